Background: an optimization exercise with open tools, aiming at small area. Do not read the settings as production practice. Function was checked by simulation only, so behaviour that the tests miss may differ from the original. Order is by start time. A run may have started before the one above it ended, and the first run may already hold edits. The series may have gaps, and a smaller design here may also do less where the tests do not look. Power figures rest on the tool's default switching activity, not on a simulated workload. The flow treats the clock pin as an ideal source, which a real chip does not have.

==> flow/design.v <==
module router(clk, reset, polarity, 
N_S_di_v0, N_S_di_v1, N_S_si_v0, N_S_si_v1, N_S_ri_v0, N_S_ri_v1, S_N_do_v0, S_N_do_v1, S_N_so_v0, S_N_so_v1, S_N_ro_v0, S_N_ro_v1,  
S_N_di_v0, S_N_di_v1, S_N_si_v0, S_N_si_v1, S_N_ri_v0, S_N_ri_v1, N_S_do_v0, N_S_do_v1, N_S_so_v0, N_S_so_v1, N_S_ro_v0, N_S_ro_v1,  
E_W_di_v0, E_W_di_v1, E_W_si_v0, E_W_si_v1, E_W_ri_v0, E_W_ri_v1, W_E_do_v0, W_E_do_v1, W_E_so_v0, W_E_so_v1, W_E_ro_v0, W_E_ro_v1,  
W_E_di_v0, W_E_di_v1, W_E_si_v0, W_E_si_v1, W_E_ri_v0, W_E_ri_v1, E_W_do_v0, E_W_do_v1, E_W_so_v0, E_W_so_v1, E_W_ro_v0, E_W_ro_v1,  
pedi_v0, pedi_v1, pesi_v0, pesi_v1, peri_v0, peri_v1, pedo_v0, pedo_v1, peso_v0, peso_v1, pero_v0, pero_v1                           
);
input clk, reset;
output polarity;
reg polarity;
input[63:0] N_S_di_v0, N_S_di_v1;
input N_S_si_v0, N_S_si_v1;
output N_S_ri_v0, N_S_ri_v1;
output[63:0] S_N_do_v0, S_N_do_v1;
output S_N_so_v0, S_N_so_v1;
input S_N_ro_v0, S_N_ro_v1;
input[63:0] S_N_di_v0, S_N_di_v1;
input S_N_si_v0, S_N_si_v1;
output S_N_ri_v0, S_N_ri_v1;
output[63:0] N_S_do_v0, N_S_do_v1;
output N_S_so_v0, N_S_so_v1;
input N_S_ro_v0, N_S_ro_v1;
input[63:0] E_W_di_v0, E_W_di_v1;
input E_W_si_v0, E_W_si_v1;
output E_W_ri_v0, E_W_ri_v1;
output[63:0] W_E_do_v0, W_E_do_v1;
output W_E_so_v0, W_E_so_v1;
input W_E_ro_v0, W_E_ro_v1;
input[63:0] W_E_di_v0, W_E_di_v1;
input W_E_si_v0, W_E_si_v1;
output W_E_ri_v0, W_E_ri_v1;
output[63:0] E_W_do_v0, E_W_do_v1;           
output E_W_so_v0, E_W_so_v1;                 
input E_W_ro_v0, E_W_ro_v1;
input[63:0] pedi_v0, pedi_v1;
input pesi_v0, pesi_v1;
output peri_v0, peri_v1;
output[63:0] pedo_v0, pedo_v1;
output peso_v0, peso_v1;
input pero_v0, pero_v1;
reg[63:0] N_S_dir_v0, N_S_dir_v1; 
reg N_S_ri_v0, N_S_ri_v1;
reg[63:0] S_N_dir_v0, S_N_dir_v1; 
reg S_N_ri_v0, S_N_ri_v1;
reg[63:0] E_W_dir_v0, E_W_dir_v1; 
reg E_W_ri_v0, E_W_ri_v1;
reg[63:0] W_E_dir_v0, W_E_dir_v1; 
reg W_E_ri_v0, W_E_ri_v1;
reg[63:0] pedir_v0, pedir_v1; 
reg peri_v0, peri_v1;
reg E_W_so_v0, E_W_so_v1;
reg[63:0] E_W_do_v0, E_W_do_v1;
reg W_E_so_v0, W_E_so_v1;
reg[63:0] W_E_do_v0, W_E_do_v1;
reg S_N_so_v0, S_N_so_v1;
reg[63:0] S_N_do_v0, S_N_do_v1;
reg N_S_so_v0, N_S_so_v1;
reg[63:0] N_S_do_v0, N_S_do_v1;
reg peso_v0, peso_v1;
reg[63:0] pedo_v0, pedo_v1;
always@(posedge clk)
begin
if(reset) 
       begin
	   polarity <= 0;
	   N_S_ri_v1 <= 1; N_S_ri_v0 <= 1; N_S_dir_v0 <= 64'hFFFFFFFF_FFFFFFFF; N_S_dir_v1 <= 64'hFFFFFFFF_FFFFFFFF;	    
	   S_N_ri_v1 <= 1; S_N_ri_v0 <= 1; S_N_dir_v0 <= 64'hFFFFFFFF_FFFFFFFF; S_N_dir_v1 <= 64'hFFFFFFFF_FFFFFFFF;	    
	   E_W_ri_v1 <= 1; E_W_ri_v0 <= 1; E_W_dir_v0 <= 64'hFFFFFFFF_FFFFFFFF; E_W_dir_v1 <= 64'hFFFFFFFF_FFFFFFFF;	    
	   W_E_ri_v1 <= 1; W_E_ri_v0 <= 1; W_E_dir_v0 <= 64'hFFFFFFFF_FFFFFFFF; W_E_dir_v1 <= 64'hFFFFFFFF_FFFFFFFF;	    
	   peri_v1 <= 1; peri_v0 <= 1; pedir_v0 <= 64'hFFFFFFFF_FFFFFFFF; pedir_v1 <= 64'hFFFFFFFF_FFFFFFFF;	    
	   E_W_so_v0 <= 0; E_W_so_v1 <= 0;    E_W_do_v0 <=64'hFFFFFFFF_FFFFFFFF; E_W_do_v1 <=64'hFFFFFFFF_FFFFFFFF;  
	   W_E_so_v0 <= 0; W_E_so_v1 <= 0;    W_E_do_v0 <=64'hFFFFFFFF_FFFFFFFF; W_E_do_v1 <=64'hFFFFFFFF_FFFFFFFF;  
	   S_N_so_v0 <= 0; S_N_so_v1 <= 0;    S_N_do_v0 <=64'hFFFFFFFF_FFFFFFFF; S_N_do_v1 <=64'hFFFFFFFF_FFFFFFFF;  
	   N_S_so_v0 <= 0; N_S_so_v1 <= 0;    N_S_do_v0 <=64'hFFFFFFFF_FFFFFFFF; N_S_do_v1 <=64'hFFFFFFFF_FFFFFFFF;  
	   peso_v0 <= 0;   peso_v1 <= 0;      pedo_v0 <=64'hFFFFFFFF_FFFFFFFF;   pedo_v1 <=64'hFFFFFFFF_FFFFFFFF;    
	   end
else  
       begin
	   polarity <= ~polarity;
	   if( (polarity==0) & (N_S_di_v0[63]==0)&(N_S_si_v0==1)&(N_S_ri_v0==1)   )  
	      begin
		  N_S_dir_v0[63:56] <= N_S_di_v0[63:56]; N_S_dir_v0[55:52] <= {N_S_di_v0[55:52]}; N_S_dir_v0[51:48] <= {1'b0,  N_S_di_v0[51:49]}; 
		  N_S_dir_v0[47:0] <= N_S_di_v0[47:0];                      N_S_ri_v0 <= 0;  
		  end
	   if( (polarity==1) & (N_S_di_v1[63]==1)&(N_S_si_v1==1)&(N_S_ri_v1==1)   )  
	      begin
		  N_S_dir_v1[63:56] <= N_S_di_v1[63:56]; N_S_dir_v1[55:52] <= {N_S_di_v1[55:52]}; N_S_dir_v1[51:48] <= {1'b0,  N_S_di_v1[51:49]}; 
		  N_S_dir_v1[47:0] <= N_S_di_v1[47:0];                      N_S_ri_v1 <= 0;  
		  end
	   if( (polarity==0) & (S_N_di_v0[63]==0)&(S_N_si_v0==1)&(S_N_ri_v0==1)  )  
	      begin
		  S_N_dir_v0[63:56] <= S_N_di_v0[63:56]; S_N_dir_v0[55:52] <= {S_N_di_v0[55:52]}; S_N_dir_v0[51:48] <= {1'b0,  S_N_di_v0[51:49]}; 
		  S_N_dir_v0[47:0] <= S_N_di_v0[47:0];                      S_N_ri_v0 <= 0;  
		  end
	   if( (polarity==1) & (S_N_di_v1[63]==1)&(S_N_si_v1==1)&(S_N_ri_v1==1)  )  
	      begin
		  S_N_dir_v1[63:56] <= S_N_di_v1[63:56]; S_N_dir_v1[55:52] <= {S_N_di_v1[55:52]}; S_N_dir_v1[51:48] <= {1'b0,  S_N_di_v1[51:49]}; 
		  S_N_dir_v1[47:0] <= S_N_di_v1[47:0];                      S_N_ri_v1 <= 0;  
		  end
	   if( (polarity==0) & (E_W_di_v0[63]==0)&(E_W_si_v0==1)&(E_W_ri_v0==1)   )  
	      begin                                            
		  E_W_dir_v0[63:56] <= E_W_di_v0[63:56]; E_W_dir_v0[55:52] <= {1'b0, E_W_di_v0[55:53]}; E_W_dir_v0[51:48] <= {E_W_di_v0[51:48]}; 
		  E_W_dir_v0[47:0] <= E_W_di_v0[47:0];                      E_W_ri_v0 <= 0;  
		  end
	   if( (polarity==1) & (E_W_di_v1[63]==1)&(E_W_si_v1==1)&(E_W_ri_v1==1)   )  
	      begin
		  E_W_dir_v1[63:56] <= E_W_di_v1[63:56]; E_W_dir_v1[55:52] <= {1'b0, E_W_di_v1[55:53]}; E_W_dir_v1[51:48] <= {E_W_di_v1[51:48]}; 
		  E_W_dir_v1[47:0] <= E_W_di_v1[47:0];                      E_W_ri_v1 <= 0;  
		  end
	   if( (polarity==0) & (W_E_di_v0[63]==0)&(W_E_si_v0==1)&(W_E_ri_v0==1)   )  
	      begin
		  W_E_dir_v0[63:56] <= W_E_di_v0[63:56]; W_E_dir_v0[55:52] <= {1'b0, W_E_di_v0[55:53]}; W_E_dir_v0[51:48] <= {W_E_di_v0[51:48]}; 
		  W_E_dir_v0[47:0] <= W_E_di_v0[47:0];                      W_E_ri_v0 <= 0;  
		  end
	   if( (polarity==1) & (W_E_di_v1[63]==1)&(W_E_si_v1==1)&(W_E_ri_v1==1) )  
          begin
		  W_E_dir_v1[63:56] <= W_E_di_v1[63:56]; W_E_dir_v1[55:52] <= {1'b0,  W_E_di_v1[55:53]}; W_E_dir_v1[51:48] <= {W_E_di_v1[51:48]}; 
		  W_E_dir_v1[47:0] <= W_E_di_v1[47:0];                      W_E_ri_v1 <= 0;  
		  end	   
	   if( (polarity==0) & (pedi_v0[63]==0)&(pesi_v0==1)&(peri_v0==1)   )  
	      begin
		  pedir_v0 <=  pedi_v0; peri_v0 <= 0;
		  end
	   if( (polarity==1) & (pedi_v1[63]==1)&(pesi_v1==1)&(peri_v1==1)   )  
	      begin
		  pedir_v1 <=  pedi_v1; peri_v1 <= 0;
		  end
	  if(  (polarity==1) & (E_W_so_v0==0)   )   
	       begin
    	   if(  (E_W_ri_v0==0) & (E_W_dir_v0[63]==0) & (E_W_dir_v0[62]==0) & (E_W_dir_v0[55:52]!=4'b0000)   ) 
                begin 
				E_W_do_v0 <= E_W_dir_v0;  E_W_ri_v0 <= 1;
                E_W_so_v0 <= 1;
                end				
    	   else if(   (peri_v0==0) & (pedir_v0[63]==0) & (pedir_v0[62]==0) & (pedir_v0[55:52]!=4'b0000)   ) 
                begin 
				E_W_do_v0 <= pedir_v0;  peri_v0 <= 1;
                E_W_so_v0 <= 1;
                end				                 		   
           end
      else if(  (polarity==0) & (E_W_so_v1==0)   )   
		   begin
    	   if(  (E_W_ri_v1==0) & (E_W_dir_v1[63]==1) & (E_W_dir_v1[62]==0) & (E_W_dir_v1[55:52]!=4'b0000)   ) 
                begin 
				E_W_do_v1 <= E_W_dir_v1;  E_W_ri_v1 <= 1;
                E_W_so_v1 <= 1;
                end				
    	   else if(   (peri_v1==0) & (pedir_v1[63]==1) & (pedir_v1[62]==0) & (pedir_v1[55:52]!=4'b0000)   ) 
                begin 
				E_W_do_v1 <= pedir_v1;  peri_v1 <= 1;
                E_W_so_v1 <= 1;
                end				                 		   
           end
	  if(  (polarity==1) & (W_E_so_v0==0)   )   
	       begin
    	   if(  (W_E_ri_v0==0) & (W_E_dir_v0[63]==0) & (W_E_dir_v0[62]==1) & (W_E_dir_v0[55:52]!=4'b0000)   ) 
                begin 
				W_E_do_v0 <= W_E_dir_v0;  W_E_ri_v0 <= 1;
                W_E_so_v0 <= 1;
                end				
    	   else if(   (peri_v0==0) & (pedir_v0[63]==0) & (pedir_v0[62]==1) & (pedir_v0[55:52]!=4'b0000)   ) 
                begin 
				W_E_do_v0 <= pedir_v0;  peri_v0 <= 1;
                W_E_so_v0 <= 1;
                end				                 		   
           end
      else if(  (polarity==0) & (W_E_so_v1==0)   )   
		   begin
    	   if(  (W_E_ri_v1==0) & (W_E_dir_v1[63]==1) & (W_E_dir_v1[62]==1) & (W_E_dir_v1[55:52]!=4'b0000)   ) 
                begin 
				W_E_do_v1 <= W_E_dir_v1;  W_E_ri_v1 <= 1;
                W_E_so_v1 <= 1;
                end				
    	   else if(   (peri_v1==0) & (pedir_v1[63]==1) & (pedir_v1[62]==1) & (pedir_v1[55:52]!=4'b0000)   ) 
                begin 
				W_E_do_v1 <= pedir_v1;  peri_v1 <= 1;
                W_E_so_v1 <= 1;
                end				                 		   
           end
	  if(  (polarity==1) & (S_N_so_v0==0)   )   
	       begin                                     
		   if( (S_N_ri_v0==0) & (S_N_dir_v0[63]==0) & (S_N_dir_v0[61]==0) & (S_N_dir_v0[55:52]==4'b0000) & (S_N_dir_v0[51:48]!=4'b0000) ) 
                begin 
				S_N_do_v0 <= S_N_dir_v0;  S_N_ri_v0 <= 1; S_N_so_v0 <= 1;
				end
		   else if( (W_E_ri_v0==0) & (W_E_dir_v0[63]==0) & (W_E_dir_v0[61]==0) & (W_E_dir_v0[55:52]==4'b0000) & (W_E_dir_v0[51:48]!=4'b0000) ) 
		        begin
				S_N_do_v0 <= W_E_dir_v0;  W_E_ri_v0 <= 1; S_N_so_v0 <= 1;
				end
		   else if( (E_W_ri_v0==0) & (E_W_dir_v0[63]==0) & (E_W_dir_v0[61]==0) & (E_W_dir_v0[55:52]==4'b0000) & (E_W_dir_v0[51:48]!=4'b0000) ) 
		        begin
				S_N_do_v0 <= E_W_dir_v0;  E_W_ri_v0 <= 1; S_N_so_v0 <= 1;
				end
		   else if( (peri_v0==0) & (pedir_v0[63]==0) & (pedir_v0[55:52]==4'b0000)& (pedir_v0[61]==0) & (pedir_v0[51:48]!=4'b0000) ) 
		        begin
				S_N_do_v0 <= pedir_v0;  peri_v0 <= 1; S_N_so_v0 <= 1;
				end				
		   end
	  else if(  (polarity==0) & (S_N_so_v1==0)   )   
		   begin                                    
		   if( (S_N_ri_v1==0) & (S_N_dir_v1[63]==1) & (S_N_dir_v1[61]==0) & (S_N_dir_v1[55:52]==4'b0000) & (S_N_dir_v1[51:48]!=4'b0000) ) 
                begin 
				S_N_do_v1 <= S_N_dir_v1;  S_N_ri_v1 <= 1; S_N_so_v1 <= 1;
				end
		   else if( (W_E_ri_v1==0) & (W_E_dir_v1[63]==1) & (W_E_dir_v1[61]==0) & (W_E_dir_v1[55:52]==4'b0000) & (W_E_dir_v1[51:48]!=4'b0000) ) 
		        begin
				S_N_do_v1 <= W_E_dir_v1;  W_E_ri_v1 <= 1; S_N_so_v1 <= 1;
				end
		   else if( (E_W_ri_v1==0) & (E_W_dir_v1[63]==1) & (E_W_dir_v1[61]==0) & (E_W_dir_v1[55:52]==4'b0000) & (E_W_dir_v1[51:48]!=4'b0000) ) 
		        begin
				S_N_do_v1 <= E_W_dir_v1;  E_W_ri_v1 <= 1; S_N_so_v1 <= 1;
				end
		   else if( (peri_v1==0) & (pedir_v1[63]==1) & (pedir_v1[55:52]==4'b0000) & (pedir_v1[61]==0) & (pedir_v1[51:48]!=4'b0000) ) 
		        begin
				S_N_do_v1 <= pedir_v1;  peri_v1 <= 1; S_N_so_v1 <= 1;
				end						
		   end	
	  if(  (polarity==1) & (N_S_so_v0==0)   )   
	       begin                                     
		   if( (N_S_ri_v0==0) & (N_S_dir_v0[63]==0) & (N_S_dir_v0[61]==1) & (N_S_dir_v0[55:52]==4'b0000) & (N_S_dir_v0[51:48]!=4'b0000) ) 
                begin 
				N_S_do_v0 <= N_S_dir_v0;  N_S_ri_v0 <= 1; N_S_so_v0 <= 1;
				end
		   else if( (W_E_ri_v0==0) & (W_E_dir_v0[63]==0) & (W_E_dir_v0[61]==1) & (W_E_dir_v0[55:52]==4'b0000) & (W_E_dir_v0[51:48]!=4'b0000) ) 
		        begin
				N_S_do_v0 <= W_E_dir_v0;  W_E_ri_v0 <= 1; N_S_so_v0 <= 1;
				end
		   else if( (E_W_ri_v0==0) & (E_W_dir_v0[63]==0) & (E_W_dir_v0[61]==1) & (E_W_dir_v0[55:52]==4'b0000) & (E_W_dir_v0[51:48]!=4'b0000) ) 
		        begin
				N_S_do_v0 <= E_W_dir_v0;  E_W_ri_v0 <= 1; N_S_so_v0 <= 1;
				end
		   else if( (peri_v0==0) & (pedir_v0[63]==0) & (pedir_v0[55:52]==4'b0000) &(pedir_v0[61]==1)& (pedir_v0[51:48]!=4'b0000) ) 
		        begin
				N_S_do_v0 <= pedir_v0;  peri_v0 <= 1; N_S_so_v0 <= 1;
				end				
		   end
	  else if(  (polarity==0) & (N_S_so_v1==0)   )   
		   begin                                    
		   if( (N_S_ri_v1==0) & (N_S_dir_v1[63]==1) & (N_S_dir_v1[61]==1) & (N_S_dir_v1[55:52]==4'b0000) & (N_S_dir_v1[51:48]!=4'b0000) ) 
                begin 
				N_S_do_v1 <= N_S_dir_v1;  N_S_ri_v1 <= 1; N_S_so_v1 <= 1;
				end
		   else if( (W_E_ri_v1==0) & (W_E_dir_v1[63]==1) & (W_E_dir_v1[61]==1) & (W_E_dir_v1[55:52]==4'b0000) & (W_E_dir_v1[51:48]!=4'b0000) ) 
		        begin
				N_S_do_v1 <= W_E_dir_v1;  W_E_ri_v1 <= 1; N_S_so_v1 <= 1;
				end
		   else if( (E_W_ri_v1==0) & (E_W_dir_v1[63]==1) & (E_W_dir_v1[61]==1) & (E_W_dir_v1[55:52]==4'b0000) & (E_W_dir_v1[51:48]!=4'b0000) ) 
		        begin
				N_S_do_v1 <= E_W_dir_v1;  E_W_ri_v1 <= 1; N_S_so_v1 <= 1;
				end
		   else if( (peri_v1==0) & (pedir_v1[63]==1) & (pedir_v1[55:52]==4'b0000)& (pedir_v1[61]==1) & (pedir_v1[51:48]!=4'b0000) ) 
		        begin
				N_S_do_v1 <= pedir_v1;  peri_v1 <= 1; N_S_so_v1 <= 1;
				end						
		   end
	  if(  (polarity==1) & (peso_v0==0)   )   
	       begin                                     
		   if( (N_S_ri_v0==0) & (N_S_dir_v0[63]==0) & (N_S_dir_v0[55:52]==4'b0000) & (N_S_dir_v0[51:48]==4'b0000) )       
                begin 
				pedo_v0 <= N_S_dir_v0;  N_S_ri_v0 <= 1; peso_v0 <= 1;
				end
		   else if( (W_E_ri_v0==0) & (W_E_dir_v0[63]==0) & (W_E_dir_v0[55:52]==4'b0000) & (W_E_dir_v0[51:48]==4'b0000) )  
		        begin
				pedo_v0 <= W_E_dir_v0;  W_E_ri_v0 <= 1; peso_v0 <= 1;
				end
		   else if( (E_W_ri_v0==0) & (E_W_dir_v0[63]==0) & (E_W_dir_v0[55:52]==4'b0000) & (E_W_dir_v0[51:48]==4'b0000) )  
		        begin
				pedo_v0 <= E_W_dir_v0;  E_W_ri_v0 <= 1; peso_v0 <= 1;
				end
		   else if( (S_N_ri_v0==0) & (S_N_dir_v0[63]==0) & (S_N_dir_v0[55:52]==4'b0000) & (S_N_dir_v0[51:48]==4'b0000) ) 
		        begin
				pedo_v0 <= S_N_dir_v0;  S_N_ri_v0 <= 1; peso_v0 <= 1;
				end				
		   end
	  else if(  (polarity==0) & (peso_v1==0)   )   
		   begin                                    
		   if( (N_S_ri_v1==0) & (N_S_dir_v1[63]==1) &  (N_S_dir_v1[55:52]==4'b0000) & (N_S_dir_v1[51:48]==4'b0000) ) 
                begin 
				pedo_v1 <= N_S_dir_v1;  N_S_ri_v1 <= 1; peso_v1 <= 1;
				end
		   else if( (W_E_ri_v1==0) & (W_E_dir_v1[63]==1) &  (W_E_dir_v1[55:52]==4'b0000) & (W_E_dir_v1[51:48]==4'b0000) ) 
		        begin
				pedo_v1 <= W_E_dir_v1;  W_E_ri_v1 <= 1; peso_v1 <= 1;
				end
		   else if( (E_W_ri_v1==0) & (E_W_dir_v1[63]==1) &  (E_W_dir_v1[55:52]==4'b0000) & (E_W_dir_v1[51:48]==4'b0000) ) 
		        begin
				pedo_v1 <= E_W_dir_v1;  E_W_ri_v1 <= 1; peso_v1 <= 1;
				end
		   else if( (S_N_ri_v1==0) & (S_N_dir_v1[63]==1) &  (S_N_dir_v1[55:52]==4'b0000) & (S_N_dir_v1[51:48]==4'b0000) ) 
		        begin
				pedo_v1 <= S_N_dir_v1;  S_N_ri_v1 <= 1; peso_v1 <= 1;
				end						
		   end
		 if(  (polarity == 0)&(E_W_ro_v0==1)&(E_W_so_v0==1)    )
               	E_W_so_v0 <= 0;  				 
		 else if(  (polarity == 1)&(E_W_ro_v1==1)&(E_W_so_v1==1)   )  
                E_W_so_v1 <= 0;		             
		 if(  (polarity == 0)&(W_E_ro_v0==1)&(W_E_so_v0==1)    )
               	W_E_so_v0 <= 0;  				 
		 else if(  (polarity == 1)&(W_E_ro_v1==1)&(W_E_so_v1==1)   )  
                W_E_so_v1 <= 0;		             
		 if(  (polarity == 0)&(S_N_ro_v0==1)&(S_N_so_v0==1)    )
               	S_N_so_v0 <= 0;  				 
		 else if(  (polarity == 1)&(S_N_ro_v1==1)&(S_N_so_v1==1)   )  
                S_N_so_v1 <= 0;		             
		 if(  (polarity == 0)&(N_S_ro_v0==1)&(N_S_so_v0==1)    )
               	N_S_so_v0 <= 0;  				 
		 else if(  (polarity == 1)&(N_S_ro_v1==1)&(N_S_so_v1==1)   )  
                N_S_so_v1 <= 0;		             
		 if(  (polarity == 0)&(pero_v0==1)&(peso_v0==1)    )
               	peso_v0 <= 0;  				 
		 else if(  (polarity == 1)&(pero_v1==1)&(peso_v1==1)   )  
                peso_v1 <= 0;		             
		end 
end 
endmodule
==> flow/run.sh <==
#!/bin/bash
# synth_recipe.tcl (not shown) runs the flow's synth.tcl, then flattens the netlist and writes it again
# the make line also repeats each setting of config.mk as NAME=value (left out here)
make -C /OpenROAD-flow-scripts/flow DESIGN_CONFIG=/design/flow/config.mk WORK_HOME=/design/flow/orfs CLKGATE_MAP_FILE= SYNTH_SCRIPT=/design/flow/synth_recipe.tcl finish
==> flow/config.mk <==
export PLATFORM = sky130hd
export DESIGN_NAME = router
export DESIGN_NICKNAME = router
export VERILOG_FILES = /design/flow/design.v
export SDC_FILE = /design/flow/constraint.sdc
export NUM_CORES = 4
export LEC_CHECK = 0
export CAP_MARGIN = 20
export CORE_AREA = 5 5 445 445
export DIE_AREA = 0 0 450 450
export SLEW_MARGIN = 20
==> flow/constraint.sdc <==
create_clock -name core_clock -period 4.0 [get_ports {clk}]
set_input_delay 0.8000 -clock core_clock [delete_from_list [all_inputs] [get_ports {clk}]]
set_output_delay 0.8000 -clock core_clock [all_outputs]
set_load 0.01 [all_outputs]
==> results.txt, run 1 <==
Setup violations, final=0; Clock transition at path regs=0.06 ns; final design utilization=40.8%; post-CTS setup buffers=0; initial core utilization=29.7%; time the worst path needs with I/O delays and setup=3.31 ns; Post-layout nets=8474; WS Path Type=register to register; vias in the first global route=57622; worst hold path class=register to register; post-detailed-routing wire length=319 mm; non-filler instance count after layout=10507; total number of vias=59840; area growth from synthesis to layout=37.8%; CTS-repair resized insts=0; top-count cell post-synth=nand2_1; Sink Count=1301; area inside the core boundary=0.193 mm²; worst voltage drop across the vdd grid=0.317 mV; Crit path max-delay family=simple AND/OR/NAND/NOR gates; crit path setup slack, layout=0.688 ns; sequence of cells on the critical path=or4_1 > nor4_1 > o41ai_4 > buf_4 > nand2b_4 > buf_4 > o32a_1; crit path launch type=register; via density per instance=5.70; cell count after synthesis=6808; FFs w/ async S/R, synth=0%; maximum clock skew at final layout=0.0561 ns; cell type of the slowest stage on the worst timing path=buf_4; row count=161; clock tree root driver cell=clkbuf_16; number of warnings printed during yosys synthesis=1; Pwr per Cell Area=401 mW/mm²; area enclosed by the die boundary=0.203 mm²; data arrival time of the critical path=4.07 ns; required time at the endpoint of the critical path=4.76 ns; drt first-iter violations=6893; number of enable-type register cells in the synthesized netlist=0; worst stage delay on the critical path=0.73 ns; transition time at the pin with the least slew margin=1.17 ns; number of buffers between clock root and the deepest sink=3; total CTS buffers=155; cell area after technology mapping=0.0571 mm²; hold buffer count at CTS=0; vertical die dimension=450 µm; PnR Total Power=31.5 mW; highest achievable clock rate=0.302 GHz; share of synthesized area occupied by flip-flops and latches=45.6%; top cells by area, synth=dfxtp_1, nand2_1, nand3b_1; Leak=32.1 nW; number of antenna violations at the first check in global routing=86; largest net degree at the start of global routing=231; count of TritonRoute iterations in the first routing pass=7; Setup crit end kind=register; # H-tree levels=4; Synth cell types=69; Endpoint, Worst Hold=pedo_v1[63]; most frequent cells after synthesis=nand2_1, dfxtp_1, nand3b_1; post-route fraction of the period consumed by the critical path=82.8%; depth of the worst hold-timing path=1; Residual DRC=0; slew margin rel.=21.9%; number of register bits inferred by synthesis=1301; gr ovfl total=0; post-place setup slack=0.774 ns; startpoint of the tightest hold check path=pedo_v1[63]; Crit path top cell by count=buf_4; R2R Path End=S_N_do_v1[58]; WL/cell=30.3 µm; most common flop cell mapped by yosys=dfxtp_1; Worst R2R Path Depth=7; TritonCTS clock tree=yes; remaining antenna violation count after routing=0; status=timing/DRC/antenna clean; synthesized area per cell=8.39 µm²; width of the chip=450 µm; wire length of the first global-routing pass=442 mm; share of post-route cells with drive strength above 1=6.32%; finished layout cell area=0.0787 mm²; Critical Path Fanout Max=59; R2R setup slack=0.69 ns; Min Hold Slack=0.443 ns; summed negative setup slack over all endpoints=0 ns; RSZ-0062 raised after global routing=no; area share of the leading cell type in the synthesized netlist=45.6%; Skew-Pair Late Insertion Delay=0.83 ns; I/O pin count=1323; fill count=19232; cell area after placement=0.0733 mm²; startpoint of the worst register-to-register path=W_E_dir_v1[52]; count of buffers inserted at the top-level ports=1314; placed wire-length estimate after detailed placement=216 mm; Placer Congestion=0.908; combined buffer and inverter count along the critical path=2; max-cap check violation count=0; total instance count after detailed placement=10181; dominant cell type by area after synthesis=dfxtp_1; Total GRT Usage=29.8%; final-report hold violation count=0; number of max-slew violations in the final report=0
-- power by group --
group | internal (mW) | leakage, nW | switching (mW) | total, mW
Sequential | 13.4 | 10.6 | 0.547 | 13.9
Clock | 8.52 | 2.56 | 6.21 | 14.7
Combinational | 1.35 | 18.9 | 1.49 | 2.84
-- how the worst max path moves through the flow --
stage / startpoint / end / slack, ns / cells after the start
after global routing: W_E_dir_v1[52] / N_S_do_v1[57] / 0.53 / 6
after CTS: polarity / polarity / 0.70 / 2
after detailed placement: W_E_dir_v1[52] / S_N_do_v1[34] / 0.77 / 7
after global placement: W_E_dir_v1[52] / S_N_do_v1[34] / 0.78 / 7
after floorplan: N_S_dir_v1[48] / pedo_v1[39] / 1.48 / 8
final: W_E_dir_v1[52] / S_N_do_v1[58] / 0.69 / 7
-- cells in the final DEF, fill, tap and decap left out, types with 66 or more instances in the layout --
cell,count
o21ai_0,118
a211o_1,292
o32a_1,164
nor2_1,277
dfxtp_1,1300
a21oi_1,406
a22o_1,107
nand2_1,1791
mux2i_1,269
clkbuf_16,156
clkdlybuf4s50_1,1313
nand3b_1,623
nand3_1,66
a41oi_1,71
buf_4,99
-- area by class of cell --
cell class / count / area [µm²] / share of cell area, %
multi-input cells: 4873 / 29000 / 36.9
flip-flops and latches: 1301 / 26000 / 33.1
repair buffers: 1470 / 15000 / 19.1
clock buffers: 224 / 4450 / 5.66
well taps: 2526 / 3160 / 4.02
clock inverters: 52 / 779 / 0.991
diodes: 50 / 125 / 0.159
inverters: 11 / 41.3 / 0.0525
-- kinds of logic after synthesis --
| group | synth area share [%] |
|---|---|
| flip-flops | 45.6 |
| AO/OA/AOI/OAI | 20.2 |
| AND/OR/NAND/NOR | 25.3 |
| buffers and inverters | 4.25 |
| multiplexers | 4.72 |
-- metal layers --
layer,track usage (%),vias up,wire [µm]
li1,-,26168,-
met5,0,-,253
met2,49.5,3742,149000
met1,33.6,28963,115000
met3,7.59,931,29400
met4,20.2,36,24900
==> run 2: changes to the inputs <==
==> flow/design.v (replaced) <==
module router(clk, reset, polarity,
N_S_di_v0, N_S_di_v1, N_S_si_v0, N_S_si_v1, N_S_ri_v0, N_S_ri_v1, S_N_do_v0, S_N_do_v1, S_N_so_v0, S_N_so_v1, S_N_ro_v0, S_N_ro_v1,
S_N_di_v0, S_N_di_v1, S_N_si_v0, S_N_si_v1, S_N_ri_v0, S_N_ri_v1, N_S_do_v0, N_S_do_v1, N_S_so_v0, N_S_so_v1, N_S_ro_v0, N_S_ro_v1,
E_W_di_v0, E_W_di_v1, E_W_si_v0, E_W_si_v1, E_W_ri_v0, E_W_ri_v1, W_E_do_v0, W_E_do_v1, W_E_so_v0, W_E_so_v1, W_E_ro_v0, W_E_ro_v1,
W_E_di_v0, W_E_di_v1, W_E_si_v0, W_E_si_v1, W_E_ri_v0, W_E_ri_v1, E_W_do_v0, E_W_do_v1, E_W_so_v0, E_W_so_v1, E_W_ro_v0, E_W_ro_v1,
pedi_v0, pedi_v1, pesi_v0, pesi_v1, peri_v0, peri_v1, pedo_v0, pedo_v1, peso_v0, peso_v1, pero_v0, pero_v1
);
input clk, reset;
output reg polarity;
input [63:0] N_S_di_v0, N_S_di_v1, S_N_di_v0, S_N_di_v1, E_W_di_v0, E_W_di_v1, W_E_di_v0, W_E_di_v1, pedi_v0, pedi_v1;
input N_S_si_v0, N_S_si_v1, S_N_si_v0, S_N_si_v1, E_W_si_v0, E_W_si_v1, W_E_si_v0, W_E_si_v1, pesi_v0, pesi_v1;
output reg N_S_ri_v0, N_S_ri_v1, S_N_ri_v0, S_N_ri_v1, E_W_ri_v0, E_W_ri_v1, W_E_ri_v0, W_E_ri_v1, peri_v0, peri_v1;
output [63:0] N_S_do_v0, N_S_do_v1, S_N_do_v0, S_N_do_v1, E_W_do_v0, E_W_do_v1, W_E_do_v0, W_E_do_v1, pedo_v0, pedo_v1;
output reg N_S_so_v0, N_S_so_v1, S_N_so_v0, S_N_so_v1, E_W_so_v0, E_W_so_v1, W_E_so_v0, W_E_so_v1, peso_v0, peso_v1;
input N_S_ro_v0, N_S_ro_v1, S_N_ro_v0, S_N_ro_v1, E_W_ro_v0, E_W_ro_v1, W_E_ro_v0, W_E_ro_v1, pero_v0, pero_v1;
reg [57:0] ns0, ns1, sn0, sn1;
reg [61:0] ew0, ew1, we0, we1;
reg [62:0] pe0, pe1;
reg full_ns0, full_ns1, full_sn0, full_sn1, full_ew0, full_ew1, full_we0, full_we1, full_pe0, full_pe1;
wire nsx0 = |N_S_di_v0[55:52], nsx1 = |N_S_di_v1[55:52];
wire snx0 = |S_N_di_v0[55:52], snx1 = |S_N_di_v1[55:52];
always @(posedge clk) begin
  ns0 <= ({58{N_S_ri_v0}} & {N_S_di_v0[62], N_S_di_v0[61] & ~nsx0, N_S_di_v0[60:56], N_S_di_v0[51:50], N_S_di_v0[49] | nsx0, N_S_di_v0[47:0]}) | ({58{full_ns0}} & ns0);
  ns1 <= ({58{N_S_ri_v1}} & {N_S_di_v1[62], N_S_di_v1[61] & ~nsx1, N_S_di_v1[60:56], N_S_di_v1[51:50], N_S_di_v1[49] | nsx1, N_S_di_v1[47:0]}) | ({58{full_ns1}} & ns1);
  sn0 <= ({58{S_N_ri_v0}} & {S_N_di_v0[62], S_N_di_v0[61] | snx0, S_N_di_v0[60:56], S_N_di_v0[51:50], S_N_di_v0[49] | snx0, S_N_di_v0[47:0]}) | ({58{full_sn0}} & sn0);
  sn1 <= ({58{S_N_ri_v1}} & {S_N_di_v1[62], S_N_di_v1[61] | snx1, S_N_di_v1[60:56], S_N_di_v1[51:50], S_N_di_v1[49] | snx1, S_N_di_v1[47:0]}) | ({58{full_sn1}} & sn1);
  ew0 <= ({62{E_W_ri_v0}} & {E_W_di_v0[62:56], E_W_di_v0[55:53], E_W_di_v0[51:0]}) | ({62{full_ew0}} & ew0);
  ew1 <= ({62{E_W_ri_v1}} & {E_W_di_v1[62:56], E_W_di_v1[55:53], E_W_di_v1[51:0]}) | ({62{full_ew1}} & ew1);
  we0 <= ({62{W_E_ri_v0}} & {W_E_di_v0[62:56], W_E_di_v0[55:53], W_E_di_v0[51:0]}) | ({62{full_we0}} & we0);
  we1 <= ({62{W_E_ri_v1}} & {W_E_di_v1[62:56], W_E_di_v1[55:53], W_E_di_v1[51:0]}) | ({62{full_we1}} & we1);
  pe0 <= ({63{peri_v0}} & pedi_v0[62:0]) | ({63{full_pe0}} & pe0);
  pe1 <= ({63{peri_v1}} & pedi_v1[62:0]) | ({63{full_pe1}} & pe1);
end
wire [62:0] vns0 = {ns0[57:51], 4'b0000, 1'b0, ns0[50:0]};
wire [62:0] vns1 = {ns1[57:51], 4'b0000, 1'b0, ns1[50:0]};
wire [62:0] vsn0 = {sn0[57:51], 4'b0000, 1'b0, sn0[50:0]};
wire [62:0] vsn1 = {sn1[57:51], 4'b0000, 1'b0, sn1[50:0]};
wire [62:0] vew0 = {ew0[61:55], 1'b0, ew0[54:0]};
wire [62:0] vew1 = {ew1[61:55], 1'b0, ew1[54:0]};
wire [62:0] vwe0 = {we0[61:55], 1'b0, we0[54:0]};
wire [62:0] vwe1 = {we1[61:55], 1'b0, we1[54:0]};
wire [62:0] vpe0 = pe0, vpe1 = pe1;
wire ns0_ns = ~N_S_ri_v0 & vns0[61] & ~(vns0[51:48] == 4'b0000),  ns0_pe = ~N_S_ri_v0 & (vns0[51:48] == 4'b0000);
wire ns1_ns = ~N_S_ri_v1 & vns1[61] & ~(vns1[51:48] == 4'b0000),  ns1_pe = ~N_S_ri_v1 & (vns1[51:48] == 4'b0000);
wire sn0_sn = ~S_N_ri_v0 & ~vsn0[61] & ~(vsn0[51:48] == 4'b0000), sn0_pe = ~S_N_ri_v0 & (vsn0[51:48] == 4'b0000);
wire sn1_sn = ~S_N_ri_v1 & ~vsn1[61] & ~(vsn1[51:48] == 4'b0000), sn1_pe = ~S_N_ri_v1 & (vsn1[51:48] == 4'b0000);
wire ew0_ew = ~E_W_ri_v0 & ~vew0[62] & ~(vew0[55:52] == 4'b0000);
wire ew0_sn = ~E_W_ri_v0 & (vew0[55:52] == 4'b0000) & ~vew0[61] & ~(vew0[51:48] == 4'b0000);
wire ew0_ns = ~E_W_ri_v0 & (vew0[55:52] == 4'b0000) &  vew0[61] & ~(vew0[51:48] == 4'b0000);
wire ew0_pe = ~E_W_ri_v0 & (vew0[55:52] == 4'b0000) & (vew0[51:48] == 4'b0000);
wire ew1_ew = ~E_W_ri_v1 & ~vew1[62] & ~(vew1[55:52] == 4'b0000);
wire ew1_sn = ~E_W_ri_v1 & (vew1[55:52] == 4'b0000) & ~vew1[61] & ~(vew1[51:48] == 4'b0000);
wire ew1_ns = ~E_W_ri_v1 & (vew1[55:52] == 4'b0000) &  vew1[61] & ~(vew1[51:48] == 4'b0000);
wire ew1_pe = ~E_W_ri_v1 & (vew1[55:52] == 4'b0000) & (vew1[51:48] == 4'b0000);
wire we0_we = ~W_E_ri_v0 & vwe0[62] & ~(vwe0[55:52] == 4'b0000);
wire we0_sn = ~W_E_ri_v0 & (vwe0[55:52] == 4'b0000) & ~vwe0[61] & ~(vwe0[51:48] == 4'b0000);
wire we0_ns = ~W_E_ri_v0 & (vwe0[55:52] == 4'b0000) &  vwe0[61] & ~(vwe0[51:48] == 4'b0000);
wire we0_pe = ~W_E_ri_v0 & (vwe0[55:52] == 4'b0000) & (vwe0[51:48] == 4'b0000);
wire we1_we = ~W_E_ri_v1 & vwe1[62] & ~(vwe1[55:52] == 4'b0000);
wire we1_sn = ~W_E_ri_v1 & (vwe1[55:52] == 4'b0000) & ~vwe1[61] & ~(vwe1[51:48] == 4'b0000);
wire we1_ns = ~W_E_ri_v1 & (vwe1[55:52] == 4'b0000) &  vwe1[61] & ~(vwe1[51:48] == 4'b0000);
wire we1_pe = ~W_E_ri_v1 & (vwe1[55:52] == 4'b0000) & (vwe1[51:48] == 4'b0000);
wire pe0_ew = ~peri_v0 & ~vpe0[62] & ~(vpe0[55:52] == 4'b0000);
wire pe0_we = ~peri_v0 &  vpe0[62] & ~(vpe0[55:52] == 4'b0000);
wire pe0_sn = ~peri_v0 & (vpe0[55:52] == 4'b0000) & ~vpe0[61] & ~(vpe0[51:48] == 4'b0000);
wire pe0_ns = ~peri_v0 & (vpe0[55:52] == 4'b0000) &  vpe0[61] & ~(vpe0[51:48] == 4'b0000);
wire pe1_ew = ~peri_v1 & ~vpe1[62] & ~(vpe1[55:52] == 4'b0000);
wire pe1_we = ~peri_v1 &  vpe1[62] & ~(vpe1[55:52] == 4'b0000);
wire pe1_sn = ~peri_v1 & (vpe1[55:52] == 4'b0000) & ~vpe1[61] & ~(vpe1[51:48] == 4'b0000);
wire pe1_ns = ~peri_v1 & (vpe1[55:52] == 4'b0000) &  vpe1[61] & ~(vpe1[51:48] == 4'b0000);
wire oew0_a = ew0_ew, oew0_b = ~ew0_ew & pe0_ew;
wire oew1_a = ew1_ew, oew1_b = ~ew1_ew & pe1_ew;
wire owe0_a = we0_we, owe0_b = ~we0_we & pe0_we;
wire owe1_a = we1_we, owe1_b = ~we1_we & pe1_we;
wire osn0_a = sn0_sn, osn0_b = ~sn0_sn & we0_sn, osn0_c = ~sn0_sn & ~we0_sn & ew0_sn, osn0_d = ~sn0_sn & ~we0_sn & ~ew0_sn & pe0_sn;
wire osn1_a = sn1_sn, osn1_b = ~sn1_sn & we1_sn, osn1_c = ~sn1_sn & ~we1_sn & ew1_sn, osn1_d = ~sn1_sn & ~we1_sn & ~ew1_sn & pe1_sn;
wire ons0_a = ns0_ns, ons0_b = ~ns0_ns & we0_ns, ons0_c = ~ns0_ns & ~we0_ns & ew0_ns, ons0_d = ~ns0_ns & ~we0_ns & ~ew0_ns & pe0_ns;
wire ons1_a = ns1_ns, ons1_b = ~ns1_ns & we1_ns, ons1_c = ~ns1_ns & ~we1_ns & ew1_ns, ons1_d = ~ns1_ns & ~we1_ns & ~ew1_ns & pe1_ns;
wire ope0_a = ns0_pe, ope0_b = ~ns0_pe & we0_pe, ope0_c = ~ns0_pe & ~we0_pe & ew0_pe, ope0_d = ~ns0_pe & ~we0_pe & ~ew0_pe & sn0_pe;
wire ope1_a = ns1_pe, ope1_b = ~ns1_pe & we1_pe, ope1_c = ~ns1_pe & ~we1_pe & ew1_pe, ope1_d = ~ns1_pe & ~we1_pe & ~ew1_pe & sn1_pe;
wire rew0 = ew0_ew | pe0_ew, rew1 = ew1_ew | pe1_ew;
wire rwe0 = we0_we | pe0_we, rwe1 = we1_we | pe1_we;
wire rsn0 = sn0_sn | we0_sn | ew0_sn | pe0_sn, rsn1 = sn1_sn | we1_sn | ew1_sn | pe1_sn;
wire rns0 = ns0_ns | we0_ns | ew0_ns | pe0_ns, rns1 = ns1_ns | we1_ns | ew1_ns | pe1_ns;
wire rpe0 = ns0_pe | we0_pe | ew0_pe | sn0_pe, rpe1 = ns1_pe | we1_pe | ew1_pe | sn1_pe;
reg [61:0] oew0, oew1, owe0, owe1;
reg [57:0] osn0, osn1, ons0, ons1;
reg [54:0] ope0, ope1;
wire hew0 = E_W_so_v0 & ~reset;
wire sew0_a = ~E_W_so_v0 & oew0_a;
wire sew0_b = ~E_W_so_v0 & oew0_b;
wire [62:0] mew0 = ({63{sew0_a}} & vew0) | ({63{sew0_b}} & vpe0);
wire hew1 = E_W_so_v1 & ~reset;
wire sew1_a = ~E_W_so_v1 & oew1_a;
wire sew1_b = ~E_W_so_v1 & oew1_b;
wire [62:0] mew1 = ({63{sew1_a}} & vew1) | ({63{sew1_b}} & vpe1);
wire hwe0 = W_E_so_v0 & ~reset;
wire swe0_a = ~W_E_so_v0 & owe0_a;
wire swe0_b = ~W_E_so_v0 & owe0_b;
wire [62:0] mwe0 = ({63{swe0_a}} & vwe0) | ({63{swe0_b}} & vpe0);
wire hwe1 = W_E_so_v1 & ~reset;
wire swe1_a = ~W_E_so_v1 & owe1_a;
wire swe1_b = ~W_E_so_v1 & owe1_b;
wire [62:0] mwe1 = ({63{swe1_a}} & vwe1) | ({63{swe1_b}} & vpe1);
wire hsn0 = S_N_so_v0 & ~reset;
wire ssn0_a = ~S_N_so_v0 & osn0_a;
wire ssn0_b = ~S_N_so_v0 & osn0_b;
wire ssn0_c = ~S_N_so_v0 & osn0_c;
wire ssn0_d = ~S_N_so_v0 & osn0_d;
wire [62:0] msn0 = ({63{ssn0_a}} & vsn0) | ({63{ssn0_b}} & vwe0) | ({63{ssn0_c}} & vew0) | ({63{ssn0_d}} & vpe0);
wire hsn1 = S_N_so_v1 & ~reset;
wire ssn1_a = ~S_N_so_v1 & osn1_a;
wire ssn1_b = ~S_N_so_v1 & osn1_b;
wire ssn1_c = ~S_N_so_v1 & osn1_c;
wire ssn1_d = ~S_N_so_v1 & osn1_d;
wire [62:0] msn1 = ({63{ssn1_a}} & vsn1) | ({63{ssn1_b}} & vwe1) | ({63{ssn1_c}} & vew1) | ({63{ssn1_d}} & vpe1);
wire hns0 = N_S_so_v0 & ~reset;
wire sns0_a = ~N_S_so_v0 & ons0_a;
wire sns0_b = ~N_S_so_v0 & ons0_b;
wire sns0_c = ~N_S_so_v0 & ons0_c;
wire sns0_d = ~N_S_so_v0 & ons0_d;
wire [62:0] mns0 = ({63{sns0_a}} & vns0) | ({63{sns0_b}} & vwe0) | ({63{sns0_c}} & vew0) | ({63{sns0_d}} & vpe0);
wire hns1 = N_S_so_v1 & ~reset;
wire sns1_a = ~N_S_so_v1 & ons1_a;
wire sns1_b = ~N_S_so_v1 & ons1_b;
wire sns1_c = ~N_S_so_v1 & ons1_c;
wire sns1_d = ~N_S_so_v1 & ons1_d;
wire [62:0] mns1 = ({63{sns1_a}} & vns1) | ({63{sns1_b}} & vwe1) | ({63{sns1_c}} & vew1) | ({63{sns1_d}} & vpe1);
wire hpe0 = peso_v0 & ~reset;
wire spe0_a = ~peso_v0 & ope0_a;
wire spe0_b = ~peso_v0 & ope0_b;
wire spe0_c = ~peso_v0 & ope0_c;
wire spe0_d = ~peso_v0 & ope0_d;
wire [62:0] mpe0 = ({63{spe0_a}} & vns0) | ({63{spe0_b}} & vwe0) | ({63{spe0_c}} & vew0) | ({63{spe0_d}} & vsn0);
wire hpe1 = peso_v1 & ~reset;
wire spe1_a = ~peso_v1 & ope1_a;
wire spe1_b = ~peso_v1 & ope1_b;
wire spe1_c = ~peso_v1 & ope1_c;
wire spe1_d = ~peso_v1 & ope1_d;
wire [62:0] mpe1 = ({63{spe1_a}} & vns1) | ({63{spe1_b}} & vwe1) | ({63{spe1_c}} & vew1) | ({63{spe1_d}} & vsn1);
always @(posedge clk) oew0 <= ({62{hew0}} & oew0) | {mew0[61:48], mew0[47:0]};
always @(posedge clk) oew1 <= ({62{hew1}} & oew1) | {mew1[61:48], mew1[47:0]};
always @(posedge clk) owe0 <= ({62{hwe0}} & owe0) | {mwe0[61:48], mwe0[47:0]};
always @(posedge clk) owe1 <= ({62{hwe1}} & owe1) | {mwe1[61:48], mwe1[47:0]};
always @(posedge clk) osn0 <= ({58{hsn0}} & osn0) | {msn0[62], msn0[60:56], msn0[51:0]};
always @(posedge clk) osn1 <= ({58{hsn1}} & osn1) | {msn1[62], msn1[60:56], msn1[51:0]};
always @(posedge clk) ons0 <= ({58{hns0}} & ons0) | {mns0[62], mns0[60:56], mns0[51:0]};
always @(posedge clk) ons1 <= ({58{hns1}} & ons1) | {mns1[62], mns1[60:56], mns1[51:0]};
always @(posedge clk) ope0 <= ({55{hpe0}} & ope0) | {mpe0[62:56], mpe0[47:0]};
always @(posedge clk) ope1 <= ({55{hpe1}} & ope1) | {mpe1[62:56], mpe1[47:0]};
assign E_W_do_v0 = {2'b00, oew0};
assign E_W_do_v1 = {2'b10, oew1};
assign W_E_do_v0 = {2'b01, owe0};
assign W_E_do_v1 = {2'b11, owe1};
assign S_N_do_v0 = {1'b0, osn0[57], 1'b0, osn0[56:52], 4'b0000, osn0[51:0]};
assign S_N_do_v1 = {1'b1, osn1[57], 1'b0, osn1[56:52], 4'b0000, osn1[51:0]};
assign N_S_do_v0 = {1'b0, ons0[57], 1'b1, ons0[56:52], 4'b0000, ons0[51:0]};
assign N_S_do_v1 = {1'b1, ons1[57], 1'b1, ons1[56:52], 4'b0000, ons1[51:0]};
assign pedo_v0 = {1'b0, ope0[54:48], 8'h00, ope0[47:0]};
assign pedo_v1 = {1'b1, ope1[54:48], 8'h00, ope1[47:0]};
wire p0 = ~polarity;   
wire p1 = polarity;    
wire lew0 = p1 & ~E_W_so_v0 & rew0, lew1 = p0 & ~E_W_so_v1 & rew1;
wire lwe0 = p1 & ~W_E_so_v0 & rwe0, lwe1 = p0 & ~W_E_so_v1 & rwe1;
wire lsn0 = p1 & ~S_N_so_v0 & rsn0, lsn1 = p0 & ~S_N_so_v1 & rsn1;
wire lns0 = p1 & ~N_S_so_v0 & rns0, lns1 = p0 & ~N_S_so_v1 & rns1;
wire lpe0 = p1 & ~peso_v0 & rpe0,   lpe1 = p0 & ~peso_v1 & rpe1;
wire fns0 = (lns0 & ons0_a) | (lpe0 & ope0_a);
wire fns1 = (lns1 & ons1_a) | (lpe1 & ope1_a);
wire fsn0 = (lsn0 & osn0_a) | (lpe0 & ope0_d);
wire fsn1 = (lsn1 & osn1_a) | (lpe1 & ope1_d);
wire few0 = (lew0 & oew0_a) | (lsn0 & osn0_c) | (lns0 & ons0_c) | (lpe0 & ope0_c);
wire few1 = (lew1 & oew1_a) | (lsn1 & osn1_c) | (lns1 & ons1_c) | (lpe1 & ope1_c);
wire fwe0 = (lwe0 & owe0_a) | (lsn0 & osn0_b) | (lns0 & ons0_b) | (lpe0 & ope0_b);
wire fwe1 = (lwe1 & owe1_a) | (lsn1 & osn1_b) | (lns1 & ons1_b) | (lpe1 & ope1_b);
wire fpe0 = (lew0 & oew0_b) | (lwe0 & owe0_b) | (lsn0 & osn0_d) | (lns0 & ons0_d);
wire fpe1 = (lew1 & oew1_b) | (lwe1 & owe1_b) | (lsn1 & osn1_d) | (lns1 & ons1_d);
always @(posedge clk) begin
  if (reset) begin
    polarity <= 1'b0;
    N_S_ri_v0 <= 1'b1; N_S_ri_v1 <= 1'b1; S_N_ri_v0 <= 1'b1; S_N_ri_v1 <= 1'b1;
    E_W_ri_v0 <= 1'b1; E_W_ri_v1 <= 1'b1; W_E_ri_v0 <= 1'b1; W_E_ri_v1 <= 1'b1;
    peri_v0 <= 1'b1; peri_v1 <= 1'b1;
    N_S_so_v0 <= 1'b0; N_S_so_v1 <= 1'b0; S_N_so_v0 <= 1'b0; S_N_so_v1 <= 1'b0;
    E_W_so_v0 <= 1'b0; E_W_so_v1 <= 1'b0; W_E_so_v0 <= 1'b0; W_E_so_v1 <= 1'b0;
    peso_v0 <= 1'b0; peso_v1 <= 1'b0;
  end else begin
    polarity <= ~polarity;
    N_S_ri_v0 <= N_S_ri_v0 ? ~(p0 & ~N_S_di_v0[63] & N_S_si_v0) : fns0;
    N_S_ri_v1 <= N_S_ri_v1 ? ~(p1 &  N_S_di_v1[63] & N_S_si_v1) : fns1;
    S_N_ri_v0 <= S_N_ri_v0 ? ~(p0 & ~S_N_di_v0[63] & S_N_si_v0) : fsn0;
    S_N_ri_v1 <= S_N_ri_v1 ? ~(p1 &  S_N_di_v1[63] & S_N_si_v1) : fsn1;
    E_W_ri_v0 <= E_W_ri_v0 ? ~(p0 & ~E_W_di_v0[63] & E_W_si_v0) : few0;
    E_W_ri_v1 <= E_W_ri_v1 ? ~(p1 &  E_W_di_v1[63] & E_W_si_v1) : few1;
    W_E_ri_v0 <= W_E_ri_v0 ? ~(p0 & ~W_E_di_v0[63] & W_E_si_v0) : fwe0;
    W_E_ri_v1 <= W_E_ri_v1 ? ~(p1 &  W_E_di_v1[63] & W_E_si_v1) : fwe1;
    peri_v0   <= peri_v0   ? ~(p0 & ~pedi_v0[63]   & pesi_v0)   : fpe0;
    peri_v1   <= peri_v1   ? ~(p1 &  pedi_v1[63]   & pesi_v1)   : fpe1;
    E_W_so_v0 <= E_W_so_v0 ? ~(p0 & E_W_ro_v0) : lew0;
    E_W_so_v1 <= E_W_so_v1 ? ~(p1 & E_W_ro_v1) : lew1;
    W_E_so_v0 <= W_E_so_v0 ? ~(p0 & W_E_ro_v0) : lwe0;
    W_E_so_v1 <= W_E_so_v1 ? ~(p1 & W_E_ro_v1) : lwe1;
    S_N_so_v0 <= S_N_so_v0 ? ~(p0 & S_N_ro_v0) : lsn0;
    S_N_so_v1 <= S_N_so_v1 ? ~(p1 & S_N_ro_v1) : lsn1;
    N_S_so_v0 <= N_S_so_v0 ? ~(p0 & N_S_ro_v0) : lns0;
    N_S_so_v1 <= N_S_so_v1 ? ~(p1 & N_S_ro_v1) : lns1;
    peso_v0   <= peso_v0   ? ~(p0 & pero_v0)   : lpe0;
    peso_v1   <= peso_v1   ? ~(p1 & pero_v1)   : lpe1;
  end
end
always @(posedge clk) begin
  full_ns0 <= ~reset & (N_S_ri_v0 ? (p0 & ~N_S_di_v0[63] & N_S_si_v0) : ~fns0);
  full_ns1 <= ~reset & (N_S_ri_v1 ? (p1 & N_S_di_v1[63] & N_S_si_v1) : ~fns1);
  full_sn0 <= ~reset & (S_N_ri_v0 ? (p0 & ~S_N_di_v0[63] & S_N_si_v0) : ~fsn0);
  full_sn1 <= ~reset & (S_N_ri_v1 ? (p1 & S_N_di_v1[63] & S_N_si_v1) : ~fsn1);
  full_ew0 <= ~reset & (E_W_ri_v0 ? (p0 & ~E_W_di_v0[63] & E_W_si_v0) : ~few0);
  full_ew1 <= ~reset & (E_W_ri_v1 ? (p1 & E_W_di_v1[63] & E_W_si_v1) : ~few1);
  full_we0 <= ~reset & (W_E_ri_v0 ? (p0 & ~W_E_di_v0[63] & W_E_si_v0) : ~fwe0);
  full_we1 <= ~reset & (W_E_ri_v1 ? (p1 & W_E_di_v1[63] & W_E_si_v1) : ~fwe1);
  full_pe0 <= ~reset & (peri_v0 ? (p0 & ~pedi_v0[63] & pesi_v0) : ~fpe0);
  full_pe1 <= ~reset & (peri_v1 ? (p1 & pedi_v1[63] & pesi_v1) : ~fpe1);
end
endmodule
--- a/flow/config.mk
+++ b/flow/config.mk
@@ -6,6 +6,6 @@
 export NUM_CORES = 4
 export LEC_CHECK = 0
 export CAP_MARGIN = 20
-export CORE_AREA = 5 5 445 445
-export DIE_AREA = 0 0 450 450
+export CORE_MARGIN = 2
+export CORE_UTILIZATION = 50
 export SLEW_MARGIN = 20
==> results.txt, run 2 <==
vertical die dimension=302 µm (-33%); number of register bits inferred by synthesis=1227 (-5.7%); row count=109 (-32%); stage where the flow stopped=I/O pin placement (3_2_place_iop); width of the chip=302 µm (-33%); synthesized area per cell=10.2 µm² (+21%); FFs w/ async S/R, synth=0% (unchanged); dominant cell type by area after synthesis=dfxtp_1; error that ended the run=[ERROR PPL-0024] Number of IO pins (1323) exceeds maximum number of available positions (1090). Increase the die perimeter from 1208.34um to 1799.28um.; initial core utilization=50.3% (+21 points); cell count after synthesis=4364 (-36%); cell area after technology mapping=0.0444 mm² (-22%); most frequent cells after synthesis=dfxtp_1, nand2_1, a22o_1; number of enable-type register cells in the synthesized netlist=0 (unchanged); area share of the leading cell type in the synthesized netlist=55.3% (+9.7 points); top-count cell post-synth=dfxtp_1; most common flop cell mapped by yosys=dfxtp_1; status=did not finish; number of warnings printed during yosys synthesis=1 (unchanged); Synth cell types=62 (-10%); top cells by area, synth=dfxtp_1, a222oi_1, a22o_1; share of synthesized area occupied by flip-flops and latches=55.3% (+9.7 points)
## run 2: cell families after synthesis
logic type	count (synthesis)	share of synthesized area [%]
AO/OA/AOI/OAI	1258	26.1
flip-flops	1227	55.3
AND/OR/NAND/NOR	1167	11.7
buffers and inverters	710	6.80
other	2	0.0169
==> run 3: changes to the inputs <==
--- a/flow/config.mk
+++ b/flow/config.mk
@@ -6,6 +6,6 @@
 export NUM_CORES = 4
 export LEC_CHECK = 0
 export CAP_MARGIN = 20
-export CORE_MARGIN = 2
-export CORE_UTILIZATION = 50
+export CORE_AREA = 5 5 445 445
+export DIE_AREA = 0 0 450 450
 export SLEW_MARGIN = 20
==> results.txt, run 3 <==
Min Hold Slack=0.475 ns; area growth from synthesis to layout=45.4%; vias in the first global route=43408; final-report hold violation count=0; WL/cell=32.6 µm; Residual DRC=0; Crit path max-delay family=flip-flops; Leak=27.0 nW; width of the chip=450 µm (+49%); top-count cell post-synth=dfxtp_1; vertical die dimension=450 µm (+49%); Placer Congestion=0.917; area enclosed by the die boundary=0.203 mm²; most common cell after layout, fill and taps aside=clkdlybuf4s50_1; crit path launch type=register; via density per instance=5.62; wire length of the first global-routing pass=360 mm; initial core utilization=23.1% (-27 points); slew margin rel.=23.7%; Synth cell types=62 (unchanged); placed wire-length estimate after detailed placement=185 mm; cell area after technology mapping=0.0444 mm² (unchanged); number of warnings printed during yosys synthesis=1 (unchanged); largest registers ranked by flip-flop count=pe0 (63), pe1 (63); finished layout cell area=0.0646 mm²; Pwr per Cell Area=474 mW/mm²; area inside the core boundary=0.193 mm²; FFs w/ async S/R, synth=0% (unchanged); RSZ-0062 raised after global routing=no; required time at the endpoint of the critical path=3.20 ns; transition time at the pin with the least slew margin=1.15 ns; Sink Count=1227; time the worst path needs with I/O delays and setup=3.13 ns; area share of the leading cell type in the synthesized netlist=55.3% (unchanged); post-CTS setup buffers=0; row count=161 (+48%); post-detailed-routing wire length=265 mm; summed negative setup slack over all endpoints=0 ns; cell count after synthesis=4364 (unchanged); most frequent cells after synthesis=dfxtp_1, nand2_1, a22o_1; gr ovfl total=0; count of buffers inserted at the top-level ports=1264; number of antenna violations at the first check in global routing=63; clock tree root driver cell=clkbuf_16; number of max-slew violations in the final report=0; largest net degree at the start of global routing=64; post-route fraction of the period consumed by the critical path=78.2%; combined buffer and inverter count along the critical path=1; Skew-Pair Late Insertion Delay=0.80 ns; Post-layout nets=6134; TritonCTS clock tree=yes; post-place setup slack=0.984 ns; worst stage delay on the critical path=0.78 ns; I/O pin count=1323; highest achievable clock rate=0.320 GHz; sequence of cells on the critical path=clkdlybuf4s50_1; share of post-route cells with drive strength above 1=7.05%; Clock transition at path regs=0.06 ns; total number of vias=45805; worst hold path class=register to register; maximum clock skew at final layout=0.0367 ns; synthesized area per cell=10.2 µm² (unchanged); most common flop cell mapped by yosys=dfxtp_1; Setup crit end kind=output pin; top cells by area, synth=dfxtp_1, a222oi_1, a22o_1; CTS-repair resized insts=0; dominant cell type by area after synthesis=dfxtp_1; Total GRT Usage=24.6%; drt first-iter violations=9034; # H-tree levels=4; Setup violations, final=0; Critical Path Fanout Max=37; worst voltage drop across the vdd grid=0.364 mV; commonest non-fill, non-tap cells in the layout=clkdlybuf4s50_1, dfxtp_1, nand2_1, a22o_1, a222oi_1; hold buffer count at CTS=0; share of synthesized area occupied by flip-flops and latches=55.3% (unchanged); data arrival time of the critical path=2.33 ns; number of buffers between clock root and the deepest sink=3; cell area after placement=0.0599 mm²; max-cap check violation count=0; status=timing/DRC/antenna clean; WS Path Type=register to output pin; count of TritonRoute iterations in the first routing pass=14; number of enable-type register cells in the synthesized netlist=0 (unchanged); cell type of the slowest stage on the worst timing path=dfxtp_4; remaining antenna violation count after routing=0; number of register bits inferred by synthesis=1227 (unchanged); total CTS buffers=138; crit path setup slack, layout=0.871 ns
==> run 3: cell counts after synthesis <==
Identical to the previous run, type by type.
==> run 3: layout make-up <==
| type | count | area, µm² |
|---|---|---|
| timing repair buffer | 1377 | 13900 |
| inverter | 253 | 950 |
| tap | 2526 | 3160 |
| clock buffer | 189 | 3890 |
| multi-input combinational | 2475 | 17300 |
| clock inverter | 55 | 643 |
| sequential | 1227 | 24600 |
| fill | 19583 | 128000 |
| antenna | 43 | 108 |
==> run 3: path summary, 6_finish.rpt <==
kind	startpoint	endpoint	slack [ns]	cells past startpoint
setup / recovery	N_S_ri_v0	N_S_ri_v0	0.87	1
hold / removal	sn0[48]	sn0[48]	0.47	2
setup reg to reg	E_W_ri_v1	ons1[13]	0.94	6
hold reg to reg	sn0[48]	sn0[48]	0.47	2
==> run 3: power by group <==
| part | switching [mW] | total (mW) | internal [mW] |
|---|---|---|---|
| combinational | 1.41 | 3.10 | 1.69 |
| clock | 5.56 | 13.0 | 7.40 |
| sequential | 1.40 | 14.5 | 13.1 |
| total | 8.36 | 30.6 | 22.2 |
==> run 3: metal layers <==
metal | up-vias | wire [µm] | global-route usage, %
li1 | 19020 | - | -
met1 | 22407 | 89700 | 27.5
met2 | 3679 | 126000 | 41.4
met3 | 683 | 30100 | 6.81
met4 | 16 | 18900 | 15.2
met5 | - | 126 | 0
==> run 3: cells by family after synthesis <==
family	synth area share, %
buffers and inverters	6.80
AO/OA/AOI/OAI	26.1
other	0.0169
flip-flops	55.3
AND/OR/NAND/NOR	11.7
==> run 3: stage by stage <==
step | std cells | util (%) | power (mW)
after floorplan | 4412 | - | 15.4
after CTS | 8102 | 33.5 | 30.7
after global placement | 7858 | 31.1 | 17.7
after detailed placement | 7858 | 31.1 | 17.8
final | 8145 | 33.5 | 30.6
after global routing | 8138 | 33.5 | 31.4
==> run 4: changes to the inputs <==
==> flow/flow/run.sh (new file) <==
#!/bin/bash
# Own layout flow: the standard flow (standard.sh, which runs the standard
# synthesis unchanged) with two ORFS settings changed:
#  - port buffers use the smallest buffer cell instead of the default choice;
#  - clock tree synthesis builds the tree without dummy loads.
# Each tool's full output stays in the ORFS logs under orfs/logs; make's own
# output goes to flow_make.log in this folder.
set -euo pipefail
cd "$(dirname "$0")/.."
bash standard.sh \
  "BUFFER_PORTS_ARGS=-buffer_cell sky130_fd_sc_hd__buf_1" \
  "CTS_ARGS=-sink_clustering_enable -repair_clock_nets -dont_use_dummy_load" \
  finish > flow_make.log 2>&1
==> flow/standard.sh (new file) <==
#!/bin/bash
# synth_recipe.tcl (not shown) runs the flow's synth.tcl, then flattens the netlist and writes it again
# the make line also repeats each setting of config.mk as NAME=value (left out here)
make -C /OpenROAD-flow-scripts/flow DESIGN_CONFIG=/design/flow/config.mk WORK_HOME=/design/flow/orfs CLKGATE_MAP_FILE= SYNTH_SCRIPT=/design/flow/synth_recipe.tcl "${@:-finish}"
removed: flow/run.sh
==> results.txt, run 4 <==
status=timing/DRC/antenna clean; Pwr per Cell Area=497 mW/mm² (+5.0%); share of post-route cells with drive strength above 1=6.01% (-1.0 points); crit path launch type=register; Setup crit end kind=output pin; vias in the first global route=43761 (+0.81%); row count=161 (unchanged); required time at the endpoint of the critical path=3.20 ns (about the same); RSZ-0062 raised after global routing=no; I/O pin count=1323 (unchanged); finished layout cell area=0.0557 mm² (-14%); final-report hold violation count=0 (unchanged); maximum clock skew at final layout=0.0748 ns (+0.0381 ns); cell type of the slowest stage on the worst timing path=buf_4; total number of vias=46086 (+0.61%); Leak=23.3 nW (-14%); worst hold path class=input port to register; number of register bits inferred by synthesis=1227 (unchanged); Worst R2R Path Depth=6 (unchanged); initial core utilization=23.1% (unchanged); cell area after placement=0.0521 mm² (-13%); depth of the worst hold-timing path=2 (unchanged); post-CTS setup buffers=0 (unchanged); # H-tree levels=4 (unchanged); combinational family with the most area after synthesis=compound AO/OA/AOI/OAI gates; number of warnings printed during yosys synthesis=1 (unchanged); Post-layout nets=6139 (+0.082%); most frequent cells after synthesis=dfxtp_1, nand2_1, a22o_1; Endpoint, Worst Hold=we0[7]; PnR Total Power=27.7 mW (-9.5%); Clock transition at path regs=0.06 ns (about the same); via density per instance=5.72 (+1.7%); worst stage delay on the critical path=0.68 ns (-0.10 ns); max-cap check violation count=0 (unchanged); area growth from synthesis to layout=25.3%; number of enable-type register cells in the synthesized netlist=0 (unchanged); worst setup path start=E_W_ri_v1; remaining antenna violation count after routing=0 (unchanged); simple logic cell fraction of the synthesized area=11.7% (unchanged); top sig layer=met5; Synth cell types=62 (unchanged); largest net degree at the start of global routing=64 (unchanged); data arrival time of the critical path=2.29 ns (-0.04 ns); TritonCTS clock tree=yes; R2R Path End=osn1[39]; vertical die dimension=450 µm (unchanged); count of TritonRoute iterations in the first routing pass=14 (unchanged); area enclosed by the die boundary=0.203 mm² (unchanged); arithmetic-cell share of the synthesized area counting full adders, half adders and majority gates=0% (unchanged); count of buffers inserted at the top-level ports=1264 (unchanged); width of the chip=450 µm (unchanged); most common flop cell mapped by yosys=dfxtp_1; total CTS buffers=135 (-2.2%); top cells by area, synth=dfxtp_1, a222oi_1, a22o_1; post-route fraction of the period consumed by the critical path=77.3% (-0.90 points); commonest non-fill, non-tap cells in the layout=buf_1, dfxtp_1, nand2_1, a22o_1, a222oi_1; cell count after synthesis=4364 (unchanged); top-count cell post-synth=dfxtp_1; final design utilization=28.9% (-4.6 points); gr ovfl total=0 (unchanged); cell area after technology mapping=0.0444 mm² (unchanged); largest registers ranked by flip-flop count=pe0 (63), pe1 (63); time the worst path needs with I/O delays and setup=3.09 ns (-0.0358 ns); highest achievable clock rate=0.323 GHz (+1.2%); transition time at the pin with the least slew margin=1.17 ns (+0.0202 ns); startpoint of the tightest hold check path=W_E_di_v0[7]; Skew-Pair Late Insertion Delay=0.77 ns (-0.03 ns); R2R setup slack=0.92 ns (-0.02 ns); number of max-slew violations in the final report=0 (unchanged); wire length on met2=119 mm (-5.6%); sequence of cells on the critical path=buf_4 > buf_1; area inside the core boundary=0.193 mm² (unchanged); Residual DRC=0 (unchanged); startpoint of the worst register-to-register path=pe1[53]; placed wire-length estimate after detailed placement=181 mm (-2.0%); summed negative setup slack over all endpoints=0 ns (unchanged); worst voltage drop across the vdd grid=0.351 mV (-3.7%); Placer Congestion=0.931 (+1.6%); post-synthesis xor/xnor area fraction=0% (unchanged); most common cell after layout, fill and taps aside=buf_1; hold buffer count at CTS=0 (unchanged); Met1 Routed Length=84.6 mm (-5.8%); synthesized area per cell=10.2 µm² (unchanged); share of synthesized area occupied by flip-flops and latches=55.3% (unchanged); Sink Count=1227 (unchanged); dominant cell type by area after synthesis=dfxtp_1; WL/cell=32.0 µm (-1.9%); Setup violations, final=0 (unchanged); number of antenna violations at the first check in global routing=70 (+11%); combined buffer and inverter count along the critical path=2 (+1); WS Path Type=register to output pin; clock tree root driver cell=clkbuf_16; Met3 Routed Length=30.3 mm (+0.66%); Total GRT Usage=23.8% (-0.74 points); drt first-iter violations=9628 (+6.6%); post-detailed-routing wire length=257 mm (-3.0%); FFs w/ async S/R, synth=0% (unchanged); Synth Area in Compound Gates=26.1% (unchanged); wire length of the first global-routing pass=349 mm (-3.0%); Critical Path Fanout Max=43 (+16%); mux share of post-synthesis cell area=0% (unchanged); CTS-repair resized insts=0 (unchanged); slew margin rel.=22.3% (-1.3 points); number of buffers between clock root and the deepest sink=3 (unchanged); Crit path max-delay family=buffers and inverters; area share of the leading cell type in the synthesized netlist=55.3% (unchanged)
## run 4: cell counts after synthesis
No cell type changed its count.
## run 4: cell families (layout without fill, tap and decap cells)
group | Yosys count | after routing
other cells | 2 | 104
buf+inv | 710 | 1773
flops | 1227 | 1227
simple gates | 1167 | 1167
compound gates | 1258 | 1258
## run 4: power breakdown
| group | total, mW | leakage (nW) | switching (mW) | internal [mW] |
|---|---|---|---|---|
| registers | 14.5 | 10.1 | 1.39 | 13.1 |
| logic | 2.40 | 11.5 | 1.40 | 0.991 |
| clock network | 10.8 | 1.66 | 4.86 | 5.90 |
| total | 27.7 | 23.3 | 7.65 | 20.0 |
## run 4: area by class of cell
type                       count  area, µm²
antenna                       54        135
clock buffer                 135       3380
fill                       20393     137000
inverter                     253        950
multi-input combinational   2475      17300
sequential                  1227      24600
tap                         2526       3160
timing repair buffer        1385       6120
## run 4: worst max path at each step
| stage | to | slack, ns | cells after the start |
|---|---|---|---|
| final | E_W_ri_v1 | 0.91 | 2 |
| after global routing | E_W_ri_v1 | 0.81 | 2 |
| after CTS | E_W_ri_v1 | 0.82 | 2 |
| after detailed placement | osn1[37] | 0.97 | 6 |
| after global placement | osn1[45] | 1.01 | 6 |
| after floorplan | ons0[37] | 1.93 | 7 |
## run 4: worst reg2reg max path, stage by stage, from the launching register on
cell and delay [ns]:
dfxtp_1 0.37, nor4_2 0.59, nand4bb_1 0.29, nor4b_4 0.59
buf_4 0.72, nand2_1 0.29, nand3_1 0.10
## run 4: per-stage QoR
stage               cells  hold WS, ns  setup WS [ns]
floorplan            4412        0.440           1.93
global placement     7866        0.449           1.01
detailed placement   7866        0.459          0.967
CTS                  8001        0.139          0.823
global route         8047        0.166          0.812
finish               8055        0.225          0.907
## run 4: per-layer routing
metal,vias to the layer above,track usage (%)
met2,3939,39.3
met3,813,6.28
met4,24,18.2
met5,-,0
met1,22364,26.2
li1,18946,-
==> run 5: changes to the inputs <==
==> flow/flow/run.sh (replaced) <==
#!/bin/bash
# Own layout flow: the standard flow (standard.sh, which runs the standard
# synthesis unchanged) with these ORFS settings changed:
#  - port buffers use the smallest buffer cell instead of the default choice;
#  - clock tree synthesis uses small clock buffers and no dummy loads.
# Each tool's full output stays in the ORFS logs under orfs/logs; make's own
# output goes to flow_make.log in this folder.
set -euo pipefail
cd "$(dirname "$0")/.."
bash standard.sh \
  "BUFFER_PORTS_ARGS=-buffer_cell sky130_fd_sc_hd__buf_1" \
  "CTS_ARGS=-sink_clustering_enable -repair_clock_nets -dont_use_dummy_load -buf_list {sky130_fd_sc_hd__clkbuf_2 sky130_fd_sc_hd__clkbuf_4 sky130_fd_sc_hd__clkbuf_8}" \
  finish > flow_make.log 2>&1
==> results.txt, run 5 <==
largest net degree at the start of global routing=64 (unchanged); Post-layout nets=6503 (+5.9%); crit path launch type=register; synthesized area per cell=10.2 µm² (unchanged); Total GRT Usage=24.2% (+0.35 points); # H-tree levels=4 (unchanged); I/O pin count=1323 (unchanged); worst voltage drop across the vdd grid=0.270 mV (-23%); transition time at the pin with the least slew margin=1.15 ns (-0.0151 ns); count of TritonRoute iterations in the first routing pass=15 (+1); maximum clock skew at final layout=0.123 ns (+0.0482 ns); Setup crit end=E_W_ri_v1; total CTS buffers=208 (+54%); area growth from synthesis to layout=30.6%; wire length of the first global-routing pass=356 mm (+2.1%); WS Path Type=register to output pin; Placer Congestion=0.931 (unchanged); initial core utilization=23.1% (unchanged); remaining antenna violation count after routing=0 (unchanged); area enclosed by the die boundary=0.203 mm² (unchanged); Skew-Pair Late Insertion Delay=0.94 ns (+0.17 ns); number of buffers between clock root and the deepest sink=3 (unchanged); cell count after synthesis=4364 (unchanged); cell area after placement=0.0521 mm² (unchanged); total instance count after detailed placement=7866 (unchanged); combined buffer and inverter count along the critical path=2 (unchanged); time the worst path needs with I/O delays and setup=3.31 ns (+0.220 ns); Crit path max-delay family=buffers and inverters; WP depth=2 (unchanged); Residual DRC=0 (unchanged); data arrival time of the critical path=2.51 ns (+0.22 ns); vertical die dimension=450 µm (unchanged); highest achievable clock rate=0.302 GHz (-6.6%); R2R Path End=osn1[37]; Worst R2R Path Depth=6 (unchanged); vias in the first global route=46330 (+5.9%); most common cell after layout, fill and taps aside=buf_1; arithmetic-cell share of the synthesized area counting full adders, half adders and majority gates=0% (unchanged); Sink Count=1227 (unchanged); number of antenna violations at the first check in global routing=44 (-37%); mux share of post-synthesis cell area=0% (unchanged); clock tree root driver cell=clkbuf_8; Synth Area in Compound Gates=26.1% (unchanged); CTS-repair resized insts=0 (unchanged); combinational family with the most area after synthesis=compound AO/OA/AOI/OAI gates; post-CTS setup buffers=0 (unchanged); area share of the leading cell type in the synthesized netlist=55.3% (unchanged); width of the chip=450 µm (unchanged); PnR Total Power=26.5 mW (-4.3%); final-report hold violation count=0 (unchanged); slew margin rel.=23.3% (+1.0 points); number of enable-type register cells in the synthesized netlist=0 (unchanged); post-detailed-routing wire length=261 mm (+1.3%); worst setup path start=E_W_ri_v1; share of synthesized area occupied by flip-flops and latches=55.3% (unchanged); sequence of cells on the critical path=buf_4 > buf_1; post-place setup slack=0.967 ns (unchanged); most frequent cells after synthesis=dfxtp_1, nand2_1, a22o_1; RSZ-0062 raised after global routing=no; status=timing/DRC/antenna clean; via density per instance=5.68 (-0.64%); Clock transition at path regs=0.06 ns (about the same); non-filler instance count after layout=8410 (+4.4%); R2R setup slack=0.85 ns (-0.07 ns); required time at the endpoint of the critical path=3.20 ns (about the same); summed negative setup slack over all endpoints=0 ns (unchanged); drt first-iter violations=9619 (-0.093%); cell type of the slowest stage on the worst timing path=buf_4; area inside the core boundary=0.193 mm² (unchanged); most common flop cell mapped by yosys=dfxtp_1; top cells by area, synth=dfxtp_1, a222oi_1, a22o_1; count of buffers inserted at the top-level ports=1264 (unchanged); crit path setup slack, layout=0.687 ns (-0.220 ns); TritonCTS clock tree=yes; largest registers ranked by flip-flop count=pe0 (63), pe1 (63); share of post-route cells with drive strength above 1=6.88% (+0.88 points); worst hold path class=input port to register; number of register bits inferred by synthesis=1227 (unchanged); post-synthesis xor/xnor area fraction=0% (unchanged); FFs w/ async S/R, synth=0% (unchanged); total number of vias=47807 (+3.7%); placed wire-length estimate after detailed placement=181 mm (unchanged); post-route fraction of the period consumed by the critical path=82.8% (+5.5 points); Critical Path Fanout Max=43 (unchanged); top-count cell post-synth=dfxtp_1; Setup crit end kind=output pin; Pwr per Cell Area=457 mW/mm² (-8.2%); number of warnings printed during yosys synthesis=1 (unchanged); finished layout cell area=0.0580 mm² (+4.3%); commonest non-fill, non-tap cells in the layout=buf_1, dfxtp_1, nand2_1, a22o_1, a222oi_1; WL/cell=31.0 µm (-3.0%); worst stage delay on the critical path=0.71 ns (+0.03 ns); number of max-slew violations in the final report=0 (unchanged); max-cap check violation count=0 (unchanged); Synth cell types=62 (unchanged); dominant cell type by area after synthesis=dfxtp_1; hold buffer count at CTS=291 (+291); gr ovfl total=0 (unchanged); simple logic cell fraction of the synthesized area=11.7% (unchanged); Setup violations, final=0 (unchanged); Leak=24.4 nW (+4.5%); startpoint of the worst register-to-register path=E_W_ri_v1; area occupied by registers=0.0246 mm² (unchanged); startpoint of the tightest hold check path=N_S_di_v0[39]; row count=161 (unchanged); area occupied by multi-input gates=0.0173 mm² (unchanged); cell area after technology mapping=0.0444 mm² (unchanged); fill count=20127 (-1.3%)
-- run 5: cell types whose count changed in the layout (fill, tap and decap cells not counted) --
| cell | change |
|---|---|
| clkbuf_16 | -135 |
| dlygate4sd3_1 | +291 |
| clkbuf_8 | +208 |
| diode_2 | -9 |
-- run 5: area by class of cell --
class | instances | area share, %
diodes | 45 | 0.194
clock buffers | 208 | 4.93
inverters | 253 | 1.64
multi-input cells | 2475 | 29.8
flip-flops and latches | 1227 | 42.4
well taps | 2526 | 5.45
repair buffers | 1676 | 15.6
-- run 5: cells by family after synthesis --
| kind of cell | Yosys count |
|---|---|
| other cells | 2 |
| simple gates | 1167 |
| compound gates | 1258 |
| flops | 1227 |
| buf+inv | 710 |
-- run 5: per-stage QoR --
step	hold slack [ns]	util (%)
final	0.143	30.1
after global routing	0.0128	30.1
after CTS	0.000361	30.1
after detailed placement	0.459	27.1
after global placement	0.449	27.1
after floorplan	0.440	-
-- run 5: metal layers --
| layer | vias up | part of all wire (%) | track usage, % |
|---|---|---|---|
| met3 | 923 | 12 | 6.55 |
| met4 | 6 | 8.9 | 18.9 |
| met1 | 22955 | 33 | 26.2 |
| met2 | 4298 | 47 | 39.9 |
| met5 | - | 0.016 | 0 |
| li1 | 19625 | - | - |
-- run 5: worst min-delay path by stage --
stage               endpoint  slack, ns  depth (start not counted)
floorplan            sn1[48]       0.44                          2
global placement    oew1[54]       0.45                          2
detailed placement  owe1[50]       0.46                          2
CTS                  sn1[52]     0.0004                          2
global route         ns0[55]       0.01                          2
finish               ns0[39]       0.14                          2
-- run 5: where the power goes --
group | total, mW | switching (mW) | internal (mW)
clock network | 9.30 | 4.76 | 4.54
registers | 14.5 | 1.39 | 13.2
logic | 2.65 | 1.48 | 1.18
total | 26.5 | 7.63 | 18.9
==> run 6: changes to the inputs <==
==> flow/flow/run.sh (replaced) <==
#!/bin/bash
# Own layout flow: the standard flow (standard.sh, which runs the standard
# synthesis unchanged) with these ORFS settings changed:
#  - port buffers use the smallest buffer cell instead of the default choice;
#  - clock tree synthesis uses small clock buffers and no dummy loads;
#  - pins may sit on every routing track, so a smaller die holds them.
# Each tool's full output stays in the ORFS logs under orfs/logs; make's own
# output goes to flow_make.log in this folder.
set -euo pipefail
cd "$(dirname "$0")/.."
bash standard.sh \
  "BUFFER_PORTS_ARGS=-buffer_cell sky130_fd_sc_hd__buf_1" \
  "CTS_ARGS=-sink_clustering_enable -repair_clock_nets -dont_use_dummy_load -buf_list {sky130_fd_sc_hd__clkbuf_2 sky130_fd_sc_hd__clkbuf_4 sky130_fd_sc_hd__clkbuf_8}" \
  "PLACE_PINS_ARGS=-min_distance 1 -min_distance_in_tracks" \
  finish > flow_make.log 2>&1
--- a/flow/config.mk
+++ b/flow/config.mk
@@ -6,6 +6,6 @@
 export NUM_CORES = 4
 export LEC_CHECK = 0
 export CAP_MARGIN = 20
-export CORE_AREA = 5 5 445 445
-export DIE_AREA = 0 0 450 450
+export CORE_AREA = 5 5 315 315
+export DIE_AREA = 0 0 320 320
 export SLEW_MARGIN = 20
==> results.txt, run 6 <==
transition time at the pin with the least slew margin=1.19 ns (+0.0370 ns); synthesized area per cell=10.2 µm² (unchanged); largest registers ranked by flip-flop count=pe0 (63), pe1 (63); highest achievable clock rate=0.305 GHz (+1.1%); hold buffer count at CTS=0 (-100%); Residual DRC=0 (unchanged); share of post-route cells with drive strength above 1=6.44% (-0.45 points); share of synthesized area occupied by flip-flops and latches=55.3% (unchanged); final-report hold violation count=0 (unchanged); Clock transition at path regs=0.06 ns (about the same); row count=113 (-30%); Setup crit end kind=output pin; commonest non-fill, non-tap cells in the layout=buf_1, dfxtp_1, nand2_1, a22o_1, a222oi_1; Skew-Pair Late Insertion Delay=0.91 ns (-0.03 ns); post-route fraction of the period consumed by the critical path=81.9% (-0.94 points); cell area after technology mapping=0.0444 mm² (unchanged); most frequent cells after synthesis=dfxtp_1, nand2_1, a22o_1; worst setup path start=N_S_ri_v0; via density per instance=6.67 (+17%); Placer Congestion=0.974 (+4.5%); number of max-slew violations in the final report=0 (unchanged); width of the chip=320 µm (-29%); status=timing/DRC/antenna clean; initial core utilization=46.7% (+24 points); remaining antenna violation count after routing=0 (unchanged); max-cap check violation count=0 (unchanged); vias in the first global route=41822 (-9.7%); Post-layout nets=6165 (-5.2%); area share of the leading cell type in the synthesized netlist=55.3% (unchanged); number of buffers between clock root and the deepest sink=3 (unchanged); post-detailed-routing wire length=231 mm (-11%); CTS-repair resized insts=0 (unchanged); Sink Count=1227 (unchanged); RSZ-0062 raised after global routing=no; count of buffers inserted at the top-level ports=1264 (unchanged); worst voltage drop across the vdd grid=0.296 mV (+9.5%); area inside the core boundary=0.0952 mm² (-51%); number of antenna violations at the first check in global routing=145 (+230%); drt first-iter violations=9658 (+0.41%); cell count after synthesis=4364 (unchanged); post-CTS setup buffers=0 (unchanged); startpoint of the worst register-to-register path=ns0[49]; # H-tree levels=4 (unchanged); Setup violations, final=0 (unchanged); largest net degree at the start of global routing=64 (unchanged); crit path launch type=register; Setup crit end=N_S_ri_v0; R2R setup slack=1.02 ns (+0.17 ns); data arrival time of the critical path=2.48 ns (-0.03 ns); area growth from synthesis to layout=19.6%; clock tree root driver cell=clkbuf_8; placed wire-length estimate after detailed placement=142 mm (-21%); most common flop cell mapped by yosys=dfxtp_1; WS Path Type=register to output pin; number of warnings printed during yosys synthesis=1 (unchanged); wire length of the first global-routing pass=319 mm (-10%); Leak=22.9 nW (-6.3%); top-count cell post-synth=dfxtp_1; FFs w/ async S/R, synth=0% (unchanged); dominant cell type by area after synthesis=dfxtp_1; WL/cell=33.6 µm (+8.4%); worst hold path class=input port to register; maximum clock skew at final layout=0.0847 ns (-0.0383 ns); vertical die dimension=320 µm (-29%); required time at the endpoint of the critical path=3.20 ns (about the same); top cells by area, synth=dfxtp_1, a222oi_1, a22o_1; R2R Path End=ope0[13]; area enclosed by the die boundary=0.102 mm² (-49%); Worst R2R Path Depth=5 (-1); summed negative setup slack over all endpoints=0 ns (unchanged); total number of vias=45940 (-3.9%); number of enable-type register cells in the synthesized netlist=0 (unchanged); total instance count after detailed placement=6567 (-17%); non-filler instance count after layout=6885 (-18%); time the worst path needs with I/O delays and setup=3.28 ns (-0.0375 ns); count of TritonRoute iterations in the first routing pass=13 (-2); Synth cell types=62 (unchanged); TritonCTS clock tree=yes; Total GRT Usage=42.5% (+18 points); Pwr per Cell Area=483 mW/mm² (+5.8%); Critical Path Fanout Max=35 (-19%); gr ovfl total=0 (unchanged); most common cell after layout, fill and taps aside=buf_1; I/O pin count=1323 (unchanged); slew margin rel.=20.9% (-2.5 points); number of register bits inferred by synthesis=1227 (unchanged); total CTS buffers=199 (-4.3%)
==> run 6: report_power, final <==
group	switching, mW	leakage (nW)	internal, mW
Combinational	1.34	11.3	0.969
Clock	4.62	1.43	4.35
Sequential	1.23	10.1	13.2
==> run 6: area by class of cell <==
| type | count | area (µm²) |
|---|---|---|
| Antenna cell | 119 | 298 |
| Clock buffer | 199 | 2740 |
| Fill cell | 9002 | 42000 |
| Inverter | 253 | 950 |
| Multi-Input combinational cell | 2475 | 17300 |
| Sequential cell | 1227 | 24600 |
| Tap cell | 1265 | 1580 |
| Timing Repair Buffer | 1347 | 5680 |
==> run 6: worst min-delay path by stage <==
stage,from,to,cells past startpoint
floorplan,sn1[48],sn1[48],2
global placement,owe1[49],owe1[49],2
detailed placement,owe1[54],owe1[54],2
CTS,S_N_di_v1[22],sn1[22],2
global route,S_N_di_v1[22],sn1[22],2
finish,S_N_di_v1[22],sn1[22],2
==> run 6: worst max-delay path, stage by stage, from the launching register on <==
cell	delay [ns]
dfxtp_4	0.70
buf_4	0.66
buf_1	0.24
==> run 6: kinds of logic after synthesis <==
kind of cell,share of synthesized area [%]
compound gates,26.1
buf+inv,6.80
flops,55.3
other cells,0.0169
simple gates,11.7
==> run 6: per-stage QoR <==
stage / util, % / area (µm²) / setup WS, ns / hold slack (ns) / power [mW]
floorplan: - / 44600 / 1.93 / 0.440 / 15.4
global placement: 52.7 / 50100 / 1.08 / 0.446 / 16.7
detailed placement: 52.7 / 50100 / 1.11 / 0.451 / 16.8
CTS: 55.5 / 52800 / 0.718 / 0.0663 / 25.5
global route: 55.8 / 53100 / 0.700 / 0.0829 / 26.4
finish: 55.9 / 53100 / 0.725 / 0.101 / 25.7
==> run 6: per-layer routing <==
metal / GRT usage [%] / share of wire (%)
met5: 2.04 / 0.24
met4: 32.8 / 8.9
met3: 19.5 / 15
met2: 61.1 / 42
met1: 48.9 / 34
==> run 7: changes to the inputs <==
==> flow/flow/run.sh (replaced) <==
#!/bin/bash
# Own layout flow: the standard flow (standard.sh, which runs the standard
# synthesis unchanged) with two ORFS settings changed:
#  - port buffers use the smallest buffer cell instead of the default choice;
#  - clock tree synthesis builds the tree without dummy loads.
# Each tool's full output stays in the ORFS logs under orfs/logs; make's own
# output goes to flow_make.log in this folder.
set -euo pipefail
cd "$(dirname "$0")/.."
bash standard.sh \
  "BUFFER_PORTS_ARGS=-buffer_cell sky130_fd_sc_hd__buf_1" \
  "CTS_ARGS=-sink_clustering_enable -repair_clock_nets -dont_use_dummy_load -sink_clustering_size 30 -sink_clustering_max_diameter 100" \
  finish > flow_make.log 2>&1
--- a/flow/config.mk
+++ b/flow/config.mk
@@ -6,6 +6,8 @@
 export NUM_CORES = 4
 export LEC_CHECK = 0
 export CAP_MARGIN = 20
-export CORE_AREA = 5 5 315 315
-export DIE_AREA = 0 0 320 320
+export CORE_AREA = 5 5 445 445
+export CTS_CLUSTER_DIAMETER = 100
+export CTS_CLUSTER_SIZE = 30
+export DIE_AREA = 0 0 450 450
 export SLEW_MARGIN = 20
==> results.txt, run 7 <==
status=timing/DRC/antenna clean; cell count after synthesis=4364 (unchanged); share of post-route cells with drive strength above 1=4.63% (-1.8 points); Clock transition at path regs=0.12 ns (+0.06 ns); count of buffers inserted at the top-level ports=1264 (unchanged); Residual DRC=0 (unchanged); vias in the first global route=43003 (+2.8%); dominant cell type by area after synthesis=dfxtp_1; count of TritonRoute iterations in the first routing pass=14 (+1); vertical die dimension=450 µm (+41%); finished layout cell area=0.0537 mm² (+1.0%); wire length of the first global-routing pass=346 mm (+8.3%); number of max-slew violations in the final report=0 (unchanged); slew margin rel.=24.2% (+3.4 points); placed wire-length estimate after detailed placement=181 mm (+27%); width of the chip=450 µm (+41%); Setup violations, final=0 (unchanged); row count=161 (+42%); Pwr per Cell Area=437 mW/mm² (-9.5%); hold buffer count at CTS=0 (unchanged); Setup crit end=E_W_ri_v1; time the worst path needs with I/O delays and setup=3.13 ns (-0.146 ns); most common cell after layout, fill and taps aside=buf_1; Skew-Pair Late Insertion Delay=0.75 ns (-0.16 ns); R2R setup slack=0.91 ns (-0.11 ns); cell area after placement=0.0521 mm² (+4.1%); remaining antenna violation count after routing=0 (unchanged); area occupied by registers=0.0246 mm² (about the same); worst voltage drop across the vdd grid=0.315 mV (+6.3%); combinational cell fraction of total power=10.2% (+1.2 points); fill count=20585 (+130%); total CTS buffers=56 (-72%); worst hold path class=input port to register; post-route fraction of the period consumed by the critical path=78.2% (-3.6 points); share of synthesized area occupied by flip-flops and latches=55.3% (unchanged); Sink Count=1227 (unchanged); commonest non-fill, non-tap cells in the layout=buf_1, dfxtp_1, nand2_1, a22o_1, a222oi_1; top-count cell post-synth=dfxtp_1; FFs w/ async S/R, synth=0% (unchanged); summed negative setup slack over all endpoints=0 ns (unchanged); post-CTS setup buffers=0 (unchanged); area share of the leading cell type in the synthesized netlist=55.3% (unchanged); number of enable-type register cells in the synthesized netlist=0 (unchanged); worst setup path start=E_W_ri_v1; TritonCTS clock tree=yes; Post-layout nets=6060 (-1.7%); gr ovfl total=0 (unchanged); synthesized area per cell=10.2 µm² (unchanged); initial core utilization=23.1% (-24 points); area occupied by multi-input gates=0.0173 mm² (about the same); cell area after technology mapping=0.0444 mm² (unchanged); internal power component=16.6 mW (-10%); WL/cell=32.0 µm (-4.9%); final-report hold violation count=0 (unchanged); I/O pin count=1323 (unchanged); required time at the endpoint of the critical path=3.20 ns (about the same); largest net degree at the start of global routing=64 (unchanged); post-detailed-routing wire length=255 mm (+10%); largest registers ranked by flip-flop count=pe0 (63), pe1 (63); PnR Total Power=23.5 mW (-8.6%); # H-tree levels=2 (-2); highest achievable clock rate=0.320 GHz (+4.7%); maximum clock skew at final layout=0.140 ns (+0.0557 ns); WS Path Type=register to output pin; non-filler instance count after layout=7975 (+16%); total number of vias=45645 (-0.64%); clock tree root driver cell=clkbuf_16; Synth cell types=62 (unchanged); Leak=22.4 nW (-2.2%); Psw=6.86 mW (-4.7%); transition time at the pin with the least slew margin=1.14 ns (-0.0509 ns); max-cap check violation count=0 (unchanged); via density per instance=5.72 (-14%); number of register bits inferred by synthesis=1227 (unchanged); portion of total power attributed to the clock network=28.0% (-7.0 points); Worst R2R Path Depth=6 (+1); Setup crit end kind=output pin; area growth from synthesis to layout=20.8%; most common flop cell mapped by yosys=dfxtp_1; data arrival time of the critical path=2.33 ns (-0.15 ns); drt first-iter violations=9388 (-2.8%); startpoint of the worst register-to-register path=pe1[53]; Placer Congestion=0.931 (-4.3%); number of buffers between clock root and the deepest sink=3 (unchanged); final design utilization=27.9% (-28 points); total instance count after detailed placement=7866 (+20%); area inside the core boundary=0.193 mm² (+100%); number of antenna violations at the first check in global routing=61 (-58%); Total GRT Usage=23.5% (-19 points); Net Sw Frac=29.2% (+1.2 points); RSZ-0062 raised after global routing=no; most frequent cells after synthesis=dfxtp_1, nand2_1, a22o_1; Critical Path Fanout Max=43 (+23%); number of warnings printed during yosys synthesis=1 (unchanged); area enclosed by the die boundary=0.203 mm² (+98%); Reg power frac=61.8% (+5.8 points); R2R Path End=osn1[39]; top cells by area, synth=dfxtp_1, a222oi_1, a22o_1; crit path launch type=register; CTS-repair resized insts=0 (unchanged)
[run 7: cell counts after synthesis]
Identical to the previous run, type by type.
[run 7: cell type report]
cell class | count | area share (%)
antenna | 53 | 0.247
clock buffer | 56 | 2.61
inverter | 253 | 1.77
multi-input combinational | 2475 | 32.2
sequential | 1227 | 45.9
tap | 2526 | 5.89
timing repair buffer | 1385 | 11.4
[run 7: worst min path at each step]
| stage | from | cells past startpoint | slack [ns] | end |
|---|---|---|---|---|
| 5_1_grt | E_W_di_v1[6] | 2 | 0.20 | ew1[6] |
| 6_report | S_N_di_v1[46] | 2 | 0.24 | sn1[46] |
| 4_1_cts | W_E_di_v1[55] | 2 | 0.17 | we1[54] |
| 3_5_place_dp | owe1[50] | 2 | 0.46 | owe1[50] |
| 2_1_floorplan | sn1[48] | 2 | 0.44 | sn1[48] |
| 3_3_place_gp | oew1[54] | 2 | 0.45 | oew1[54] |
[run 7: cells by family after synthesis]
kind of cell | synth area share [%]
compound gates | 26.1
buf+inv | 6.80
flops | 55.3
other cells | 0.0169
simple gates | 11.7
[run 7: power groups by stage]
| stage | sequential [mW] | clock, mW | combinational, mW |
|---|---|---|---|
| floorplan | 14.2 | 0 | 1.27 |
| global placement | 14.7 | 0 | 2.32 |
| detailed placement | 14.7 | 0 | 2.35 |
| CTS | 14.4 | 6.67 | 2.37 |
| global route | 14.6 | 7.07 | 2.52 |
| finish | 14.5 | 6.57 | 2.39 |
[run 7: routing by layer]
layer  global-route usage (%)  wire length (µm)  share of wire [%]  up-vias
met4                     17.7             22700                8.9       18
met1                     26.2             85000                 33    22298
met2                     39.0            118000                 46     3823
met3                     5.39             28900                 11      736
met5                        0               115              0.045        -
li1                         -                 -                  -    18770
[run 7: critical path: stages (launching register included)]
cell and delay [ns]:
dfxtp_4 0.64, buf_4 0.69, buf_1 0.22
[run 7: metrics by stage]
stage / setup slack, ns / hold slack, ns
2_1_floorplan: 1.93 / 0.440
3_3_place_gp: 1.01 / 0.449
4_1_cts: 0.798 / 0.168
5_1_grt: 0.803 / 0.197
3_5_place_dp: 0.967 / 0.459
6_report: 0.870 / 0.239
==> run 8: changes to the inputs <==
--- a/flow/flow/run.sh
+++ b/flow/flow/run.sh
@@ -10,4 +10,5 @@
 bash standard.sh \
   "BUFFER_PORTS_ARGS=-buffer_cell sky130_fd_sc_hd__buf_1" \
   "CTS_ARGS=-sink_clustering_enable -repair_clock_nets -dont_use_dummy_load -sink_clustering_size 30 -sink_clustering_max_diameter 100" \
+  "PLACE_PINS_ARGS=-min_distance 1 -min_distance_in_tracks" \
   finish > flow_make.log 2>&1
==> flow/config.mk (replaced) <==
export PLATFORM = sky130hd
export DESIGN_NAME = router
export DESIGN_NICKNAME = router
export VERILOG_FILES = /design/flow/design.v
export SDC_FILE = /design/flow/constraint.sdc
export NUM_CORES = 4
export LEC_CHECK = 0
export CAP_MARGIN = 20
export CORE_AREA = 5 5 315 315
export DIE_AREA = 0 0 320 320
export SLEW_MARGIN = 20
==> results.txt, run 8 <==
PnR Total Power=22.7 mW (-3.2%); combinational cell fraction of total power=10.1% (about the same); crit path launch type=register; I/O pin count=1323 (unchanged); synthesized area per cell=10.2 µm² (unchanged); required time at the endpoint of the critical path=3.20 ns (about the same); commonest non-fill, non-tap cells in the layout=buf_1, dfxtp_1, nand2_1, a22o_1, a222oi_1; number of register bits inferred by synthesis=1227 (unchanged); total CTS buffers=48 (-14%); area growth from synthesis to layout=16.1%; worst hold path class=input port to register; Critical Path Fanout Max=35 (-19%); Setup crit end kind=output pin; WS Path Type=register to output pin; final design utilization=54.2% (+26 points); Placer Congestion=0.974 (+4.5%); Psw=6.45 mW (-6.0%); Leak=22.0 nW (-1.5%); row count=113 (-30%); initial core utilization=46.7% (+24 points); WL/cell=33.9 µm (+6.2%); number of max-slew violations in the final report=0 (unchanged); transition time at the pin with the least slew margin=1.17 ns (+0.0371 ns); count of TritonRoute iterations in the first routing pass=17 (+3); area share of the leading cell type in the synthesized netlist=55.3% (unchanged); Setup violations, final=0 (unchanged); post-route fraction of the period consumed by the critical path=78.0% (-0.22 points); remaining antenna violation count after routing=0 (unchanged); Reg power frac=63.2% (+1.4 points); gr ovfl total=0 (unchanged); share of synthesized area occupied by flip-flops and latches=55.3% (unchanged); final-report hold violation count=0 (unchanged); TritonCTS clock tree=yes; area inside the core boundary=0.0952 mm² (-51%); Total GRT Usage=41.8% (+18 points); FFs w/ async S/R, synth=0% (unchanged); via density per instance=6.69 (+17%); RSZ-0062 raised after global routing=no; post-CTS setup buffers=0 (unchanged); Sink Count=1227 (unchanged); largest net degree at the start of global routing=64 (unchanged); post-place setup slack=1.11 ns (+0.141 ns); Post-layout nets=6015 (-0.74%); most frequent cells after synthesis=dfxtp_1, nand2_1, a22o_1; number of buffers between clock root and the deepest sink=3 (unchanged); Pwr per Cell Area=440 mW/mm² (+0.72%); Clock transition at path regs=0.12 ns (about the same); number of warnings printed during yosys synthesis=1 (unchanged); hold buffer count at CTS=0 (unchanged); most common flop cell mapped by yosys=dfxtp_1; share of post-route cells with drive strength above 1=3.81% (-0.82 points); cell count after synthesis=4364 (unchanged); Residual DRC=0 (unchanged); status=timing/DRC/antenna clean; summed negative setup slack over all endpoints=0 ns (unchanged); largest registers ranked by flip-flop count=pe0 (63), pe1 (63); slew margin rel.=21.8% (-2.5 points); top-count cell post-synth=dfxtp_1; clock tree root driver cell=clkbuf_16; portion of total power attributed to the clock network=26.7% (-1.3 points); wire length of the first global-routing pass=315 mm (-8.9%); count of buffers inserted at the top-level ports=1264 (unchanged); dominant cell type by area after synthesis=dfxtp_1; fill count=9093 (-56%); data arrival time of the critical path=2.32 ns (about the same); Skew-Pair Late Insertion Delay=0.67 ns (-0.08 ns); maximum clock skew at final layout=0.0617 ns (-0.0787 ns); vias in the first global route=40662 (-5.4%); drt first-iter violations=9713 (+3.5%); CTS-repair resized insts=0 (unchanged); # H-tree levels=2 (unchanged); number of antenna violations at the first check in global routing=136 (+120%); highest achievable clock rate=0.320 GHz (+0.28%); Synth cell types=62 (unchanged); area enclosed by the die boundary=0.102 mm² (-49%); width of the chip=320 µm (-29%); Net Sw Frac=28.4% (-0.85 points); internal power component=16.3 mW (-2.1%); worst voltage drop across the vdd grid=0.361 mV (+15%); most common cell after layout, fill and taps aside=buf_1; top cells by area, synth=dfxtp_1, a222oi_1, a22o_1; max-cap check violation count=0 (unchanged); number of enable-type register cells in the synthesized netlist=0 (unchanged); vertical die dimension=320 µm (-29%); cell area after technology mapping=0.0444 mm² (unchanged); total number of vias=44979 (-1.5%); crit path setup slack, layout=0.879 ns (+0.00882 ns); placed wire-length estimate after detailed placement=142 mm (-21%); time the worst path needs with I/O delays and setup=3.12 ns (-0.00882 ns); post-detailed-routing wire length=228 mm (-11%)
run 8: cell counts after synthesis:
Identical to the previous run, type by type.
run 8: stage by stage:
step	cell area [µm²]	hold slack [ns]	cells
after floorplan	44600	0.440	4412
after global placement	50100	0.446	6567
after detailed placement	50100	0.451	6567
after CTS	51300	0.286	6615
after global routing	51500	0.300	6695
final	51600	0.311	6723
run 8: routing by layer:
metal | part of all wire, % | GRT usage [%] | up-vias
li1 | - | - | 18706
met1 | 34 | 48.7 | 21690
met2 | 42 | 61.0 | 3653
met3 | 14 | 17.9 | 852
met4 | 9.1 | 30.5 | 78
met5 | 0.33 | 3.38 | -
run 8: path summary, 6_finish.rpt:
kind              cells after the start           from   endpoint  slack, ns
setup / recovery                      2      N_S_ri_v0  N_S_ri_v0       0.88
hold / removal                        2  E_W_di_v0[40]    ew0[40]       0.31
setup reg to reg                      5        ns0[48]   ope0[20]       1.05
hold reg to reg                       2        sn1[56]    sn1[56]       0.48
run 8: logic make-up (layout without fill, tap and decap cells):
| family | Yosys count | count (layout) | synth area share [%] |
|---|---|---|---|
| AOI/OAI and AO/OA | 1258 | 1258 | 26.1 |
| DFF | 1227 | 1227 | 55.3 |
| buffers and inverters | 710 | 1649 | 6.80 |
| other | 2 | 157 | 0.0169 |
| and+or+nand+nor | 1167 | 1167 | 11.7 |
run 8: power by group through the flow:
stage               sequential (mW)  clock (mW)  combinational [mW]
floorplan                      14.2           0                1.27
CTS                            14.3        6.07                2.21
global route                   14.5        6.51                2.41
global placement               14.6           0                2.17
detailed placement             14.6           0                2.20
finish                         14.4        6.07                2.30
run 8: cell type report:
cell class	instances	area, µm²	share of cell area, %
tap	1265	1580	3.07
timing repair buffer	1348	5690	11.0
antenna	107	268	0.519
inverter	253	950	1.84
multi-input combinational	2475	17300	33.5
sequential	1227	24600	47.7
clock buffer	48	1200	2.33
run 8: worst max-delay path, stage by stage, from the launching register on:
cell and delay [ns]:
dfxtp_4 0.73, buf_4 0.64, buf_1 0.24
==> run 9: changes to the inputs <==
==> flow/flow/run.sh (replaced) <==
#!/bin/bash
# Own layout flow: the standard flow (standard.sh, which runs the standard
# synthesis unchanged) with these ORFS settings changed:
#  - port buffers (one per port, as in the standard flow) use the smallest
#    buffer cell instead of the default choice;
#  - clock tree synthesis uses larger sink clusters and no dummy loads.
# Each tool's full output stays in the ORFS logs under orfs/logs; make's own
# output goes to flow_make.log in this folder.
set -euo pipefail
cd "$(dirname "$0")/.."
bash standard.sh \
  "BUFFER_PORTS_ARGS=-buffer_cell sky130_fd_sc_hd__buf_1" \
  "CTS_ARGS=-sink_clustering_enable -repair_clock_nets -dont_use_dummy_load -sink_clustering_size 20 -sink_clustering_max_diameter 80" \
  finish > flow_make.log 2>&1
--- a/flow/config.mk
+++ b/flow/config.mk
@@ -6,6 +6,6 @@
 export NUM_CORES = 4
 export LEC_CHECK = 0
 export CAP_MARGIN = 20
-export CORE_AREA = 5 5 315 315
-export DIE_AREA = 0 0 320 320
+export CORE_AREA = 5 5 445 445
+export DIE_AREA = 0 0 450 450
 export SLEW_MARGIN = 20
==> results.txt, run 9 <==
area inside the core boundary=0.193 mm² (+100%); portion of total power attributed to the clock network=32.0% (+5.3 points); area occupied by registers=0.0246 mm² (about the same); number of buffers between clock root and the deepest sink=3 (unchanged); share of synthesized area occupied by flip-flops and latches=55.3% (unchanged); cell type of the slowest stage on the worst timing path=nor3_2; number of warnings printed during yosys synthesis=1 (unchanged); vias in the first global route=43242 (+6.3%); number of antenna violations at the first check in global routing=62 (-54%); post-place setup slack=0.967 ns (-0.141 ns); most common flop cell mapped by yosys=dfxtp_1; number of register bits inferred by synthesis=1227 (unchanged); area enclosed by the die boundary=0.203 mm² (+98%); transition time at the pin with the least slew margin=1.14 ns (-0.0340 ns); combinational cell fraction of total power=9.6% (-0.5 points); Critical Path Fanout Max=26 (-26%); finished layout cell area=0.0543 mm² (+5.3%); cell area after technology mapping=0.0444 mm² (unchanged); remaining antenna violation count after routing=0 (unchanged); hold buffer count at CTS=0 (unchanged); top cells by area, synth=dfxtp_1, a222oi_1, a22o_1; required time at the endpoint of the critical path=4.59 ns (+1.39 ns); fill count=20531 (+130%); count of TritonRoute iterations in the first routing pass=13 (-4); number of max-slew violations in the final report=0 (unchanged); data arrival time of the critical path=3.69 ns (+1.37 ns); synthesized area per cell=10.2 µm² (unchanged); Net Sw Frac=28.7% (+0.31 points); startpoint of the worst register-to-register path=E_W_ri_v1; max-cap check violation count=0 (unchanged); area share of the leading cell type in the synthesized netlist=55.3% (unchanged); Placer Congestion=0.931 (-4.3%); Setup crit end kind=register; RSZ-0062 raised after global routing=no; crit path setup slack, layout=0.902 ns (+0.0228 ns); area growth from synthesis to layout=22.3%; WL/cell=32.0 µm (-5.7%); slew margin rel.=24.0% (+2.3 points); startpoint of the tightest hold check path=pedi_v1[53]; number of enable-type register cells in the synthesized netlist=0 (unchanged); PnR Total Power=24.9 mW (+9.5%); post-CTS setup buffers=0 (unchanged); I/O pin count=1323 (unchanged); cell count after synthesis=4364 (unchanged); combined buffer and inverter count along the critical path=1 (-1); non-filler instance count after layout=7997 (+19%); worst setup path start=E_W_ri_v1; Residual DRC=0 (unchanged); top-count cell post-synth=dfxtp_1; most frequent cells after synthesis=dfxtp_1, nand2_1, a22o_1; initial core utilization=23.1% (-24 points); clock tree root driver cell=clkbuf_16; Sink Count=1227 (unchanged); count of buffers inserted at the top-level ports=1264 (unchanged); Skew-Pair Late Insertion Delay=0.73 ns (+0.06 ns); sequence of cells on the critical path=nor4_1 > nand3b_1 > nor3_2 > buf_4 > nand2_1 > nand3_1; FFs w/ async S/R, synth=0% (unchanged); Clock transition at path regs=0.09 ns (-0.03 ns); # H-tree levels=3 (+1); total CTS buffers=82 (+71%); drt first-iter violations=9798 (+0.88%); TritonCTS clock tree=yes; maximum clock skew at final layout=0.103 ns (+0.0415 ns); largest net degree at the start of global routing=64 (unchanged); Min Hold Slack=0.277 ns (-0.0334 ns); width of the chip=450 µm (+41%); most common cell after layout, fill and taps aside=buf_1; vertical die dimension=450 µm (+41%); internal power component=17.7 mW (+9.0%); Psw=7.13 mW (+11%); Synth cell types=62 (unchanged); status=timing/DRC/antenna clean; gr ovfl total=0 (unchanged); share of post-route cells with drive strength above 1=5.09% (+1.3 points); Reg power frac=58.3% (-4.9 points); Pwr per Cell Area=458 mW/mm² (+4.0%); WS Path Type=register to register; row count=161 (+42%); commonest non-fill, non-tap cells in the layout=buf_1, dfxtp_1, nand2_1, a22o_1, a222oi_1; dominant cell type by area after synthesis=dfxtp_1; post-detailed-routing wire length=256 mm (+12%); largest registers ranked by flip-flop count=pe0 (63), pe1 (63); Leak=22.7 nW (+3.0%); crit path launch type=register; Total GRT Usage=23.6% (-18 points); final design utilization=28.2% (-26 points); Post-layout nets=6086 (+1.2%); final-report hold violation count=0 (unchanged); total instance count after detailed placement=7866 (+20%); wire length of the first global-routing pass=347 mm (+10%); worst stage delay on the critical path=0.90 ns (+0.17 ns); post-route fraction of the period consumed by the critical path=77.5% (-0.57 points); via density per instance=5.73 (-14%); CTS-repair resized insts=0 (unchanged); Crit path max-delay family=simple AND/OR/NAND/NOR gates; area occupied by multi-input gates=0.0173 mm² (about the same); summed negative setup slack over all endpoints=0 ns (unchanged); placed wire-length estimate after detailed placement=181 mm (+27%); time the worst path needs with I/O delays and setup=3.10 ns (-0.0228 ns); cell area after placement=0.0521 mm² (+4.1%); Setup violations, final=0 (unchanged); worst hold path class=input port to register; total number of vias=45800 (+1.8%); highest achievable clock rate=0.323 GHz (+0.73%); worst voltage drop across the vdd grid=0.314 mV (-13%)
==> run 9: cell counts after synthesis <==
Identical to the previous run, type by type.
==> run 9: cell families (layout without fill, tap and decap cells) <==
| family | Yosys count | in the layout | synth area share [%] |
|---|---|---|---|
| other cells | 2 | 99 | 0.0169 |
| compound gates | 1258 | 1258 | 26.1 |
| simple gates | 1167 | 1167 | 11.7 |
| flops | 1227 | 1227 | 55.3 |
| buf+inv | 710 | 1720 | 6.80 |
==> run 9: path summary, 6_finish.rpt <==
check / endpoint / slack (ns) / depth (start not counted)
setup / recovery: osn1[37] / 0.90 / 6
hold / removal: pe1[53] / 0.28 / 2
setup reg to reg: osn1[37] / 0.90 / 6
hold reg to reg: sn0[48] / 0.47 / 2
==> run 9: cell type report <==
type / count / share of cell area [%]
sequential: 1227 / 45.3
multi-input combinational: 2475 / 31.8
timing repair buffer: 1385 / 11.3
tap: 2526 / 5.82
clock buffer: 82 / 3.78
inverter: 253 / 1.75
antenna: 49 / 0.226
==> run 9: layer usage <==
metal	global-route usage, %	wire length [µm]	up-vias
li1	-	-	18831
met1	26.3	84400	22309
met2	39.2	119000	3869
met3	5.79	29400	771
met4	17.6	22500	20
met5	0	125	-
==> run 9: worst reg2reg max path: stages (launching register included) <==
cell      delay, ns
dfxtp_4        0.48
nor4_1         0.69
nand3b_1       0.27
nor3_2         0.90
buf_4          0.43
nand2_1        0.10
nand3_1        0.10
==> run 9: power groups by stage <==
| stage | clock, mW | combinational (mW) | sequential (mW) |
|---|---|---|---|
| finish | 7.97 | 2.39 | 14.5 |
| global route | 8.51 | 2.52 | 14.6 |
| CTS | 8.09 | 2.37 | 14.4 |
| detailed placement | 0 | 2.35 | 14.7 |
| global placement | 0 | 2.32 | 14.7 |
| floorplan | 0 | 1.27 | 14.2 |
==> run 10: changes to the inputs <==
==> flow/flow/run.sh (replaced) <==
#!/bin/bash
# Own layout flow: the standard flow (standard.sh, which runs the standard
# synthesis unchanged) with these ORFS settings changed:
#  - port buffers (one per port, as in the standard flow) use the smallest
#    buffer cell instead of the default choice;
#  - clock tree synthesis uses larger sink clusters and no dummy loads;
set -euo pipefail
cd "$(dirname "$0")/.."
bash standard.sh \
  "BUFFER_PORTS_ARGS=-buffer_cell sky130_fd_sc_hd__buf_1" \
  "CTS_ARGS=-sink_clustering_enable -repair_clock_nets -dont_use_dummy_load -sink_clustering_size 24 -sink_clustering_max_diameter 80" \
  "PLACE_PINS_ARGS=-min_distance 1 -min_distance_in_tracks" \
  finish > flow_make.log 2>&1
--- a/flow/config.mk
+++ b/flow/config.mk
@@ -6,6 +6,6 @@
 export NUM_CORES = 4
 export LEC_CHECK = 0
 export CAP_MARGIN = 20
-export CORE_AREA = 5 5 445 445
-export DIE_AREA = 0 0 450 450
+export CORE_AREA = 5 5 315 315
+export DIE_AREA = 0 0 320 320
 export SLEW_MARGIN = 20
==> results.txt, run 10 <==
number of enable-type register cells in the synthesized netlist=0 (unchanged); most common cell after layout, fill and taps aside=buf_1; number of buffers between clock root and the deepest sink=3 (unchanged); WS Path Type=register to output pin; TritonCTS clock tree=yes; width of the chip=320 µm (-29%); wire length of the first global-routing pass=316 mm (-9.0%); number of warnings printed during yosys synthesis=1 (unchanged); crit path launch type=register; data arrival time of the critical path=2.34 ns (-1.35 ns); transition time at the pin with the least slew margin=1.18 ns (+0.0370 ns); Residual DRC=0 (unchanged); Total GRT Usage=42.0% (+18 points); FFs w/ async S/R, synth=0% (unchanged); synthesized area per cell=10.2 µm² (unchanged); area growth from synthesis to layout=16.7%; hold buffer count at CTS=0 (unchanged); final-report hold violation count=0 (unchanged); sequence of cells on the critical path=buf_4 > buf_1; post-CTS setup buffers=0 (unchanged); cell area after placement=0.0501 mm² (-3.9%); maximum clock skew at final layout=0.0413 ns (-0.0619 ns); non-filler instance count after layout=6738 (-16%); post-detailed-routing wire length=229 mm (-11%); area enclosed by the die boundary=0.102 mm² (-49%); R2R Path End=osn1[24]; worst voltage drop across the vdd grid=0.332 mV (+5.7%); via density per instance=6.68 (+17%); worst hold path class=input port to register; total number of vias=45019 (-1.7%); GRT met3 Usage=19.0% (+13 points); largest registers ranked by flip-flop count=pe0 (63), pe1 (63); routing usage on met1=48.7% (+22 points); startpoint of the tightest hold check path=N_S_ro_v1; WL/cell=34.0 µm (+6.2%); commonest non-fill, non-tap cells in the layout=buf_1, dfxtp_1, nand2_1, a22o_1, a222oi_1; max-cap check violation count=0 (unchanged); Worst R2R Path Depth=6 (unchanged); startpoint of the worst register-to-register path=W_E_ri_v1; Leak=22.2 nW (-2.3%); most common flop cell mapped by yosys=dfxtp_1; number of register bits inferred by synthesis=1227 (unchanged); # H-tree levels=2 (-1); cell count after synthesis=4364 (unchanged); Setup violations, final=0 (unchanged); gr ovfl total=0 (unchanged); number of antenna violations at the first check in global routing=141 (+130%); worst stage delay on the critical path=0.71 ns (-0.19 ns); time the worst path needs with I/O delays and setup=3.14 ns (+0.0396 ns); vertical die dimension=320 µm (-29%); layer with the highest usage after global routing=met2; area inside the core boundary=0.0952 mm² (-51%); Clock transition at path regs=0.10 ns (about the same); slew margin rel.=21.6% (-2.5 points); count of buffers inserted at the top-level ports=1264 (unchanged); finished layout cell area=0.0519 mm² (-4.5%); R2R setup slack=1.11 ns (+0.21 ns); placed wire-length estimate after detailed placement=142 mm (-21%); total instance count after detailed placement=6567 (-17%); drt first-iter violations=9315 (-4.9%); remaining antenna violation count after routing=0 (unchanged); Placer Congestion=0.974 (+4.5%); most frequent cells after synthesis=dfxtp_1, nand2_1, a22o_1; Setup crit end kind=output pin; Pwr per Cell Area=450 mW/mm² (-1.8%); count of TritonRoute iterations in the first routing pass=14 (+1); Synth cell types=62 (unchanged); share of synthesized area occupied by flip-flops and latches=55.3% (unchanged); area share of the leading cell type in the synthesized netlist=55.3% (unchanged); highest achievable clock rate=0.319 GHz (-1.3%); total CTS buffers=59 (-28%); GRT met2 Usage=60.5% (+21 points); largest net degree at the start of global routing=64 (unchanged); cell type of the slowest stage on the worst timing path=dfxtp_4; Post-layout nets=6025 (-1.0%); row count=113 (-30%); top-count cell post-synth=dfxtp_1; worst setup path start=N_S_ri_v0; CTS-repair resized insts=0 (unchanged); Skew-Pair Late Insertion Delay=0.72 ns (about the same); cell area after technology mapping=0.0444 mm² (unchanged); clock tree root driver cell=clkbuf_16; RSZ-0062 raised after global routing=no; I/O pin count=1323 (unchanged); post-route fraction of the period consumed by the critical path=78.4% (+0.99 points); depth of the worst hold-timing path=2 (unchanged); required time at the endpoint of the critical path=3.20 ns (-1.39 ns); share of post-route cells with drive strength above 1=3.99% (-1.1 points); Sink Count=1227 (unchanged); number of max-slew violations in the final report=0 (unchanged); vias in the first global route=40675 (-5.9%); initial core utilization=46.7% (+24 points); top cells by area, synth=dfxtp_1, a222oi_1, a22o_1; summed negative setup slack over all endpoints=0 ns (unchanged); dominant cell type by area after synthesis=dfxtp_1; status=timing/DRC/antenna clean; Endpoint, Worst Hold=N_S_so_v1; Critical Path Fanout Max=35 (+35%)
run 10: cell types whose count changed in the layout (fill, tap and decap cells not counted), sizes merged:
cell | previous run | this run
buf | 1384 | 1346
clkbuf | 83 | 60
diode | 49 | 112
run 10: critical path, delay by kind of cell, from the launching register on:
| kind | cells | cell delay (ns) |
|---|---|---|
| buffers and inverters | 2 | 0.89 |
| flip-flops | 1 | 0.71 |
run 10: metrics by stage:
step | worst slack [ns] | total power [mW] | hold WS, ns | utilization [%]
5_1_grt | 0.843 | 24.0 | 0.236 | 54.4
4_1_cts | 0.872 | 23.2 | 0.216 | 54.2
3_3_place_gp | 1.08 | 16.7 | 0.446 | 52.7
6_report | 0.862 | 23.3 | 0.254 | 54.5
3_5_place_dp | 1.11 | 16.8 | 0.451 | 52.7
2_1_floorplan | 1.93 | 15.4 | 0.440 | -
run 10: how the worst max path moves through the flow:
stage           endpoint  slack, ns
2_1_floorplan   ons0[37]       1.93
3_3_place_gp    osn0[19]       1.08
3_5_place_dp    osn0[28]       1.11
4_1_cts        N_S_ri_v0       0.87
5_1_grt        N_S_ri_v0       0.84
6_report       N_S_ri_v0       0.86
run 10: final cells by class:
type                       count  area [µm²]
tap                         1265        1580
sequential                  1227       24600
clock buffer                  59        1480
timing repair buffer        1347        5680
inverter                     253         950
fill                        9057       43300
multi-input combinational   2475       17300
antenna                      112         280
run 10: cells by family (layout without fill, tap and decap cells):
kind of cell	Yosys count	in the layout	share of synthesized area (%)
flops	1227	1227	55.3
other cells	2	162	0.0169
buf+inv	710	1659	6.80
simple gates	1167	1167	11.7
compound gates	1258	1258	26.1
run 10: per-layer routing:
| layer | vias to the layer above | part of all wire [%] |
|---|---|---|
| li1 | 18776 | - |
| met1 | 21712 | 34 |
| met2 | 3598 | 42 |
| met3 | 861 | 15 |
| met4 | 72 | 9.3 |
| met5 | - | 0.24 |
run 10: where the power goes:
part / total [mW] / switching [mW] / internal (mW)
clock network: 6.66 / 4.03 / 2.63
logic: 2.30 / 1.33 / 0.969
registers: 14.4 / 1.23 / 13.1
==> run 11: changes to the inputs <==
--- a/flow/config.mk
+++ b/flow/config.mk
@@ -5,7 +5,7 @@
 export SDC_FILE = /design/flow/constraint.sdc
 export NUM_CORES = 4
 export LEC_CHECK = 0
-export CAP_MARGIN = 20
+export CAP_MARGIN = 0
 export CORE_AREA = 5 5 315 315
 export DIE_AREA = 0 0 320 320
-export SLEW_MARGIN = 20
+export SLEW_MARGIN = 0
==> results.txt, run 11 <==
simple logic cell fraction of the synthesized area=11.7% (unchanged); placed wire-length estimate after detailed placement=142 mm (unchanged); post-CTS setup buffers=0 (unchanged); vertical die dimension=320 µm (unchanged); data arrival time of the critical path=2.34 ns (about the same); count of buffers inserted at the top-level ports=1264 (unchanged); cell area after technology mapping=0.0444 mm² (unchanged); maximum clock skew at final layout=0.0413 ns (unchanged); max-cap check violation count=0 (unchanged); cell type of the slowest stage on the worst timing path=dfxtp_4; most frequent cells after synthesis=dfxtp_1, nand2_1, a22o_1; Crit path max-delay family=buffers and inverters; total CTS buffers=59 (unchanged); number of antenna violations at the first check in global routing=141 (unchanged); largest net degree at the start of global routing=64 (unchanged); largest registers ranked by flip-flop count=pe0 (63), pe1 (63); sequence of cells on the critical path=buf_4 > buf_1; area share of the leading cell type in the synthesized netlist=55.3% (unchanged); non-filler instance count after layout=6738 (unchanged); Residual DRC=0 (unchanged); slew margin rel.=21.6% (unchanged); area occupied by multi-input gates=0.0173 mm² (unchanged); area growth from synthesis to layout=16.7% (unchanged); most common cell after layout, fill and taps aside=buf_1; worst stage delay on the critical path=0.71 ns (about the same); WL/cell=34.0 µm (unchanged); post-detailed-routing wire length=229 mm (unchanged); Leak=22.2 nW (unchanged); gr ovfl total=0 (unchanged); highest achievable clock rate=0.319 GHz (unchanged); final design utilization=54.5% (unchanged); Placer Congestion=0.974 (unchanged); top-count cell post-synth=dfxtp_1; Setup crit end kind=output pin; drt first-iter violations=9315 (unchanged); I/O pin count=1323 (unchanged); number of max-slew violations in the final report=0 (unchanged); Total GRT Usage=42.0% (unchanged); required time at the endpoint of the critical path=3.20 ns (about the same); combined buffer and inverter count along the critical path=2 (unchanged); post-route fraction of the period consumed by the critical path=78.4% (unchanged); clock tree root driver cell=clkbuf_16; top cells by area, synth=dfxtp_1, a222oi_1, a22o_1; hold buffer count at CTS=0 (unchanged); TritonCTS clock tree=yes; Synth Area in Compound Gates=26.1% (unchanged); dominant cell type by area after synthesis=dfxtp_1; CTS-repair resized insts=0 (unchanged); worst voltage drop across the vdd grid=0.332 mV (unchanged); synthesized area per cell=10.2 µm² (unchanged); Clock transition at path regs=0.10 ns (about the same); vias in the first global route=40675 (unchanged); number of buffers between clock root and the deepest sink=3 (unchanged); Setup violations, final=0 (unchanged); width of the chip=320 µm (unchanged); transition time at the pin with the least slew margin=1.18 ns (unchanged); area inside the core boundary=0.0952 mm² (unchanged); number of register bits inferred by synthesis=1227 (unchanged); mux share of post-synthesis cell area=0% (unchanged); area occupied by registers=0.0246 mm² (unchanged); crit path launch type=register; fill count=9057 (unchanged); number of warnings printed during yosys synthesis=1 (unchanged); RSZ-0062 raised after global routing=no; worst hold path class=input port to register; time the worst path needs with I/O delays and setup=3.14 ns (unchanged); arithmetic-cell share of the synthesized area counting full adders, half adders and majority gates=0% (unchanged); summed negative setup slack over all endpoints=0 ns (unchanged); cell area after placement=0.0501 mm² (unchanged); Skew-Pair Late Insertion Delay=0.72 ns (about the same); remaining antenna violation count after routing=0 (unchanged); Pwr per Cell Area=450 mW/mm² (unchanged); share of synthesized area occupied by flip-flops and latches=55.3% (unchanged); area enclosed by the die boundary=0.102 mm² (unchanged); commonest non-fill, non-tap cells in the layout=buf_1, dfxtp_1, nand2_1, a22o_1, a222oi_1; combinational family with the most area after synthesis=compound AO/OA/AOI/OAI gates; total instance count after detailed placement=6567 (unchanged); count of TritonRoute iterations in the first routing pass=14 (unchanged); row count=113 (unchanged); final-report hold violation count=0 (unchanged); wire length of the first global-routing pass=316 mm (unchanged); post-synthesis xor/xnor area fraction=0% (unchanged); status=timing/DRC/antenna clean; initial core utilization=46.7% (unchanged); total number of vias=45019 (unchanged); Critical Path Fanout Max=35 (unchanged); cell count after synthesis=4364 (unchanged); # H-tree levels=2 (unchanged); number of enable-type register cells in the synthesized netlist=0 (unchanged); Sink Count=1227 (unchanged); share of post-route cells with drive strength above 1=3.99% (unchanged); FFs w/ async S/R, synth=0% (unchanged); via density per instance=6.68 (unchanged); finished layout cell area=0.0519 mm² (unchanged); most common flop cell mapped by yosys=dfxtp_1; WS Path Type=register to output pin; Post-layout nets=6025 (unchanged); Synth cell types=62 (unchanged)
[run 11: cell counts after synthesis]
Identical to the previous run, type by type.
[run 11: metal layers]
metal | wire, µm | vias up | global-route usage (%)
met4 | 21200 | 72 | 31.8
met5 | 539 | - | 2.27
li1 | - | 18776 | -
met3 | 33200 | 861 | 19.0
met1 | 77200 | 21712 | 48.7
met2 | 96800 | 3598 | 60.5
[run 11: kinds of logic after synthesis]
group | after synthesis
buffers and inverters | 710
AOI/OAI and AO/OA | 1258
other | 2
DFF | 1227
and+or+nand+nor | 1167
[run 11: layout make-up]
cell class | instances | share of cell area (%)
Sequential cell | 1227 | 47.5
Inverter | 253 | 1.83
Timing Repair Buffer | 1347 | 11.0
Clock buffer | 59 | 2.85
Tap cell | 1265 | 3.05
Antenna cell | 112 | 0.540
Multi-Input combinational cell | 2475 | 33.3
[run 11: worst reg2reg max path, stage by stage (launching register included)]
cell,delay [ns]
dfxtp_4,0.43
nor4_2,0.60
nand3b_1,0.23
nor2_4,0.26
buf_4,0.77
a222oi_1,0.41
nand3_1,0.14
[run 11: where the power goes]
group,switching (mW),total (mW),internal [mW],leakage (nW)
sequential,1.23,14.4,13.1,10.1
clock,4.03,6.66,2.63,0.728
combinational,1.33,2.30,0.969,11.3
[run 11: through the flow]
step           hold slack [ns]  setup WS [ns]  power, mW
6_report                 0.254          0.862       23.3
5_1_grt                  0.236          0.843       24.0
4_1_cts                  0.216          0.872       23.2
3_5_place_dp             0.451           1.11       16.8
3_3_place_gp             0.446           1.08       16.7
2_1_floorplan            0.440           1.93       15.4
[run 11: worst paths after layout]
path | cells past startpoint | to | from | slack, ns
hold / removal | 2 | N_S_so_v1 | N_S_ro_v1 | 0.25
setup reg to reg | 6 | osn1[24] | W_E_ri_v1 | 1.11
setup / recovery | 2 | N_S_ri_v0 | N_S_ri_v0 | 0.86
hold reg to reg | 2 | sn1[56] | sn1[56] | 0.48
==> run 12: changes to the inputs <==
--- a/flow/config.mk
+++ b/flow/config.mk
@@ -5,7 +5,9 @@
 export SDC_FILE = /design/flow/constraint.sdc
 export NUM_CORES = 4
 export LEC_CHECK = 0
-export CAP_MARGIN = 0
+export CAP_MARGIN = 20
 export CORE_AREA = 5 5 315 315
 export DIE_AREA = 0 0 320 320
-export SLEW_MARGIN = 0
+export GPL_TIMING_DRIVEN = 0
+export PLACE_DENSITY = 0.7
+export SLEW_MARGIN = 20
==> results.txt, run 12 <==
gr ovfl total=0 (unchanged); cell type of the slowest stage on the worst timing path=clkbuf_1; top cells by area, synth=dfxtp_1, a222oi_1, a22o_1; worst stage delay on the critical path=0.76 ns (+0.05 ns); share of post-route cells with drive strength above 1=3.35% (-0.65 points); # H-tree levels=2 (unchanged); Pwr per Cell Area=447 mW/mm² (-0.57%); I/O pin count=1323 (unchanged); Clock transition at path regs=0.10 ns (about the same); summed negative setup slack over all endpoints=0 ns (unchanged); count of TritonRoute iterations in the first routing pass=14 (unchanged); non-filler instance count after layout=7098 (+5.3%); row count=113 (unchanged); post-CTS setup buffers=0 (unchanged); dominant cell type by area after synthesis=dfxtp_1; Setup crit end kind=register; total number of vias=47728 (+6.0%); time the worst path needs with I/O delays and setup=3.74 ns (+0.603 ns); Synth cell types=62 (unchanged); Crit path max-delay family=buffers and inverters; Sink Count=1227 (unchanged); most frequent cells after synthesis=dfxtp_1, nand2_1, a22o_1; cell count after synthesis=4364 (unchanged); Placer Congestion=1.05 (+7.4%); WP depth=8 (+6); Crit path top cell by count=clkbuf_1; depth of the worst hold-timing path=2 (unchanged); status=timing/DRC/antenna clean; placed wire-length estimate after detailed placement=174 mm (+22%); max-cap check violation count=0 (unchanged); TritonCTS clock tree=yes; Setup violations, final=0 (unchanged); remaining antenna violation count after routing=0 (unchanged); number of buffers between clock root and the deepest sink=3 (unchanged); most common cell after layout, fill and taps aside=buf_1; top-count cell post-synth=dfxtp_1; worst hold path class=input port to register; synthesized area per cell=10.2 µm² (unchanged); area share of the leading cell type in the synthesized netlist=55.3% (unchanged); R2R setup slack=0.26 ns (-0.85 ns); clock tree root driver cell=clkbuf_16; WL/cell=33.6 µm (-0.99%); post-detailed-routing wire length=239 mm (+4.3%); width of the chip=320 µm (unchanged); number of warnings printed during yosys synthesis=1 (unchanged); Total GRT Usage=43.7% (+1.7 points); post-route fraction of the period consumed by the critical path=93.5% (+15 points); cell area after technology mapping=0.0444 mm² (unchanged); sequence of cells on the critical path=clkbuf_1 > inv_1 > o311ai_1 > and4b_1 > clkbuf_1 > clkbuf_1 > a222oi_1 > inv_1; vertical die dimension=320 µm (unchanged); area growth from synthesis to layout=18.6%; required time at the endpoint of the critical path=4.61 ns (+1.41 ns); WS Path Type=register to register; wire length of the first global-routing pass=328 mm (+3.7%); data arrival time of the critical path=4.35 ns (+2.01 ns); final-report hold violation count=0 (unchanged); Post-layout nets=6402 (+6.3%); number of register bits inferred by synthesis=1227 (unchanged); count of buffers inserted at the top-level ports=1264 (unchanged); Skew-Pair Late Insertion Delay=0.72 ns (about the same); via density per instance=6.72 (+0.64%); largest registers ranked by flip-flop count=pe0 (63), pe1 (63); share of synthesized area occupied by flip-flops and latches=55.3% (unchanged); combined buffer and inverter count along the critical path=5 (+3); number of antenna violations at the first check in global routing=124 (-12%); Residual DRC=0 (unchanged); highest achievable clock rate=0.267 GHz (-16%); worst voltage drop across the vdd grid=0.463 mV (+39%); Critical Path Fanout Max=10 (-71%); hold buffer count at CTS=0 (unchanged); transition time at the pin with the least slew margin=1.22 ns (+0.0476 ns); Leak=22.7 nW (+2.2%); RSZ-0062 raised after global routing=no; vias in the first global route=43170 (+6.1%); FFs w/ async S/R, synth=0% (unchanged); total instance count after detailed placement=6944 (+5.7%); CTS-repair resized insts=0 (unchanged); area inside the core boundary=0.0952 mm² (unchanged); number of max-slew violations in the final report=0 (unchanged); number of enable-type register cells in the synthesized netlist=0 (unchanged); total CTS buffers=59 (unchanged); crit path launch type=register; drt first-iter violations=11371 (+22%); largest net degree at the start of global routing=25 (-61%); most common flop cell mapped by yosys=dfxtp_1; commonest non-fill, non-tap cells in the layout=buf_1, dfxtp_1, nand2_1, a22o_1, a222oi_1; Worst R2R Path Depth=8 (+2); slew margin rel.=18.4% (-3.2 points); initial core utilization=46.7% (unchanged); area enclosed by the die boundary=0.102 mm² (unchanged); maximum clock skew at final layout=0.0689 ns (+0.0276 ns)
-- run 12: layout make-up --
type                            instances  area [µm²]
Sequential cell                      1227       24600
Tap cell                             1265        1580
Antenna cell                           95         238
Inverter                              253         950
Buffer                                457        2070
Fill cell                            8890       42500
Clock buffer                           59        1480
Timing Repair Buffer                 1267        4760
Multi-Input combinational cell       2475       17000
-- run 12: worst paths after layout --
kind                to  startpoint
max           owe1[45]   W_E_ri_v1
min          N_S_so_v1   N_S_ro_v1
max reg2reg   owe1[45]   W_E_ri_v1
min reg2reg   ope1[43]     sn1[43]
-- run 12: report_power, final --
group          internal [mW]  switching, mW
combinational           1.01           1.62
clock                   2.63           4.03
sequential              13.1           1.14
-- run 12: kinds of logic (layout without fill, tap and decap cells) --
kind of cell,Yosys count,in the layout,share of synthesized area (%)
buf+inv,710,2036,6.80
compound gates,1258,1258,26.1
simple gates,1167,1167,11.7
flops,1227,1227,55.3
other cells,2,145,0.0169
-- run 12: metal layers --
layer / GRT usage, % / part of all wire [%] / vias to the layer above
li1: - / - / 19495
met1: 51.2 / 34 / 22784
met2: 62.0 / 41 / 4421
met3: 19.4 / 16 / 972
met4: 34.1 / 9.8 / 56
met5: 2.08 / 0.19 / -
-- run 12: metrics by stage --
step / hold WS, ns / instance area (µm²) / total power [mW] / setup slack (ns) / util [%]
5_1_grt: 0.275 / 52600 / 24.0 / 0.304 / 55.3
3_5_place_dp: 0.449 / 51000 / 16.9 / 0.302 / 53.6
6_report: 0.276 / 52700 / 23.5 / 0.260 / 55.4
3_3_place_gp: 0.446 / 50900 / 16.9 / 0.241 / 53.5
2_1_floorplan: 0.440 / 44600 / 15.4 / 1.93 / -
4_1_cts: 0.247 / 52500 / 23.3 / 0.493 / 55.1

-- re-timing with driven ports --
In the flow no input, the clock included, has a driving cell. The finished layouts below were timed again as built, in two steps. Step 1: set_driving_cell puts a clkbuf_16 on clk and a buf_2 on each other input, an assumption about the parent block. Step 2 also shifts input and output timing later by t, the mid clock arrival at the registers, as if the neighbouring blocks saw the same clock. a / b / c = no drivers / after step 1 / after step 2; a / b = the first two.
| run | t (ns) | setup WS [ns] | worst setup path at the end | worst data-port slew with drivers (ns) |
|---|---|---|---|---|
| run 1 | 0.889 | 0.688 / 0.688 / 0.688 | register to register | 0.27 |
| run 3 | 0.845 | 0.871 / 0.800 / 0.941 | register to register | 0.31 |
| run 4 | 0.812 | 0.907 / 0.833 / 0.826 | input to register | 0.30 |
| run 5 | 0.944 | 0.687 / 0.618 / 0.843 | input to register | 0.36 |
| run 6 | 0.939 | 0.725 / 0.653 / 0.879 | input to register | 0.31 |
| run 7 | 0.755 | 0.870 / 0.796 / 0.882 | input to register | 0.34 |
| run 8 | 0.720 | 0.879 / 0.806 / 0.894 | input to register | 0.30 |
| run 9 | 0.748 | 0.902 / 0.835 / 0.877 | input to register | 0.36 |
| run 10 | 0.783 | 0.862 / 0.785 / 0.920 | input to register | 0.31 |
| run 11 | 0.783 | 0.862 / 0.785 / 0.920 | input to register | 0.31 |
| run 12 | 0.753 | 0.260 / 0.260 / 0.041 | input to register | 0.33 |
After both steps setup and hold are still met in every run listed. The setup slack of run 12, which loses most, moves by 0.000 ns with the drivers and by -0.219 ns with both steps.
